Source: an optimization exercise on an open RTL-to-GDS flow (aim: small area). Production flows keep margins and buffers that such runs may drop. At most, simulation tests tie the RTL to the original design; equivalence was not proved. The runs stand in the order in which they began. Some may have run side by side, so a run need not build on the results above it, and the first need not be the original design. The series may have gaps, and a smaller design here may also do less where the tests do not look. Function not checked in runs 1 and 3: the RTL went through the layout flow alone. Power figures rest on the tool's default switching activity, not on a simulated workload.

==> flow/design.v <==
module pccpu(
	input clock, reset,
	input start, enable,
	input [15:0]d_datain, i_datain,
	input [3:0] select_y,
	output [7:0] i_addr,
	output [7:0]d_addr,
	output d_we,
	output reg[15:0]  y,
	output [15:0]d_dataout
	);
	reg[7:0] pc; 
	reg[15:0] id_ir; 
	reg[15:0] gr[0:7]; 
	reg[7:0] ex_ir, wb_ir, mem_ir;
	reg[15:0]  smdr, reg_C, smdr_1, reg_C1;
	reg[15:0] reg_B, reg_A;
	reg zf, nf, cf;
	reg dw;
	reg cout;
	reg [15:0] ALUo;
	reg state;
	reg next_state;
always @(posedge clock or posedge reset)
	begin
		if (reset)
			state <= 1'b0;
		else
			state <= next_state;
	end
always @(*)
	begin
		case (state)
			1'b0 : 
				if ((enable == 1'b1) 
				&& (start == 1'b1))
					next_state <= 1'b1;
				else	
					next_state <= 1'b0;
			1'b1 :
				if ((enable == 1'b0) 
				|| (wb_ir[7:3] == 5'b00110))
					next_state <= 1'b0;
				else
					next_state <= 1'b1;
			default : next_state <= 1'b0;
		endcase
	end
always @(posedge clock or posedge reset)
	begin
		if (reset)
			begin
				id_ir <= 16'b1001_0000_0000_0000;
				pc <= 8'b0000_0000;
			end
		else if (state == 1'b1)
			begin
				if(id_ir[12:11] == 2'b11) 
				begin
					id_ir <= {5'b11001,11'b000_0000_0000};
					pc <= pc;
				end
				else if((id_ir[15:11] == 5'b11001) 
					||(id_ir[15:11]==5'b11110&&{i_datain[3:0]}=={1'b0,id_ir[10:8]}) 
					||(id_ir[15:11]==5'b11110&&{i_datain[7:4]}=={1'b0,id_ir[10:8]})
					||(id_ir[15:11]==5'b11110&&{i_datain[11:8]}=={1'b1,id_ir[10:8]})
					) 
				begin
					id_ir <= {5'b01001,11'b000_0000_0000};
					pc <= pc;
				end
				else 
				begin
					id_ir <= i_datain;
					if(((mem_ir[7:3] == 5'b11111)&& (zf == 1'b1)) 
					|| ((mem_ir[7:3] == 5'b00111)&& (nf == 1'b1))
					|| ((mem_ir[7:3] == 5'b10011)&& (cf == 1'b1))
					|| ((mem_ir[7:3] == 5'b11011)&& (zf == 1'b0)) 
					|| ((mem_ir[7:3] == 5'b01111)&& (nf == 1'b0))
					|| ((mem_ir[7:3] == 5'b10111)&& (cf == 1'b0)) 
					|| (mem_ir[7:3] == 5'b01011)
					|| (mem_ir[7:3] == 5'b00011))
					begin 	
						pc <= reg_C[7:0];
					end
					else
					begin 
					pc <= pc + 1'b1;
					end
				end
			end
	end
assign i_addr = pc; 
	always @(posedge clock or posedge reset)
	begin
		if (reset)
			begin
				ex_ir <= 8'b1001_0000;
				reg_A <= 16'b0000_0000_0000_0000;
				reg_B <= 16'b0000_0000_0000_0000;
				smdr <= 16'b0000_0000_0000_0000;
			end
		else if (state == 1'b1)
			begin				
				ex_ir <= id_ir[15:8];
				if(id_ir[11]==1'b1) 
					begin
					if(ex_ir[2:0]==id_ir[10:8])
							begin
								reg_A <= ALUo;  
							end
					else if(mem_ir[2:0]==id_ir[10:8]||wb_ir[2:0]==id_ir[10:8] )
							begin
							if(ex_ir[7:3] == 5'b01001&&mem_ir[2:0]==id_ir[10:8])
								begin		
									reg_A <= d_datain;  
								end
							else if(ex_ir[7:3] == 5'b11110)
								begin
									reg_A <= reg_C1;
								end
							else
								begin
									reg_A <= reg_C; 
								end
							end
					else	
						reg_A <= gr[id_ir[10:8]];
					end
				else 
					begin
					if(ex_ir[2:0]==id_ir[6:4]) 
							begin
								reg_A <= ALUo;
							end 
					else if(mem_ir[2:0]==id_ir[6:4]||wb_ir[2:0]==id_ir[6:4])
							begin
							if(ex_ir[7:3] == 5'b01001&&mem_ir[2:0]==id_ir[6:4])
								begin
									reg_A <= d_datain; 
								end
							else if(wb_ir[2:0]==id_ir[6:4])
								begin
									reg_A <= reg_C1;	
								end
							else
								begin
									reg_A <= reg_C;     
								end
							end
					else
						reg_A <= gr[id_ir[6:4]];
					end
				if(id_ir[4:3]==2'b00) 
					begin
					if(ex_ir[2:0]==id_ir[2:0]) 
						begin
							reg_B <= ALUo; 
						end
					else if(mem_ir[2:0]==id_ir[2:0]||wb_ir[2:0]==id_ir[2:0])
						begin
							if(ex_ir[7:3] == 5'b01001)
								begin
									reg_B <= d_datain; 
								end
							else if(wb_ir[2:0]==id_ir[2:0])
								begin
									reg_B <= reg_C1;
								end
							else
								begin
									reg_B <= reg_C; 
								end
						end
					else
							reg_B <= gr[id_ir[2:0]];
					end
				else  
					begin
					if(id_ir[15:11]==	5'b00001)
						reg_B <= {id_ir[7:0], 8'b0000_0000};
					else if(id_ir[12:11]==2'b11
							||id_ir[15:11]==5'b00101
							||id_ir[15:11]==5'b01101)
						reg_B <= {8'b0000_0000, id_ir[7:0]};
					else
						reg_B <= {12'b0000_0000_0000, id_ir[3:0]};
				   end
				if(id_ir[15:11]==5'b11010)
					begin
					if(mem_ir[2:0]==id_ir[10:8]) 
							begin 
							if(mem_ir[7:3] == 5'b11110)
								smdr <= d_datain;
							else
								smdr <= ALUo;
							end
					else
							smdr <= gr[id_ir[10:8]];
					end
				else
					smdr <= smdr;
			end
	end		
always @(*)
	begin
		if(reset)
			begin
				ALUo <= 0;
				cout <= 0;
			end
		else
			begin
				if(ex_ir[4:3] == 2'b11||ex_ir[7:3]==5'b11110
				||ex_ir[7:3]==5'b11010||ex_ir[7:3]==5'b00001||
				ex_ir[7:3]==5'b00101||ex_ir[7:3]==5'b11100
				)begin
					{cout, ALUo} <= reg_A + reg_B;
					end
				else if(ex_ir[7:3] ==5'b01100||ex_ir[7:3] ==5'b01101||ex_ir[7:3] == 5'b11000)
					begin 
						{cout, ALUo}<= reg_A - reg_B;
					end
				else if(ex_ir[7:3]==5'b10100)
					begin {cout, ALUo}<= (reg_A - reg_B) - cf ; end
				else if(ex_ir[7:3]==5'b00100)
					begin {cout, ALUo} <= (reg_A + reg_B) + cf; end
				else if(ex_ir[7:3]==5'b01000)
					begin {cout, ALUo}<= reg_A & reg_B;         end
				else if(ex_ir[7:3]==5'b10000)
					begin {cout, ALUo}<= reg_A | reg_B;         end
				else if(ex_ir[7:3]==5'b00000)
					begin {cout, ALUo}<= reg_A ^ reg_B;         end
				else if(ex_ir[7:3]==5'b01010)
					begin {cout, ALUo}<= reg_A << reg_B;        end
				else if(ex_ir[7:3]==5'b00010)
					begin {cout, ALUo}<= reg_A <<< reg_B;       end
				else if(ex_ir[7:3]==5'b10110)
					begin ALUo <= reg_A >>> reg_B; cout<=cf;    end
				else if(ex_ir[7:3]==5'b01110)
					begin ALUo<= reg_A >> reg_B;  cout<=cf;     end
				else
					begin {cout, ALUo} <= {cf,16'b0};           end
			end		
	end
always @(posedge clock or posedge reset)
	begin
		if (reset)
			begin
				mem_ir <= 8'b1001_0000;
				reg_C <= 16'b0000_0000_0000_0000;
				zf <= 0;
				cf <= 0;
				nf <= 0;
				dw <= 1'b0;
				smdr_1 <= 16'b0000_0000_0000_0000;
			end	
		else if (state == 1'b1)
			begin
				mem_ir <= ex_ir;
				reg_C <= ALUo;
				if ((ex_ir[3] == 1'b1) 
				|| (ex_ir[7:3] == 5'b00101)
				|| (ex_ir[7:3] == 5'b00001)
				|| (ex_ir[7:3] == 5'b01101))
					begin				
						if (reg_C == 16'b0000_0000_0000_0000)
							zf <= 1'b1;
						else
							zf <= 1'b0;
						nf <= reg_C[15];
						cf <= cout;
					end
				else
					begin
						zf <= zf;
						nf <= nf;
						cf <= cf;
					end
				if (ex_ir[7:3] == 5'b11010)
					begin
						dw <= 1'b1;
						smdr_1 <= smdr;
					end
				else
					begin
					dw <= 1'b0;
					smdr_1 <= smdr_1;
					end
			end
	end
always @(posedge clock or posedge reset)
	begin
		if (reset)
			begin
				wb_ir <= 8'b1001_0000;
				reg_C1 <= 16'b0000_0000_0000_0000;
			end	
		else if (state == 1'b1)
			begin
				wb_ir <= mem_ir;				
				if (mem_ir[7:3] == 5'b11110)
					reg_C1 <= d_datain;
				else
					reg_C1 <= reg_C;
			end
		else
			begin
				wb_ir <= wb_ir;
				reg_C1 <= reg_C1;
			end
	end	
assign d_we = dw;
assign d_dataout = smdr_1;
assign d_addr = reg_C[7:0];
always @(posedge clock or posedge reset)
	begin
		if (reset)
			begin
				gr[0] <= 16'b0000_0000_0000_0000;
				gr[1] <= 16'b0000_0000_0000_0000;
				gr[2] <= 16'b0000_0000_0000_0000;
				gr[3] <= 16'b0000_0000_0000_0000;
				gr[4] <= 16'b0000_0000_0000_0000;
				gr[5] <= 16'b0000_0000_0000_0000;
				gr[6] <= 16'b0000_0000_0000_0000;
				gr[7] <= 16'b0000_0000_0000_0000;
			end	
		else if (state == 1'b1)
			begin
				if ((wb_ir[7:3] == 5'b10010)
				||(wb_ir[4:3] == 2'b11)
				||(wb_ir[7:3] == 5'b00110)
				||(wb_ir[7:3] == 5'b11001)
				||(wb_ir[7:3] ==5'b01001)
				||(wb_ir[7:3] ==5'b11010)
				||(wb_ir[7:3] ==5'b11000))
					gr[wb_ir[2:0]] <= gr[wb_ir[2:0]];					
				else
					gr[wb_ir[2:0]] <= reg_C1;
			end
		else
			gr[wb_ir[2:0]] <= gr[wb_ir[2:0]];
	end
always @(*)
   begin
     case (select_y)
       4'b0001 : y = gr[1];
       4'b0010 : y = gr[2];
       4'b0011 : y = gr[3];
       4'b0100 : y = gr[4];
       4'b0101 : y = gr[5];
       4'b0110 : y = gr[6];
       4'b0111 : y = gr[7];
       4'b1000 : y = reg_A;
       4'b1001 : y = reg_B;
       4'b1011 : y = reg_C;
       4'b1100 : y = reg_C1;
       4'b1101 : y = smdr;
       4'b1110 : y = id_ir;
       default : y = {3'b000, dw, 2'b00, zf, nf, pc};
     endcase
   end
endmodule
==> flow/run.sh <==
#!/bin/bash
# synth_recipe.tcl (not shown) runs the flow's synth.tcl, then flattens the netlist and writes it again
# the make line also repeats each setting of config.mk as NAME=value (left out here)
make -C /OpenROAD-flow-scripts/flow DESIGN_CONFIG=/design/flow/config.mk WORK_HOME=/design/flow/orfs CLKGATE_MAP_FILE= SYNTH_SCRIPT=/design/flow/synth_recipe.tcl finish
==> flow/config.mk <==
export PLATFORM = sky130hd
export DESIGN_NAME = pccpu
export DESIGN_NICKNAME = pccpu
export VERILOG_FILES = /design/flow/design.v
export SDC_FILE = /design/flow/constraint.sdc
export NUM_CORES = 4
export LEC_CHECK = 0
export CAP_MARGIN = 20
export CORE_MARGIN = 2
export CORE_UTILIZATION = 40
export SLEW_MARGIN = 20
==> flow/constraint.sdc <==
create_clock -name core_clock -period 8.0 [get_ports {clock}]
set_input_delay 1.6000 -clock core_clock [delete_from_list [all_inputs] [get_ports {clock}]]
set_output_delay 1.6000 -clock core_clock [all_outputs]
set_load 0.01 [all_outputs]
==> results of run 1 <==
-- per-layer routing --
layer,routed length (um),up-vias,track usage [%]
met2,45200,1619,52.2
met5,115,-,0
li1,-,9926,-
met3,12000,362,8.43
met4,8010,8,21.8
met1,42400,11500,47.1
-- path summary, 6_finish.rpt --
check	start	endpoint	slack, ns	cells after the start
hold / removal	smdr_1[4]	smdr_1[4]	0.50	1
min in group asynchronous	reset	reg_C[3]	1.95	4
setup / recovery	select_y[1]	y[5]	1.99	6
max in group asynchronous	reset	id_ir[10]	4.46	5
hold reg to reg	smdr_1[4]	smdr_1[4]	0.50	1
setup reg to reg	reg_B[2]	reg_B[13]	2.67	14
-- worst max-delay path: stages --
cell             delay (ns)
clkdlybuf4s50_1        0.65
xor2_1                 0.27
o32ai_2                0.90
a21oi_1                0.19
nand3_1                0.21
clkdlybuf4s50_1        0.58
-- power groups by stage --
stage / sequential [W] / combinational (W) / clock [W]
finish: 0.00344 / 0.00748 / 0.00159
global route: 0.00344 / 0.00794 / 0.00166
CTS: 0.00332 / 0.00720 / 0.00161
detailed placement: 0.00334 / 0.00717 / 0
global placement: 0.00334 / 0.00709 / 0
floorplan: 0.00255 / 0.00512 / 0
-- through the flow --
stage / hold slack (ns) / area [um2] / utilization [%]
after floorplan: 0.467 / 22800 / -
after global placement: 0.490 / 24300 / 43.2
after global routing: 0.529 / 25400 / 45.2
after detailed placement: 0.497 / 24300 / 43.2
after CTS: 0.511 / 25400 / 45.2
final: 0.503 / 25500 / 45.2
-- state kept, by name (all words and copies together), names as in the netlist, 8 cells and up --
register,count
wb_ir,8
smdr,16
reg_B,16
reg_A,16
gr,128
pc,8
id_ir,16
smdr_1,16
reg_C,16
reg_C1,16
ex_ir,8
mem_ir,8
-- logic make-up (layout without fill, tap and decap cells) --
logic type | after synthesis | count (layout)
DFF | 277 | 277
adders and majority gates | 55 | 55
muxes | 328 | 328
buffers and inverters | 307 | 294
AOI/OAI and AO/OA | 850 | 850
other | 0 | 4
and+or+nand+nor | 760 | 760
xor gates and xnor gates | 82 | 82
-- cell type report --
| type | instances | area [um2] | area share [%] |
|---|---|---|---|
| Clock inverter | 17 | 253 | 0.993 |
| Antenna cell | 4 | 10.0 | 0.0393 |
| Tap cell | 756 | 946 | 3.72 |
| Sequential cell | 277 | 6950 | 27.3 |
| Timing Repair Buffer | 164 | 1460 | 5.75 |
| Inverter | 74 | 282 | 1.11 |
| Multi-Input combinational cell | 2075 | 14700 | 57.7 |
| Clock buffer | 39 | 866 | 3.40 |
-- cells in the mapped netlist (8+ instances only) --
library cell,count
nor2b_1,31
nand4_1,13
mux2_2,194
a31oi_1,41
a21o_1,8
o221ai_1,45
a211oi_1,20
ha_1,53
o31ai_1,14
o22ai_1,43
a22o_1,33
a222oi_1,16
buf_1,24
dfrtp_1,269
and2_1,8
a21oi_1,190
mux2i_1,101
or3_1,11
nor3b_1,10
nand3_1,89
a22oi_1,72
a211o_1,12
nor3_1,40
xor2_1,35
xnor2_1,47
mux4_2,32
buf_4,8
nor2_1,218
a221oi_1,59
nand2_1,238
o21ai_0,181
clkbuf_1,192
nor4_1,21
nand2b_1,25
and3_1,17
a221o_1,13
o211ai_1,22
inv_1,65
dfstp_2,8
-- cell usage in the layout, fill, tap and decap left out, types with 64 or more instances in the layout --
| cell type | Yosys | routed |
|---|---|---|
| a21oi_1 | 190 | 190 |
| a22oi_1 | 72 | 72 |
| buf_4 | 8 | 74 |
| clkdlybuf4s50_1 | 0 | 88 |
| dfrtp_1 | 269 | 263 |
| inv_1 | 65 | 64 |
| mux2_2 | 194 | 194 |
| mux2i_1 | 101 | 101 |
| nand2_1 | 238 | 238 |
| nand3_1 | 89 | 89 |
| nor2_1 | 218 | 215 |
| o21ai_0 | 181 | 181 |
==> summary.md, run 1 <==
| Metric | Value |
|---|---|
| Max Buffers Root-to-Sink | 3 |
| FP Rows | 87 |
| Post-Syn Nets | 2,754 |
| Antenna violations before repair | 4 |
| CTS buffer count | 31 |
| Post-route ant nets | 0 |
| Max-Cap Viols | 0 |
| Cell Pwr Density | 491 nW/um2 |
| DRT Pass-1 Iters | 9 |
| Total of fill cells in the finished design | 5,468 |
| Synth area leader | dfrtp_1 |
| Place WS | 1.96 ns |
| Crit Path Max Fanout | 11 |
| Setup violators final | 0 |
| Peak VDD IR | 0.000225 V |
| Drt total wl | 108,000 um |
| Number of global-route vias before repair | 22,100 |
| Simple-gate portion of the synthesized area | 15.5% |
| Gate power share | 59.8% |
| Wire per inst | 31.7 um |
| Clk Latency, worst-skew pair | 0.61 ns |
| Total grt overflow | 0 |
| Synth Area in Compound Gates | 25.1% |
| Synth area leaders | dfrtp_1 30%, mux2_2 9.6%, mux2i_1 4.4% |
| Kind of critical path | input port to output pin |
| CTS H-tree lvls | 1 |
| Cell Int Power | 0.00579 W |
| Die Ht | 242 um |
| Vias | 23,400 |
| Port Buffer Count | 88 |
| Slew @ Worst Pin | 1.24 ns |
| RSZ-0062 raised after global routing | no |
| Post-synth EDFFs | 0 |
| Clock sinks | 277 |
| Root cell of the clock tree | clkbuf_16 |
| CTS resizes | 0 |
| NumNets Final | 2,718 |
| Leak | 10.2 nW |
| Post-synthesis cell type count | 89 |
| Clock Power Share | 12.7% |
| Sequential element share of the synthesized area | 30.5% |
| Post-CTS Setup Repair Bufs | 0 |
| Worst Setup Start Kind | input port |
| Yosys warns | 2 |
| Post-synthesis instance area | 22,700 um2 |
| Post-Synth Adder-Cell Area | 3.09% |
| Main combinational cell family by area after synthesis | compound AO/OA/AOI/OAI gates |
| Drc violations | 0 |
| Seq cells post-synth | 277 |
| Post-synthesis mux area share | 17.3% |
| First-pass GRT wire length | 157,000 um |
| Req. time, crit path | 6.40 ns |
| DIE WIDTH | 242 um |
| RePlAce Congestion | 1.06 |
| Final Power | 0.0125 W |
| Sequential Power Share | 27.5% |
| Hold_buf cts | 0 |
| Max Freq | 166 MHz |
| Final setup margin | 1.99 ns |
| DR vias/cell | 6.87 |
| Final Non-Filler Cells | 3,406 |
| Critical Path AT | 4.41 ns |
| Min cycle time layout | 6.01 ns |
| Post-Place Cells | 3,345 |
| Outcome | no timing/DRC/antenna violations |
| Hold WC Path Type | flip-flop to flip-flop |
| GRT Total Usage | 35.5% |
| Syn Area/Cell | 8.55 um2 |
| Synth async-reset ratio | 100% |
| Synth top area share | 29.6% |
| DR iter-0 viols | 3,446 |
| Reg clk slew, reported paths | 0.06 ns |
| CTS tree | done |
| Clock skew | 0.0228 ns |
| Synth Instances | 2,659 |
| I/O pin total | 89 |
| Area grow syn2layout | 11.9% |
| Fraction of the cycle the final worst path needs | 75.2% |
| Hpwl dp | 77,800 um |
| Setup tns final | 0 ns |
| Die area | 58,800 um2 |
| CORE AREA | 56,300 um2 |
| Final Hold Vio Count | 0 |
| Slew HR | 17.3% |
| CP endpoint kind | output pin |
| Largest net degree at the start of global routing | 84 |
| Layout cells sized above 1 | 15.5% |
| Switch share | 53.7% |
| Xor/xnor share of the synthesized area | 3.16% |
| Initial Util | 40.4% |
| Slew Limit Fails | 0 |
| Sw Pwr | 0.00672 W |
| Ys flop type | dfrtp_1 |
==> inputs of run 2 (changes only) <==
==> flow/design.v (replaced) <==
module pccpu(
	input clock, reset,
	input start, enable,
	input [15:0] d_datain, i_datain,
	input [3:0] select_y,
	output [7:0] i_addr,
	output [7:0] d_addr,
	output d_we,
	output reg [15:0] y,
	output [15:0] d_dataout
	);
	localparam [4:0] OP_LDIH = 5'b00001, OP_ADDI = 5'b00101, OP_SUBI = 5'b01101,
	                 OP_HALT = 5'b00110, OP_STALL1 = 5'b01001, OP_STALL2 = 5'b11001,
	                 OP_STORE = 5'b11010, OP_LOAD = 5'b11110, OP_NOP = 5'b10010,
	                 OP_CMP = 5'b11000, OP_JUMP = 5'b01011, OP_JMPR = 5'b00011,
	                 OP_BZ = 5'b11111, OP_BNZ = 5'b11011, OP_BN = 5'b00111,
	                 OP_BNN = 5'b01111, OP_BC = 5'b10011, OP_BNC = 5'b10111,
	                 OP_ADD = 5'b11100, OP_ADDC = 5'b00100, OP_SUB = 5'b01100,
	                 OP_SUBC = 5'b10100, OP_AND = 5'b01000, OP_OR = 5'b10000,
	                 OP_XOR = 5'b00000, OP_SLL = 5'b01010, OP_SLA = 5'b00010,
	                 OP_SRL = 5'b01110, OP_SRA = 5'b10110;
	reg state;
	reg [7:0] pc;
	reg [15:0] id_ir;
	reg [7:0] ex_ir, mem_ir;
	reg [2:0] wb_d;
	reg wb_we, wb_halt;
	reg [15:0] reg_A, reg_B, reg_C, reg_C1, smdr, smdr_1;
	reg zf, nf, cf, dw;
	reg [15:0] gr [0:7];
	reg [7:0] gv;
	wire run = state;
	wire [4:0] id_op = id_ir[15:11];
	wire [4:0] ex_op = ex_ir[7:3];
	wire [4:0] mem_op = mem_ir[7:3];
	wire [2:0] ex_d = ex_ir[2:0];
	wire [2:0] mem_d = mem_ir[2:0];
	always @(posedge clock or posedge reset)
		if (reset) state <= 1'b0;
		else if (!state) state <= enable & start;
		else state <= enable & ~wb_halt;
	wire id_branch = id_ir[12] & id_ir[11];
	wire id_load = (id_op == OP_LOAD);
	wire ld_haz = id_load & (({1'b0, id_ir[10:8]} == i_datain[3:0]) |
	                         ({1'b0, id_ir[10:8]} == i_datain[7:4]) |
	                         ({1'b1, id_ir[10:8]} == i_datain[11:8]));
	wire stall1 = (id_op == OP_STALL2) | ld_haz;
	reg taken;
	always @(*) begin
		if (mem_op[1:0] == 2'b11)
			case (mem_op[4:2])
				3'b111: taken = zf;
				3'b110: taken = ~zf;
				3'b001: taken = nf;
				3'b011: taken = ~nf;
				3'b100: taken = cf;
				3'b101: taken = ~cf;
				default: taken = 1'b1;
			endcase
		else
			taken = 1'b0;
	end
	always @(posedge clock or posedge reset)
		if (reset) begin
			id_ir <= 16'b1001_0000_0000_0000;
			pc <= 8'd0;
		end else if (run) begin
			if (id_branch)
				id_ir <= {OP_STALL2, 11'b0};
			else if (stall1)
				id_ir <= {OP_STALL1, 11'b0};
			else begin
				id_ir <= i_datain;
				pc <= taken ? reg_C[7:0] : pc + 8'd1;
			end
		end
	assign i_addr = pc;
	wire [2:0] ra = id_ir[11] ? id_ir[10:8] : id_ir[6:4];
	wire [2:0] rb = id_ir[2:0];
	wire [2:0] rs = id_ir[10:8];
	function [15:0] rd;
		input [2:0] a;
		input [7:0] v;
		input [127:0] f;
		integer i;
		begin
			rd = 16'd0;
			for (i = 0; i < 8; i = i + 1)
				rd = rd | ({16{(a == i) & v[i]}} & f[16*i +: 16]);
		end
	endfunction
	wire [127:0] grf = {gr[7], gr[6], gr[5], gr[4], gr[3], gr[2], gr[1], gr[0]};
	wire [15:0] gr_a = rd(ra, gv, grf);
	wire [15:0] gr_b = rd(rb, gv, grf);
	wire [15:0] gr_s = rd(rs, gv, grf);
	wire [15:0] ALUo;
	wire cout;
	wire ex_stall1 = (ex_op == OP_STALL1);
	wire ex_load = (ex_op == OP_LOAD);
	wire op_sub = (ex_op == OP_SUB) | (ex_op == OP_SUBI) | (ex_op == OP_CMP) | (ex_op == OP_SUBC);
	wire op_add = (ex_op[1:0] == 2'b11) | ex_load | (ex_op == OP_STORE) | (ex_op == OP_LDIH) |
	              (ex_op == OP_ADDI) | (ex_op == OP_ADD) | (ex_op == OP_ADDC);
	wire use_cf = (ex_op == OP_ADDC) | (ex_op == OP_SUBC);
	wire cin = op_sub ^ (use_cf & cf);
	wire [15:0] bx = reg_B ^ {16{op_sub}};
	wire [15:0] pp = reg_A ^ bx;
	wire [15:0] gg = reg_A & bx;
	wire [16:0] cc;
	assign cc[0] = cin;
	genvar gi;
	generate
		for (gi = 0; gi < 16; gi = gi + 1) begin : rca
			assign cc[gi + 1] = gg[gi] | (pp[gi] & cc[gi]);
		end
	endgenerate
	wire [15:0] sum = pp ^ cc[15:0];
	wire op_shl = (ex_op == OP_SLL) | (ex_op == OP_SLA);
	wire op_shr = (ex_op == OP_SRL) | (ex_op == OP_SRA);
	wire big = |reg_B[15:4];
	function [15:0] rev16;
		input [15:0] x;
		integer i;
		begin
			for (i = 0; i < 16; i = i + 1) rev16[i] = x[15 - i];
		end
	endfunction
	wire [15:0] sh_in = op_shl ? rev16(reg_A) : reg_A;
	wire [15:0] sh_r = sh_in >> reg_B[3:0];
	wire [15:0] sh_o = big ? 16'd0 : (op_shl ? rev16(sh_r) : sh_r);
	assign ALUo = ((op_add | op_sub) ? sum : 16'd0) |
	              (((ex_op == OP_AND) | (ex_op == OP_OR)) ? gg : 16'd0) |
	              (((ex_op == OP_XOR) | (ex_op == OP_OR)) ? pp : 16'd0) |
	              ((op_shl | op_shr) ? sh_o : 16'd0);
	wire flag_wr = ex_op[0];
	wire cf_keep = ~(op_add | op_sub);
	assign cout = cf_keep ? cf : (cc[16] ^ op_sub);
	wire a_ex = (ex_d == ra);
	wire a_mem = (mem_d == ra);
	wire a_wb = (wb_d == ra);
	wire b_ex = (ex_d == rb);
	wire b_mem = (mem_d == rb);
	wire b_wb = (wb_d == rb);
	wire mem_load = (mem_op == OP_LOAD);
	reg [15:0] a_nx, b_nx;
	always @(*) begin
		if (a_ex) a_nx = ALUo;
		else if (a_mem | a_wb) begin
			if (ex_stall1 & a_mem) a_nx = d_datain;
			else if (id_ir[11] ? ex_load : a_wb) a_nx = reg_C1;
			else a_nx = reg_C;
		end else a_nx = gr_a;
		if (id_ir[4:3] == 2'b00) begin
			if (b_ex) b_nx = ALUo;
			else if (b_mem | b_wb) begin
				if (ex_stall1) b_nx = d_datain;
				else if (b_wb) b_nx = reg_C1;
				else b_nx = reg_C;
			end else b_nx = gr_b;
		end else if (id_op == OP_LDIH)
			b_nx = {id_ir[7:0], 8'b0};
		else if (id_branch | (id_op == OP_ADDI) | (id_op == OP_SUBI))
			b_nx = {8'b0, id_ir[7:0]};
		else
			b_nx = {12'b0, id_ir[3:0]};
	end
	wire [15:0] s_nx = (mem_d == rs) ? (mem_load ? d_datain : ALUo) : gr_s;
	always @(posedge clock or posedge reset)
		if (reset) begin
			ex_ir <= 8'b1001_0000;
			reg_A <= 16'd0;
			reg_B <= 16'd0;
			smdr <= 16'd0;
		end else if (run) begin
			ex_ir <= id_ir[15:8];
			reg_A <= a_nx;
			reg_B <= b_nx;
			if (id_op == OP_STORE) smdr <= s_nx;
		end
	always @(posedge clock or posedge reset)
		if (reset) begin
			mem_ir <= 8'b1001_0000;
			reg_C <= 16'd0;
			zf <= 1'b0;
			nf <= 1'b0;
			cf <= 1'b0;
			dw <= 1'b0;
			smdr_1 <= 16'd0;
		end else if (run) begin
			mem_ir <= ex_ir;
			reg_C <= ALUo;
			if (flag_wr) begin
				zf <= (reg_C == 16'd0);
				nf <= reg_C[15];
				cf <= cout;
			end
			dw <= (ex_op == OP_STORE);
			if (ex_op == OP_STORE) smdr_1 <= smdr;
		end
	wire mem_nowr = (mem_op == OP_NOP) | (mem_op[1:0] == 2'b11) | (mem_op == OP_HALT) |
	                (mem_op == OP_STALL2) | (mem_op == OP_STALL1) | (mem_op == OP_STORE) |
	                (mem_op == OP_CMP);
	always @(posedge clock or posedge reset)
		if (reset) begin
			wb_d <= 3'd0;
			wb_we <= 1'b0;
			wb_halt <= 1'b0;
			reg_C1 <= 16'd0;
		end else if (run) begin
			wb_d <= mem_d;
			wb_we <= ~mem_nowr;
			wb_halt <= (mem_op == OP_HALT);
			reg_C1 <= mem_load ? d_datain : reg_C;
		end
	assign d_we = dw;
	assign d_dataout = smdr_1;
	assign d_addr = reg_C[7:0];
	wire wr = run & wb_we;
	always @(posedge clock or posedge reset)
		if (reset) gv <= 8'd0;
		else if (wr) gv[wb_d] <= 1'b1;
	integer k;
	always @(posedge clock)
		for (k = 0; k < 8; k = k + 1)
			if (wr && wb_d == k) gr[k] <= reg_C1;
	wire [15:0] gr_y = rd(select_y[2:0], gv & 8'hFE, grf);
	always @(*) begin
		case (select_y)
			4'b0001, 4'b0010, 4'b0011, 4'b0100,
			4'b0101, 4'b0110, 4'b0111: y = gr_y;
			4'b1000: y = reg_A;
			4'b1001: y = reg_B;
			4'b1011: y = reg_C;
			4'b1100: y = reg_C1;
			4'b1101: y = smdr;
			4'b1110: y = id_ir;
			default: y = {3'b000, dw, 2'b00, zf, nf, pc};
		endcase
	end
endmodule
==> summary.md, run 2 <==
| Metric | Value |
|---|---|
| Clock skew | 0.0247 ns (+0.00190 ns) |
| Bufs and invs on worst path | 2 (unchanged) |
| Main combinational cell family by area after synthesis | compound AO/OA/AOI/OAI gates |
| RePlAce Congestion | 1.02 (-3.8%) |
| CORE AREA | 45,600 um2 (-19%) |
| Place WS | -0.00888 ns (-1.97 ns) |
| Max Freq | 127 MHz (-23%) |
| Port Buffer Count | 88 (unchanged) |
| Clk Latency, worst-skew pair | 0.56 ns (-0.05 ns) |
| Die Ht | 220 um (-9.5%) |
| Slew HR | 16.7% (-0.60 points) |
| Reg clk slew, reported paths | 0.06 ns (about the same) |
| Post-route ant nets | 0 (unchanged) |
| Max incr delay on CP | 0.46 ns (-0.44 ns) |
| Fin Hold WS | 0.504 ns (+0.000406 ns) |
| Simple-gate portion of the synthesized area | 14.3% (-1.3 points) |
| Synth Area in Compound Gates | 27.1% (+1.9 points) |
| Max Buffers Root-to-Sink | 3 (unchanged) |
| CP dominant cell by count | fa_2 |
| Top-count cell post-synth | a22oi_1 |
| Die area | 48,200 um2 (-18%) |
| Synth cell count leaders | 175 x a22oi_1, 154 x nand2_1, 148 x dfrtp_1, 128 x edfxtp_1, 123 x clkbuf_1 |
| Max-Cap Viols | 0 (unchanged) |
| Total of fill cells in the finished design | 4,276 (-22%) |
| Post-Syn Nets | 1,960 (-29%) |
| Antenna violations before repair | 4 (unchanged) |
| Outcome | no timing/DRC/antenna violations |
| Largest register by flop count | gr |
| Largest register FFs | 128 (unchanged) |
| Largest net degree at the start of global routing | 82 (-2.4%) |
| DRT Pass-1 Iters | 10 (+1) |
| Root cell of the clock tree | clkbuf_16 |
| RSZ-0062 raised after global routing | yes |
| Cell Pwr Density | 453 nW/um2 (-7.9%) |
| CTS H-tree lvls | 2 (+1) |
| Xor/xnor share of the synthesized area | 2.45% (-0.71 points) |
| Kind of critical path | flip-flop to flip-flop |
| Hold_buf cts | 0 (unchanged) |
| Critical Path AT | 8.30 ns (+3.89 ns) |
| Hold WC Path Type | flip-flop to flip-flop |
| Crit-path slowest cell | dfrtp_2 |
| CTS buffer count | 35 (+13%) |
| Total grt overflow | 0 (unchanged) |
| Synth async-reset ratio | 54.6% (-45 points) |
| Final setup margin | 0.143 ns (-1.84 ns) |
| Crit Path Max Fanout | 5 (-6) |
| Sequential element share of the synthesized area | 41.5% (+11 points) |
| GRT Total Usage | 35.8% (+0.32 points) |
| FP Rows | 78 (-10%) |
| CP endpoint kind | flip-flop |
| First-pass GRT wire length | 125,000 um (-20%) |
| Slew Limit Fails | 0 (unchanged) |
| Synth area leaders | edfxtp_1 21%, dfrtp_1 20%, a22oi_1 7.1% |
| Drt total wl | 87,600 um (-19%) |
| Commonest non-fill, non-tap cell in the layout | a22oi_1 |
| Drc violations | 0 (unchanged) |
| Post-synthesis mux area share | 7.04% (-10 points) |
| DR vias/cell | 7.22 (+5.1%) |
| Design area | 21,600 um2 (-15%) |
| Commonest cells after routing, fill and taps aside | 175 x a22oi_1, 154 x nand2_1, 145 x dfrtp_1, 128 x edfxtp_1, 104 x nor2_1 |
| Post-synthesis instance area | 18,600 um2 (-18%) |
| Leak | 8.08 nW (-21%) |
| Hpwl dp | 61,200 um (-21%) |
| Synth Instances | 1,880 (-29%) |
| Post-synth EDFFs | 128 (+128) |
| ANT cells | 0 (-4) |
| Area post-placement | 20,400 um2 (-16%) |
| Number of global-route vias before repair | 17,100 (-22%) |
| Fraction of the cycle the final worst path needs | 98.2% (+23 points) |
| Worst Setup Start Kind | flip-flop |
| CTS tree | done |
| Setup tns final | 0 ns (unchanged) |
| Final Hold Vio Count | 0 (unchanged) |
| Initial Util | 40.8% (+0.36 points) |
| DR iter-0 viols | 3,591 (+4.2%) |
| Vias | 18,500 (-21%) |
| Ys flop type | dfrtp_1 |
| Kind of cell adding the most delay to the critical path | adder cells |
| Seq cells post-synth | 282 (+1.8%) |
| Syn Area/Cell | 9.89 um2 (+16%) |
| Area grow syn2layout | 16.1% |
| Setup violators final | 0 (unchanged) |
| Post-Synth Adder-Cell Area | 3.34% (+0.25 points) |
| Synth top area share | 20.7% (-8.9 points) |
| Layout cells sized above 1 | 14.4% (-1.1 points) |
| Wire per inst | 34.2 um (+8.1%) |
| Yosys warns | 2 (unchanged) |
| Post-synthesis cell type count | 89 (unchanged) |
| Clock sinks | 282 (+1.8%) |
| DIE WIDTH | 220 um (-9.5%) |
| Slew @ Worst Pin | 1.25 ns (+0.00806 ns) |
| Req. time, crit path | 8.44 ns (+2.04 ns) |
| I/O pin total | 89 (unchanged) |
| Synth area leader | edfxtp_1 |
| Peak VDD IR | 0.000272 V (+21%) |
| NumNets Final | 2,012 (-26%) |
| Min cycle time layout | 7.86 ns (+1.84 ns) |
-- run 2: cell types whose count changed after synthesis, sizes merged, moves of 29 or more --
| cell | before | now |
|---|---|---|
| nand2 | 238 | 154 |
| a22oi | 72 | 175 |
| ha | 53 | 24 |
| clkbuf | 192 | 123 |
| dfrtp | 269 | 148 |
| o22ai | 43 | 6 |
| mux2 | 195 | 38 |
| edfxtp | 0 | 128 |
| a21oi | 191 | 85 |
| inv | 71 | 39 |
| nor2 | 219 | 107 |
| o21ai | 183 | 77 |
| mux2i | 101 | 53 |
-- run 2: logic make-up after synthesis --
group | count (synthesis)
buffers and inverters | 201
flip-flops | 282
AO/OA/AOI/OAI | 672
adder cells (fa/ha/maj) | 40
XOR/XNOR | 52
multiplexers | 106
AND/OR/NAND/NOR | 527
-- run 2: stage by stage --
| step | std cells | power (W) | util [%] |
|---|---|---|---|
| CTS | 2556 | 0.00948 | 47.3 |
| global placement | 2492 | 0.00788 | 44.8 |
| finish | 2559 | 0.00977 | 47.3 |
| global route | 2559 | 0.0101 | 47.3 |
| floorplan | 1880 | 0.00558 | - |
| detailed placement | 2492 | 0.00791 | 44.8 |
-- run 2: timing repair --
item                       CTS  global route
resized for setup            0             5
setup endpoints to repair    0             6
buffers inserted             0             3
-- run 2: layout make-up --
cell class                      instances  area [um2]  share of cell area (%)
Sequential cell                       282        7710                    35.7
Multi-Input combinational cell       1397       10300                    47.7
Inverter                               40         155                   0.719
Timing Repair Buffer                  176        1540                    7.14
Tap cell                              600         751                    3.48
Clock buffer                           46         968                    4.49
Clock inverter                         18         154                   0.713
-- run 2: routing by layer --
| layer | routed length (um) | track usage (%) |
|---|---|---|
| met1 | 32500 | 46.9 |
| met2 | 37700 | 54.1 |
| met3 | 11200 | 10.0 |
| met4 | 6010 | 18.4 |
| met5 | 71 | 0 |
-- run 2: worst register-to-register path: stages (launching register included) --
cell and delay (ns):
dfrtp_2 0.46, nor2b_4 0.14, nand2b_1 0.12, nand3b_1 0.13
a21oi_4 0.24, xnor2_4 0.09, fa_2 0.37, fa_2 0.38
fa_2 0.41, fa_2 0.41, fa_2 0.36, fa_2 0.35
fa_2 0.35, fa_2 0.36, fa_2 0.35, fa_2 0.34
fa_2 0.35, fa_2 0.36, inv_2 0.07, fa_1 0.15
inv_1 0.05, fa_2 0.35, fa_2 0.36, fa_1 0.46
a222oi_1 0.30, nand2_1 0.16, a221o_1 0.32
-- run 2: power breakdown --
| group | internal (W) | switching [W] |
|---|---|---|
| clock network | 0.000897 | 0.000672 |
| logic | 0.00196 | 0.00347 |
| registers | 0.00194 | 0.000829 |
| total | 0.00480 | 0.00497 |
-- run 2: worst paths after layout --
| kind | start | endpoint | slack [ns] | cells after the start |
|---|---|---|---|---|
| worst max-delay path | ex_ir[5] | reg_A[15] | 0.14 | 26 |
| max in group asynchronous | reset | state | 5.31 | 3 |
| worst min-delay path | smdr_1[11] | smdr_1[11] | 0.50 | 1 |
| min in group asynchronous | reset | smdr[13] | 1.47 | 2 |
| worst max register to register | ex_ir[5] | reg_A[15] | 0.14 | 26 |
| worst min register to register | smdr_1[11] | smdr_1[11] | 0.50 | 1 |
==> inputs of run 3 (changes only) <==
--- a/flow/design.v
+++ b/flow/design.v
@@ -6,7 +6,7 @@
 	output [7:0] i_addr,
 	output [7:0] d_addr,
 	output d_we,
-	output reg [15:0] y,
+	output [15:0] y,
 	output [15:0] d_dataout
 	);
 	localparam [4:0] OP_LDIH = 5'b00001, OP_ADDI = 5'b00101, OP_SUBI = 5'b01101,
@@ -27,6 +27,7 @@
 	reg wb_we, wb_halt;
 	reg [15:0] reg_A, reg_B, reg_C, reg_C1, smdr, smdr_1;
 	reg zf, nf, cf, dw;
+	reg ex_sub;
 	reg [15:0] gr [0:7];
 	reg [7:0] gv;
 	wire run = state;
@@ -97,7 +98,7 @@
 	wire cout;
 	wire ex_stall1 = (ex_op == OP_STALL1);
 	wire ex_load = (ex_op == OP_LOAD);
-	wire op_sub = (ex_op == OP_SUB) | (ex_op == OP_SUBI) | (ex_op == OP_CMP) | (ex_op == OP_SUBC);
+	wire op_sub = ex_sub;
 	wire op_add = (ex_op[1:0] == 2'b11) | ex_load | (ex_op == OP_STORE) | (ex_op == OP_LDIH) |
 	              (ex_op == OP_ADDI) | (ex_op == OP_ADD) | (ex_op == OP_ADDC);
 	wire use_cf = (ex_op == OP_ADDC) | (ex_op == OP_SUBC);
@@ -105,15 +106,24 @@
 	wire [15:0] bx = reg_B ^ {16{op_sub}};
 	wire [15:0] pp = reg_A ^ bx;
 	wire [15:0] gg = reg_A & bx;
-	wire [16:0] cc;
+	wire [10:0] cc;
+	wire [16:10] c0, c1;
 	assign cc[0] = cin;
+	assign c0[10] = 1'b0;
+	assign c1[10] = 1'b1;
 	genvar gi;
 	generate
-		for (gi = 0; gi < 16; gi = gi + 1) begin : rca
+		for (gi = 0; gi < 10; gi = gi + 1) begin : rca
 			assign cc[gi + 1] = gg[gi] | (pp[gi] & cc[gi]);
 		end
+		for (gi = 10; gi < 16; gi = gi + 1) begin : csa
+			assign c0[gi + 1] = gg[gi] | (pp[gi] & c0[gi]);
+			assign c1[gi + 1] = gg[gi] | (pp[gi] & c1[gi]);
+		end
 	endgenerate
-	wire [15:0] sum = pp ^ cc[15:0];
+	wire [16:10] chi = cc[10] ? c1 : c0;
+	wire [15:0] sum = pp ^ {chi[15:10], cc[9:0]};
+	wire c16 = chi[16];
 	wire op_shl = (ex_op == OP_SLL) | (ex_op == OP_SLA);
 	wire op_shr = (ex_op == OP_SRL) | (ex_op == OP_SRA);
 	wire big = |reg_B[15:4];
@@ -126,14 +136,16 @@
 	endfunction
 	wire [15:0] sh_in = op_shl ? rev16(reg_A) : reg_A;
 	wire [15:0] sh_r = sh_in >> reg_B[3:0];
-	wire [15:0] sh_o = big ? 16'd0 : (op_shl ? rev16(sh_r) : sh_r);
+	wire sh_l = op_shl & ~big;
+	wire sh_rr = op_shr & ~big;
 	assign ALUo = ((op_add | op_sub) ? sum : 16'd0) |
 	              (((ex_op == OP_AND) | (ex_op == OP_OR)) ? gg : 16'd0) |
 	              (((ex_op == OP_XOR) | (ex_op == OP_OR)) ? pp : 16'd0) |
-	              ((op_shl | op_shr) ? sh_o : 16'd0);
+	              (sh_l ? rev16(sh_r) : 16'd0) |
+	              (sh_rr ? sh_r : 16'd0);
 	wire flag_wr = ex_op[0];
 	wire cf_keep = ~(op_add | op_sub);
-	assign cout = cf_keep ? cf : (cc[16] ^ op_sub);
+	assign cout = cf_keep ? cf : (c16 ^ op_sub);
 	wire a_ex = (ex_d == ra);
 	wire a_mem = (mem_d == ra);
 	wire a_wb = (wb_d == ra);
@@ -141,37 +153,50 @@
 	wire b_mem = (mem_d == rb);
 	wire b_wb = (wb_d == rb);
 	wire mem_load = (mem_op == OP_LOAD);
-	reg [15:0] a_nx, b_nx;
-	always @(*) begin
-		if (a_ex) a_nx = ALUo;
-		else if (a_mem | a_wb) begin
-			if (ex_stall1 & a_mem) a_nx = d_datain;
-			else if (id_ir[11] ? ex_load : a_wb) a_nx = reg_C1;
-			else a_nx = reg_C;
-		end else a_nx = gr_a;
-		if (id_ir[4:3] == 2'b00) begin
-			if (b_ex) b_nx = ALUo;
-			else if (b_mem | b_wb) begin
-				if (ex_stall1) b_nx = d_datain;
-				else if (b_wb) b_nx = reg_C1;
-				else b_nx = reg_C;
-			end else b_nx = gr_b;
-		end else if (id_op == OP_LDIH)
-			b_nx = {id_ir[7:0], 8'b0};
-		else if (id_branch | (id_op == OP_ADDI) | (id_op == OP_SUBI))
-			b_nx = {8'b0, id_ir[7:0]};
-		else
-			b_nx = {12'b0, id_ir[3:0]};
-	end
-	wire [15:0] s_nx = (mem_d == rs) ? (mem_load ? d_datain : ALUo) : gr_s;
+	wire a_fw = ~a_ex & (a_mem | a_wb);
+	wire a_din = ex_stall1 & a_mem;
+	wire a_c1 = id_ir[11] ? ex_load : a_wb;
+	wire sa_alu = a_ex;
+	wire sa_din = a_fw & a_din;
+	wire sa_c1 = a_fw & ~a_din & a_c1;
+	wire sa_c = a_fw & ~a_din & ~a_c1;
+	wire sa_gr = ~a_ex & ~a_mem & ~a_wb;
+	wire b_reg = (id_ir[4:3] == 2'b00);
+	wire b_fw = ~b_ex & (b_mem | b_wb);
+	wire sb_alu = b_reg & b_ex;
+	wire sb_din = b_reg & b_fw & ex_stall1;
+	wire sb_c1 = b_reg & b_fw & ~ex_stall1 & b_wb;
+	wire sb_c = b_reg & b_fw & ~ex_stall1 & ~b_wb;
+	wire sb_gr = b_reg & ~b_ex & ~b_mem & ~b_wb;
+	wire id_ldih = (id_op == OP_LDIH);
+	wire imm_hi = ~b_reg & id_ldih;
+	wire imm_lo8 = ~b_reg & ~id_ldih & (id_branch | (id_op == OP_ADDI) | (id_op == OP_SUBI));
+	wire imm_lo4 = ~b_reg & ~id_ldih;
+	wire s_m = (mem_d == rs);
+	wire ss_din = s_m & mem_load;
+	wire ss_alu = s_m & ~mem_load;
+	wire ss_gr = ~s_m;
+	function [15:0] sel;
+		input s;
+		input [15:0] x;
+		sel = {16{s}} & x;
+	endfunction
+	wire [15:0] a_nx = sel(sa_alu, ALUo) | sel(sa_din, d_datain) | sel(sa_c1, reg_C1) |
+	                   sel(sa_c, reg_C) | rd(ra, gv & {8{sa_gr}}, grf);
+	wire [15:0] b_nx = sel(sb_alu, ALUo) | sel(sb_din, d_datain) | sel(sb_c1, reg_C1) |
+	                   sel(sb_c, reg_C) | rd(rb, gv & {8{sb_gr}}, grf) |
+	                   {{8{imm_hi}} & id_ir[7:0], {4{imm_lo8}} & id_ir[7:4], {4{imm_lo4}} & id_ir[3:0]};
+	wire [15:0] s_nx = sel(ss_din, d_datain) | sel(ss_alu, ALUo) | rd(rs, gv & {8{ss_gr}}, grf);
 	always @(posedge clock or posedge reset)
 		if (reset) begin
 			ex_ir <= 8'b1001_0000;
+			ex_sub <= 1'b0;
 			reg_A <= 16'd0;
 			reg_B <= 16'd0;
 			smdr <= 16'd0;
 		end else if (run) begin
 			ex_ir <= id_ir[15:8];
+			ex_sub <= (id_op == OP_SUB) | (id_op == OP_SUBI) | (id_op == OP_CMP) | (id_op == OP_SUBC);
 			reg_A <= a_nx;
 			reg_B <= b_nx;
 			if (id_op == OP_STORE) smdr <= s_nx;
@@ -222,18 +247,10 @@
 	always @(posedge clock)
 		for (k = 0; k < 8; k = k + 1)
 			if (wr && wb_d == k) gr[k] <= reg_C1;
-	wire [15:0] gr_y = rd(select_y[2:0], gv & 8'hFE, grf);
-	always @(*) begin
-		case (select_y)
-			4'b0001, 4'b0010, 4'b0011, 4'b0100,
-			4'b0101, 4'b0110, 4'b0111: y = gr_y;
-			4'b1000: y = reg_A;
-			4'b1001: y = reg_B;
-			4'b1011: y = reg_C;
-			4'b1100: y = reg_C1;
-			4'b1101: y = smdr;
-			4'b1110: y = id_ir;
-			default: y = {3'b000, dw, 2'b00, zf, nf, pc};
-		endcase
-	end
+	wire [15:0] sy = 16'd1 << select_y;
+	wire sy_misc = sy[0] | sy[10] | sy[15];
+	assign y = rd(select_y[2:0], gv & {sy[7:1], 1'b0}, grf) |
+	           sel(sy[8], reg_A) | sel(sy[9], reg_B) | sel(sy[11], reg_C) |
+	           sel(sy[12], reg_C1) | sel(sy[13], smdr) | sel(sy[14], id_ir) |
+	           sel(sy_misc, {3'b000, dw, 2'b00, zf, nf, pc});
 endmodule
==> flow/flow/run.sh (new file) <==
#!/bin/bash
# Own layout flow: the standard layout (standard.sh) with two changes.
#  1. Synthesis is the standard flow's own script (synth_recipe.tcl, which sources ORFS's synth.tcl),
#     except that ABC maps the logic with flow/abc_area.script, an area-oriented script,
#     in place of ORFS's delay-oriented one. Registers are untouched: ABC runs without -dff,
#     after dfflibmap, so register names and cells are those of the standard synthesis.
#  2. Port buffers are sky130_fd_sc_hd__buf_1 (every port still gets its own buffer).
# Each tool's full output goes to a log file of its own in this folder.
set -euo pipefail
W=$PWD

sed "s#log_cmd abc {\*}\$abc_args#log_cmd abc -script $W/flow/abc_area.script {*}[lrange \$abc_args 2 end]#" \
  "$FLOW_HOME/scripts/synth.tcl" > "$W/own_synth_main.tcl"
grep -q "flow/abc_area.script" "$W/own_synth_main.tcl"
sed "s#\$::env(SCRIPTS_DIR)/synth.tcl#$W/own_synth_main.tcl#" synth_recipe.tcl > "$W/own_synth.tcl"
grep -q "own_synth_main.tcl" "$W/own_synth.tcl"
sed "s#SYNTH_SCRIPT=[^ ]*#SYNTH_SCRIPT=$W/own_synth.tcl#" standard.sh > "$W/own_standard.sh"
grep -q "own_synth.tcl" "$W/own_standard.sh"

bash "$W/own_standard.sh" synth > "$W/synth.log" 2>&1
bash standard.sh "BUFFER_PORTS_ARGS=-buffer_cell sky130_fd_sc_hd__buf_1" finish > "$W/layout.log" 2>&1
test -s out/final.def
==> flow/flow/abc_area.script (new file) <==
&get -n
&st
&dch
&nf -R 1000 -p
&put
==> flow/standard.sh (new file) <==
#!/bin/bash
# synth_recipe.tcl (not shown) runs the flow's synth.tcl, then flattens the netlist and writes it again
# the make line also repeats each setting of config.mk as NAME=value (left out here)
make -C /OpenROAD-flow-scripts/flow DESIGN_CONFIG=/design/flow/config.mk WORK_HOME=/design/flow/orfs CLKGATE_MAP_FILE= SYNTH_SCRIPT=/design/flow/synth_recipe.tcl "${@:-finish}"
removed: flow/run.sh
==> summary.md, run 3 <==
| Metric | Value |
|---|---|
| Outcome | no timing/DRC/antenna violations |
| Commonest non-fill, non-tap cell in the layout | nand2_1 |
| Hold WC Path Type | flip-flop to flip-flop |
| Post-synthesis cell type count | 57 (-36%) |
| Ys flop type | dfrtp_1 |
| Synth Instances | 1,630 (-13%) |
| Min cycle time layout | 7.55 ns (-0.302 ns) |
| NumNets Final | 1,885 (-6.3%) |
| Post-Syn Nets | 1,705 (-13%) |
| Final Hold Vio Count | 0 (unchanged) |
| Most Crowded Layer GR | met2 |
| Post-route ant nets | 0 (unchanged) |
| Setup violators final | 0 (unchanged) |
| GR Util met1 | 47.9% (+1.0 points) |
| Clock skew | 0.0237 ns (-0.00103 ns) |
| Initial Util | 40.3% (-0.52 points) |
| Leak | 6.95 nW (-14%) |
| Vias | 16,800 (-9.3%) |
| Clk Latency, worst-skew pair | 0.57 ns (about the same) |
| Total grt overflow | 0 (unchanged) |
| Post-Place Cells | 2,306 (-7.5%) |
| Bufs and invs on worst path | 1 (-1) |
| RSZ-0062 raised after global routing | no |
| Area grow syn2layout | 17.4% |
| Req. time, crit path | 8.37 ns (-0.07 ns) |
| Synth async-reset ratio | 54.8% (+0.16 points) |
| Largest net degree at the start of global routing | 149 (+82%) |
| Max Freq | 132 MHz (+4.0%) |
| Largest register by flop count | gr |
| Cell Pwr Density | 415 nW/um2 (-8.3%) |
| Max-Cap Viols | 0 (unchanged) |
| RePlAce Congestion | 0.966 (-5.1%) |
| Drc violations | 0 (unchanged) |
| CORE AREA | 40,600 um2 (-11%) |
| Reg2reg start | ex_ir[5] |
| GRT Total Usage | 36.1% (+0.26 points) |
| Design area | 19,200 um2 (-11%) |
| Crit-path slowest cell | fa_1 |
| Max Buffers Root-to-Sink | 3 (unchanged) |
| Port Buffer Count | 88 (unchanged) |
| Worst hold start | smdr_1[15] |
| Commonest cells after routing, fill and taps aside | 261 x nand2_1, 148 x dfrtp_1, 134 x a222oi_1, 128 x edfxtp_1, 125 x o21ai_0 |
| Hpwl dp | 50,600 um (-17%) |
| Worst R2R End | reg_A[15] |
| Hold Crit Depth | 1 (unchanged) |
| Wire per inst | 32.7 um (-4.4%) |
| Peak VDD IR | 0.000184 V (-32%) |
| Post-synth EDFFs | 128 (unchanged) |
| Clock sinks | 283 (+0.35%) |
| Fraction of the cycle the final worst path needs | 94.4% (-3.8 points) |
| Fin Hold WS | 0.487 ns (-0.0166 ns) |
| Die Ht | 206 um (-6.1%) |
| Setup tns final | 0 ns (unchanged) |
| Final setup margin | 0.445 ns (+0.302 ns) |
| Synth cell count leaders | 261 x nand2_1, 149 x dfrtp_1, 134 x a222oi_1, 128 x edfxtp_1, 127 x o21ai_0 |
| R2R depth | 27 (+3.8%) |
| DR iter-0 viols | 3,867 (+7.7%) |
| R2R setup slack | 0.45 ns (+0.30 ns) |
| Drt total wl | 77,400 um (-12%) |
| CP dominant cell by count | fa_1 |
| Synth area leader | edfxtp_1 |
| FP Rows | 74 (-5.1%) |
| Final Non-Filler Cells | 2,368 (-7.5%) |
| Critical Path AT | 7.92 ns (-0.38 ns) |
| Slew HR | 9.49% (-7.2 points) |
| Crit path depth | 27 (+3.8%) |
| Yosys warns | 2 (unchanged) |
| Syn Area/Cell | 10.0 um2 (+1.5%) |
| Worst Setup Start Kind | flip-flop |
| Post-CTS Setup Repair Bufs | 0 (unchanged) |
| CTS tree | done |
| Slew @ Worst Pin | 1.36 ns (+0.110 ns) |
| CP endpoint kind | flip-flop |
| DRT Pass-1 Iters | 12 (+2) |
| Area post-placement | 18,100 um2 (-12%) |
| Kind of critical path | flip-flop to flip-flop |
| Slew Limit Fails | 0 (unchanged) |
| Reg clk slew, reported paths | 0.06 ns (about the same) |
| GRT met2 Usage | 51.2% (-2.9 points) |
| Place WS | 0.157 ns (+0.166 ns) |
| ANT cells | 0 (unchanged) |
| Top-count cell post-synth | nand2_1 |
| CTS buffer count | 34 (-2.9%) |
| Layout cells sized above 1 | 9.20% (-5.2 points) |
| Synth top area share | 23.5% (+2.8 points) |
| Root cell of the clock tree | clkbuf_16 |
| Seq cells post-synth | 283 (+0.35%) |
| Sequential element share of the synthesized area | 47.2% (+5.8 points) |
| Max incr delay on CP | 0.45 ns (about the same) |
| Number of global-route vias before repair | 15,500 (-9.2%) |
| Hold_buf cts | 0 (unchanged) |
| DIE WIDTH | 206 um (-6.1%) |
| I/O pin total | 89 (unchanged) |
| Met3 Use GR | 13.0% (+3.0 points) |
| Synth area leaders | edfxtp_1 23%, dfrtp_1 23%, a222oi_1 8.2% |
| CTS H-tree lvls | 2 (unchanged) |
| First-pass GRT wire length | 110,000 um (-12%) |
| Die area | 42,500 um2 (-12%) |
| WHS Endpoint | smdr_1[15] |
| Largest register FFs | 128 (unchanged) |
| Post-synthesis instance area | 16,400 um2 (-12%) |
| Kind of cell adding the most delay to the critical path | adder cells |
| Crit Path Max Fanout | 3 (-2) |
| DR vias/cell | 7.08 (-2.0%) |
| Antenna violations before repair | 3 (-1) |
## run 3: cell types whose count changed after synthesis, sizes merged, moves of 39 or more
cell / previous run / this run
clkinv: 1 / 62
a22oi: 175 / 84
nand2: 154 / 261
a222oi: 37 / 134
o21ai: 77 / 127
inv: 39 / 0
clkbuf: 123 / 0
## run 3: metal layers
metal | vias to the layer above | part of all wire (%) | routed length, um
met1 | 8088 | 38 | 29700
met5 | - | 0.017 | 13
met2 | 1361 | 41 | 32100
li1 | 6956 | - | -
met3 | 361 | 14 | 10800
met4 | 2 | 6.2 | 4780
## run 3: kinds of logic (layout without fill, tap and decap cells)
kind of cell | Yosys count | in the layout | share of synthesized area, %
and+or+nand+nor | 573 | 573 | 16.0
buffers and inverters | 70 | 276 | 1.79
xor gates and xnor gates | 54 | 54 | 2.89
DFF | 283 | 283 | 47.2
AOI/OAI and AO/OA | 569 | 569 | 25.8
muxes | 46 | 46 | 3.10
adders and majority gates | 35 | 35 | 3.18
## run 3: worst max-delay path by stage
stage          slack (ns)   endpoint      from
3_5_place_dp         0.16  reg_A[15]  ex_ir[5]
5_1_grt              0.05  reg_A[15]  ex_ir[5]
2_1_floorplan        0.35  reg_A[15]    ex_sub
4_1_cts              0.14  reg_A[15]  ex_ir[5]
3_3_place_gp         0.26  reg_A[15]  ex_ir[5]
6_report             0.45  reg_A[15]  ex_ir[5]
## run 3: area by class of cell
cell class	count	area, um2
sequential	283	7730
tap	532	666
timing repair buffer	152	823
clock buffer	43	915
multi-input combinational	1277	8610
fill	3795	21400
clock inverter	19	223
inverter	62	238
## run 3: timing repair
item                                    in CTS  in global routing
endpoints found under the hold margin        0                  0
endpoints found under the setup margin       0                  4
gates resized for setup                      0                  7
## run 3: report_power, final
part	internal, W	total (W)	switching, W
sequential	0.00195	0.00267	0.000712
combinational	0.00128	0.00371	0.00244
clock	0.000948	0.00160	0.000651
total	0.00418	0.00798	0.00380
## run 3: worst reg2reg max path, stage by stage, from the launching register on
cell	delay [ns]
dfrtp_1	0.35
clkinv_1	0.08
nor2_1	0.15
nand3_1	0.16
xnor2_1	0.18
fa_1	0.43
fa_2	0.39
fa_1	0.43
fa_1	0.43
fa_1	0.43
fa_1	0.43
fa_1	0.43
fa_1	0.45
fa_2	0.39
fa_2	0.40
nor2_1	0.10
a21oi_1	0.07
a21oi_2	0.19
nor2b_1	0.08
o21a_1	0.19
o21ai_1	0.15
nand2b_1	0.10
fa_1	0.45
a222oi_1	0.34
a21boi_2	0.20
o21ai_0	0.13
nand2_1	0.14
o221ai_1	0.12
## run 3: per-stage QoR
step | utilization, % | total power (W)
3_5_place_dp | 44.4 | 0.00620
4_1_cts | 47.2 | 0.00781
2_1_floorplan | - | 0.00458
5_1_grt | 47.3 | 0.00835
3_3_place_gp | 44.4 | 0.00615
6_report | 47.3 | 0.00798
==> inputs of run 4 (changes only) <==
--- a/flow/design.v
+++ b/flow/design.v
@@ -28,6 +28,7 @@
 	reg [15:0] reg_A, reg_B, reg_C, reg_C1, smdr, smdr_1;
 	reg zf, nf, cf, dw;
 	reg ex_sub;
+	reg abv, sv;
 	reg [15:0] gr [0:7];
 	reg [7:0] gv;
 	wire run = state;
@@ -61,6 +62,11 @@
 		else
 			taken = 1'b0;
 	end
+	reg [7:0] pc_inc;
+	integer pi;
+	always @(*)
+		for (pi = 0; pi < 8; pi = pi + 1)
+			pc_inc[pi] = pc[pi] ^ (&(pc | ~((8'd1 << pi) - 8'd1)));
 	always @(posedge clock or posedge reset)
 		if (reset) begin
 			id_ir <= 16'b1001_0000_0000_0000;
@@ -72,7 +78,7 @@
 				id_ir <= {OP_STALL1, 11'b0};
 			else begin
 				id_ir <= i_datain;
-				pc <= taken ? reg_C[7:0] : pc + 8'd1;
+				pc <= taken ? reg_C[7:0] : pc_inc;
 			end
 		end
 	assign i_addr = pc;
@@ -187,19 +193,23 @@
 	                   sel(sb_c, reg_C) | rd(rb, gv & {8{sb_gr}}, grf) |
 	                   {{8{imm_hi}} & id_ir[7:0], {4{imm_lo8}} & id_ir[7:4], {4{imm_lo4}} & id_ir[3:0]};
 	wire [15:0] s_nx = sel(ss_din, d_datain) | sel(ss_alu, ALUo) | rd(rs, gv & {8{ss_gr}}, grf);
-	always @(posedge clock or posedge reset)
-		if (reset) begin
-			ex_ir <= 8'b1001_0000;
-			ex_sub <= 1'b0;
-			reg_A <= 16'd0;
-			reg_B <= 16'd0;
-			smdr <= 16'd0;
-		end else if (run) begin
-			ex_ir <= id_ir[15:8];
-			ex_sub <= (id_op == OP_SUB) | (id_op == OP_SUBI) | (id_op == OP_CMP) | (id_op == OP_SUBC);
+	always @(posedge clock)
+		if (run) begin
 			reg_A <= a_nx;
 			reg_B <= b_nx;
 			if (id_op == OP_STORE) smdr <= s_nx;
+		end
+	always @(posedge clock or posedge reset)
+		if (reset) begin
+			ex_ir <= 8'b1001_0000;
+			ex_sub <= 1'b0;
+			abv <= 1'b0;
+			sv <= 1'b0;
+		end else if (run) begin
+			ex_ir <= id_ir[15:8];
+			ex_sub <= (id_op == OP_SUB) | (id_op == OP_SUBI) | (id_op == OP_CMP) | (id_op == OP_SUBC);
+			abv <= 1'b1;
+			if (id_op == OP_STORE) sv <= 1'b1;
 		end
 	always @(posedge clock or posedge reset)
 		if (reset) begin
@@ -229,13 +239,13 @@
 			wb_d <= 3'd0;
 			wb_we <= 1'b0;
 			wb_halt <= 1'b0;
-			reg_C1 <= 16'd0;
 		end else if (run) begin
 			wb_d <= mem_d;
 			wb_we <= ~mem_nowr;
 			wb_halt <= (mem_op == OP_HALT);
-			reg_C1 <= mem_load ? d_datain : reg_C;
-		end
+		end
+	always @(posedge clock)
+		if (run) reg_C1 <= mem_load ? d_datain : reg_C;
 	assign d_we = dw;
 	assign d_dataout = smdr_1;
 	assign d_addr = reg_C[7:0];
@@ -250,7 +260,7 @@
 	wire [15:0] sy = 16'd1 << select_y;
 	wire sy_misc = sy[0] | sy[10] | sy[15];
 	assign y = rd(select_y[2:0], gv & {sy[7:1], 1'b0}, grf) |
-	           sel(sy[8], reg_A) | sel(sy[9], reg_B) | sel(sy[11], reg_C) |
-	           sel(sy[12], reg_C1) | sel(sy[13], smdr) | sel(sy[14], id_ir) |
+	           sel(sy[8] & abv, reg_A) | sel(sy[9] & abv, reg_B) | sel(sy[11], reg_C) |
+	           sel(sy[12] & abv, reg_C1) | sel(sy[13] & sv, smdr) | sel(sy[14], id_ir) |
 	           sel(sy_misc, {3'b000, dw, 2'b00, zf, nf, pc});
 endmodule
==> summary.md, run 4 <==
| Metric | Value |
|---|---|
| Final setup margin | 0.441 ns (-0.00418 ns) |
| Vias | 15,700 (-6.5%) |
| Clock skew | 0.0214 ns (-0.00223 ns) |
| Port Buffer Count | 88 (unchanged) |
| Hold WC Path Type | flip-flop to flip-flop |
| Sw Pwr | 0.00401 W (+5.7%) |
| CP endpoint kind | flip-flop |
| Seq cells post-synth | 285 (+0.71%) |
| Worst Setup Start Kind | flip-flop |
| Final core occ | 47.2% (about the same) |
| Yosys warns | 2 (unchanged) |
| RePlAce Congestion | 0.990 (+2.5%) |
| Min cycle time layout | 7.56 ns (+0.00418 ns) |
| Sequential element share of the synthesized area | 50.1% (+2.8 points) |
| I/O pin total | 89 (unchanged) |
| FP Rows | 73 (-1.4%) |
| Setup violators final | 0 (unchanged) |
| Commonest non-fill, non-tap cell in the layout | edfxtp_1 |
| Synth async-reset ratio | 32.6% (-22 points) |
| Drc violations | 0 (unchanged) |
| DR vias/cell | 7.22 (+2.0%) |
| DIE WIDTH | 205 um (-0.57%) |
| Clock Power Share | 17.9% (-2.1 points) |
| RSZ-0062 raised after global routing | no |
| Post-Syn Nets | 1,523 (-11%) |
| Slew Limit Fails | 0 (unchanged) |
| DR iter-0 viols | 3,880 (+0.34%) |
| R2R depth | 27 (unchanged) |
| Hpwl dp | 49,400 um (-2.4%) |
| Top-count cell post-synth | edfxtp_1 |
| Post-synth EDFFs | 192 (+50%) |
| CORE AREA | 39,800 um2 (-2.0%) |
| Place WS | -0.109 ns (-0.266 ns) |
| Switch share | 47.1% (-0.53 points) |
| Post-synthesis cell type count | 56 (-1.8%) |
| Largest register FFs | 128 (unchanged) |
| Crit Path Max Fanout | 2 (-1) |
| Outcome | no timing/DRC/antenna violations |
| Drt total wl | 73,400 um (-5.2%) |
| Total grt overflow | 0 (unchanged) |
| Synth area leaders | edfxtp_1 36%, dfrtp_1 13%, a222oi_1 9.7% |
| Cell Int Power | 0.00451 W (+7.9%) |
| Ys flop type | edfxtp_1 |
| Die Ht | 205 um (-0.57%) |
| Clock sinks | 285 (+0.71%) |
| Final Hold Vio Count | 0 (unchanged) |
| Req. time, crit path | 8.33 ns (-0.04 ns) |
| CTS H-tree lvls | 1 (-1) |
| Post-route ant nets | 0 (unchanged) |
| Commonest cells after routing, fill and taps aside | 192 x edfxtp_1, 185 x nand2_1, 156 x a222oi_1, 93 x o21ai_0, 88 x buf_1 |
| Synth top area share | 35.7% (+12 points) |
| Area grow syn2layout | 16.3% |
| Hold Crit Depth | 1 (unchanged) |
| Largest net degree at the start of global routing | 76 (-49%) |
| Slew HR | 15.3% (+5.8 points) |
| Initial Util | 40.6% (+0.35 points) |
| Peak VDD IR | 0.000177 V (-3.7%) |
| Critical Path AT | 7.89 ns (-0.03 ns) |
| Root cell of the clock tree | clkbuf_16 |
| Syn Area/Cell | 11.2 um2 (+11%) |
| Post-synthesis instance area | 16,200 um2 (-1.2%) |
| Sequential Power Share | 32.4% (-1.0 points) |
| Synth Instances | 1,445 (-11%) |
| CTS tree | done |
| Max Buffers Root-to-Sink | 3 (unchanged) |
| Max-Cap Viols | 0 (unchanged) |
| Fraction of the cycle the final worst path needs | 94.5% (about the same) |
| Synth area leader | edfxtp_1 |
| First-pass GRT wire length | 104,000 um (-4.9%) |
| Number of global-route vias before repair | 15,000 (-3.4%) |
| Layout cells sized above 1 | 9.86% (+0.66 points) |
| Leak | 6.69 nW (-3.8%) |
| Slew @ Worst Pin | 1.27 ns (-0.0865 ns) |
| Kind of critical path | flip-flop to flip-flop |
| Antenna violations before repair | 4 (+1) |
| Die area | 42,000 um2 (-1.1%) |
| Gate power share | 49.7% (+3.1 points) |
| NumNets Final | 1,697 (-10%) |
| Synth cell count leaders | 192 x edfxtp_1, 185 x nand2_1, 156 x a222oi_1, 95 x o21ai_0, 87 x dfrtp_1 |
| GRT Total Usage | 34.4% (-1.7 points) |
| Reg clk slew, reported paths | 0.07 ns (about the same) |
| CTS buffer count | 31 (-8.8%) |
| Clk Latency, worst-skew pair | 0.60 ns (+0.03 ns) |
| Largest register by flop count | gr |
| Max Freq | 132 MHz (about the same) |
| DRT Pass-1 Iters | 14 (+2) |
| Cell Pwr Density | 453 nW/um2 (+9.1%) |
| Wire per inst | 33.8 um (+3.4%) |
run 4: area by class of cell:
type / count / area, um2
Inverter: 29 / 111
Tap cell: 525 / 657
Clock inverter: 17 / 198
Clock buffer: 40 / 881
Timing Repair Buffer: 149 / 788
Multi-Input combinational cell: 1123 / 8060
Antenna cell: 3 / 7.51
Fill cell: 3763 / 21000
Sequential cell: 285 / 8100
run 4: worst max-delay path, cell delays in order, from the launching register on:
cell      delay (ns)
dfrtp_1         0.37
nand2b_1        0.17
nor3_2          0.13
nand2_1         0.09
xnor2_1         0.15
fa_2            0.38
fa_2            0.40
fa_2            0.38
fa_2            0.37
fa_2            0.37
fa_2            0.38
fa_1            0.43
fa_2            0.38
fa_1            0.43
fa_2            0.43
nor2_4          0.13
a21oi_4         0.04
a21oi_2         0.18
nor2b_2         0.07
o21a_1          0.19
o21ai_1         0.15
nand2b_1        0.10
fa_1            0.45
a222oi_1        0.33
o21ai_1         0.09
o21bai_2        0.23
a222oi_1        0.34
nand3_1         0.11
run 4: path summary, 6_finish.rpt:
path	to	slack, ns	start
max in group asynchronous	reg_C[2]	5.79	reset
setup / recovery	reg_A[15]	0.44	ex_ir[6]
min in group asynchronous	state	1.03	reset
setup reg to reg	reg_A[15]	0.44	ex_ir[6]
hold / removal	sv	0.48	sv
hold reg to reg	sv	0.48	sv
run 4: routing by layer:
metal,global-route usage (%),up-vias,part of all wire (%),wire [um]
li1,-,6407,-,-
met5,0.833,-,0.22,158
met1,43.9,7586,37,27200
met3,13.0,362,14,10500
met4,17.5,6,6.5,4800
met2,50.9,1317,42,30800
run 4: timing repair:
action                                  4_1_cts  5_1_grt
hold buffers                                  0        0
endpoints found under the setup margin        3        4
gates resized for setup                       3       15
pin swaps                                     0        5
gates cloned                                  0        0
setup buffers                                 0        1
run 4: power groups by stage:
stage,registers [W],logic (W),clock network [W]
floorplan,0.00254,0.00240,0
global placement,0.00274,0.00390,0
detailed placement,0.00274,0.00395,0
CTS,0.00272,0.00399,0.00154
global route,0.00278,0.00452,0.00160
finish,0.00276,0.00423,0.00153
run 4: logic make-up after synthesis:
group                    count (synthesis)  synth area share (%)
AND/OR/NAND/NOR                        475                  14.3
buffers and inverters                   37                  1.04
flip-flops                             285                  50.1
adder cells (fa/ha/maj)                 38                  3.45
multiplexers                            79                  5.40
XOR/XNOR                                52                  2.82
AO/OA/AOI/OAI                          479                  22.9
run 4: metrics by stage:
step,std cells,total power (W),instance area [um2],hold slack (ns),TNS (ns)
after floorplan,1445,0.00494,16200,0.435,0
after global placement,2110,0.00664,17700,0.457,-0.0218
after detailed placement,2110,0.00669,17700,0.459,-0.109
after CTS,2167,0.00825,18700,0.483,0
after global routing,2170,0.00891,18800,0.516,0
final,2171,0.00852,18800,0.479,0
==> inputs of run 5 (changes only) <==
--- a/flow/flow/run.sh
+++ b/flow/flow/run.sh
@@ -1,13 +1,15 @@
 #!/bin/bash
-# Own layout flow: the standard layout (standard.sh) with two changes.
+# Own layout flow: the standard layout (standard.sh) with these changes.
 #  1. Synthesis is the standard flow's own script (synth_recipe.tcl, which sources ORFS's synth.tcl),
 #     except that ABC maps the logic with flow/abc_area.script, an area-oriented script,
 #     in place of ORFS's delay-oriented one. Registers are untouched: ABC runs without -dff,
 #     after dfflibmap, so register names and cells are those of the standard synthesis.
 #  2. Port buffers are sky130_fd_sc_hd__buf_1 (every port still gets its own buffer).
+#  3. Clock tree: larger sink clusters, driven by clkbuf_16, without dummy loads.
 # Each tool's full output goes to a log file of its own in this folder.
 set -euo pipefail
 W=$PWD
+CLUSTER="${CLUSTER:-20 -sink_clustering_max_diameter 80}"
 
 sed "s#log_cmd abc {\*}\$abc_args#log_cmd abc -script $W/flow/abc_area.script {*}[lrange \$abc_args 2 end]#" \
   "$FLOW_HOME/scripts/synth.tcl" > "$W/own_synth_main.tcl"
@@ -18,5 +20,7 @@
 grep -q "own_synth.tcl" "$W/own_standard.sh"
 
 bash "$W/own_standard.sh" synth > "$W/synth.log" 2>&1
-bash standard.sh "BUFFER_PORTS_ARGS=-buffer_cell sky130_fd_sc_hd__buf_1" finish > "$W/layout.log" 2>&1
+bash standard.sh "BUFFER_PORTS_ARGS=-buffer_cell sky130_fd_sc_hd__buf_1" \
+  "CTS_ARGS=-sink_clustering_enable -repair_clock_nets -sink_clustering_size $CLUSTER -buf_list sky130_fd_sc_hd__clkbuf_16 -dont_use_dummy_load" \
+  finish > "$W/layout.log" 2>&1
 test -s out/final.def
==> flow/flow/abc_area.script (replaced) <==
&get -n
&st
&dc2
&dch -f
&nf -R 1000 -p -C 32 -F 8 -A 4
&put
--- a/flow/config.mk
+++ b/flow/config.mk
@@ -7,5 +7,5 @@
 export LEC_CHECK = 0
 export CAP_MARGIN = 20
 export CORE_MARGIN = 2
-export CORE_UTILIZATION = 40
+export CORE_UTILIZATION = 45
 export SLEW_MARGIN = 20
==> summary.md, run 5 <==
| Metric | Value |
|---|---|
| CTS H-tree lvls | 1 (unchanged) |
| Max Buffers Root-to-Sink | 3 (unchanged) |
| Synth area leader | edfxtp_1 |
| Total of fill cells in the finished design | 3,182 (-15%) |
| Crit-path slowest cell | fa_1 |
| Initial Util | 45.4% (+4.7 points) |
| GRT Total Usage | 40.7% (+6.3 points) |
| Clk Latency, worst-skew pair | 0.55 ns (-0.05 ns) |
| Slew @ Worst Pin | 1.38 ns (+0.111 ns) |
| Crit Path Max Fanout | 4 (+2) |
| Sw Pwr | 0.00381 W (-5.1%) |
| Drc violations | 0 (unchanged) |
| Max incr delay on CP | 0.46 ns (about the same) |
| Fraction of the cycle the final worst path needs | 95.9% (+1.4 points) |
| Gate power share | 52.5% (+2.8 points) |
| Clock skew | 0.0632 ns (+0.0418 ns) |
| Min cycle time layout | 7.67 ns (+0.111 ns) |
| Synth top area share | 36.1% (+0.44 points) |
| DRT Pass-1 Iters | 12 (-2) |
| R2R setup slack | 0.33 ns (-0.11 ns) |
| CTS tree | done |
| Wire per inst | 38.5 um (+14%) |
| Antenna violations before repair | 2 (-2) |
| Peak VDD IR | 0.000201 V (+13%) |
| Clock Power Share | 11.8% (-6.1 points) |
| Synth cell count leaders | 192 x edfxtp_1, 154 x a222oi_1, 91 x nand2_1, 87 x dfrtp_1, 72 x o21ai_0 |
| Worst Setup Start Kind | flip-flop |
| Storage cell area | 8100 um2 (unchanged) |
| Top-count cell post-synth | edfxtp_1 |
| Area grow syn2layout | 12.6% |
| Crit path capture | smdr[15] |
| Largest register by flop count | gr |
| Post-synthesis instance area | 16,000 um2 (-1.2%) |
| Drt total wl | 76,000 um (+3.6%) |
| Final Hold Vio Count | 0 (unchanged) |
| Syn Area/Cell | 11.8 um2 (+5.3%) |
| Reg2reg start | ex_ir[5] |
| CORE AREA | 35,200 um2 (-12%) |
| Kind of critical path | flip-flop to flip-flop |
| Ys flop type | edfxtp_1 |
| DR iter-0 viols | 4,383 (+13%) |
| Slew HR | 7.94% (-7.4 points) |
| Largest net degree at the start of global routing | 54 (-29%) |
| Yosys warns | 2 (unchanged) |
| Slew Limit Fails | 0 (unchanged) |
| Req. time, crit path | 8.27 ns (-0.06 ns) |
| Crit path from | ex_ir[5] |
| Design area | 18,000 um2 (-4.3%) |
| Die Ht | 192 um (-6.2%) |
| Post-Syn Nets | 1,434 (-5.8%) |
| Cell Pwr Density | 432 nW/um2 (-4.7%) |
| Layout cells sized above 1 | 8.51% (-1.4 points) |
| Total grt overflow | 0 (unchanged) |
| Largest register FFs | 128 (unchanged) |
| CP endpoint kind | flip-flop |
| Post-synthesis cell type count | 56 (unchanged) |
| Synth area leaders | edfxtp_1 36%, dfrtp_1 14%, a222oi_1 9.6% |
| RSZ-0062 raised after global routing | no |
| RePlAce Congestion | 1.02 (+3.0%) |
| Root cell of the clock tree | clkbuf_16 |
| Port Buffer Count | 88 (unchanged) |
| Die area | 37,000 um2 (-12%) |
| Max Freq | 130 MHz (-1.4%) |
| Setup tns final | 0 ns (unchanged) |
| DIE WIDTH | 192 um (-6.2%) |
| Critical Path AT | 7.94 ns (+0.05 ns) |
| Seq cells post-synth | 285 (unchanged) |
| Post-route ant nets | 0 (unchanged) |
| Fin Hold WS | 0.489 ns (+0.00924 ns) |
| Reg clk slew, reported paths | 0.08 ns (about the same) |
| Number of global-route vias before repair | 14,900 (-0.79%) |
| Setup violators final | 0 (unchanged) |
| First-pass GRT wire length | 107,000 um (+2.7%) |
| CP dominant cell by count | fa_2 |
| Vias | 15,900 (+1.5%) |
| Worst R2R End | smdr[15] |
| Switch share | 49.0% (+1.9 points) |
| Hold WC Path Type | flip-flop to flip-flop |
| Synth async-reset ratio | 32.6% (unchanged) |
| ANT cells | 0 (-3) |
| Clock sinks | 285 (unchanged) |
| Hpwl dp | 48,000 um (-2.7%) |
| Max-Cap Viols | 0 (unchanged) |
| Commonest non-fill, non-tap cell in the layout | edfxtp_1 |
| Leak | 6.34 nW (-5.2%) |
| Cell Int Power | 0.00397 W (-12%) |
| DR vias/cell | 8.05 (+12%) |
| Sequential Power Share | 35.7% (+3.3 points) |
| I/O pin total | 89 (unchanged) |
| R2R depth | 25 (-7.4%) |
| Final Power | 0.00778 W (-8.8%) |
| Outcome | no timing/DRC/antenna violations |
| Multi-input gate area | 7900 um2 (-1.9%) |
| Commonest cells after routing, fill and taps aside | 192 x edfxtp_1, 154 x a222oi_1, 91 x nand2_1, 88 x buf_1, 86 x dfrtp_1 |
| CTS buffer count | 19 (-39%) |
| FP Rows | 69 (-5.5%) |
| NumNets Final | 1,596 (-6.0%) |
| Post-synth EDFFs | 192 (unchanged) |
| Sequential element share of the synthesized area | 50.7% (+0.61 points) |
| Area post-placement | 17,500 um2 (-1.1%) |
| Synth Instances | 1,356 (-6.2%) |
[run 5: changes by cell type after synthesis, sizes merged, moves of 16 or more]
cell,change
o21ai,-23
a221oi,+18
a22o,+34
nand2,-94
a22oi,-29
and4,-16
[run 5: through the flow]
step	utilization, %	worst slack [ns]	cells
6_report	51.1	0.330	1977
5_1_grt	51.1	0.0271	1977
4_1_cts	50.9	0.0399	1976
3_5_place_dp	49.6	0.0146	1957
3_3_place_gp	49.6	0.111	1957
2_1_floorplan	-	0.238	1356
[run 5: critical path, delay by kind of cell (launching register included)]
family / cells / cell delay, ns
AND/OR/NAND/NOR: 7 / 1.07
XOR/XNOR: 1 / 0.18
adder cells (fa/ha/maj): 11 / 4.44
flip-flops: 1 / 0.36
buffers and inverters: 1 / 0.09
AO/OA/AOI/OAI: 5 / 1.26
[run 5: metal layers]
layer	GRT usage (%)	wire length (um)	up-vias
met5	0.549	27	-
met4	20.4	5510	4
met3	17.6	13100	457
met2	56.3	29700	1674
met1	54.0	27700	7590
li1	-	-	6195
[run 5: cell type report]
cell class / instances / area share (%)
well taps: 461 / 3.21
flip-flops and latches: 285 / 45.0
multi-input cells: 1027 / 43.9
repair buffers: 149 / 4.42
clock buffers: 19 / 2.64
inverters: 36 / 0.765
[run 5: how the worst min path moves through the flow]
stage / depth (start not counted) / from / slack (ns) / to
floorplan: 1 / abv / 0.44 / abv
global placement: 1 / abv / 0.46 / abv
detailed placement: 1 / abv / 0.47 / abv
CTS: 1 / abv / 0.49 / abv
global route: 1 / wb_halt / 0.51 / wb_halt
finish: 1 / smdr_1[14] / 0.49 / smdr_1[14]
[run 5: power by group through the flow]
stage	Combinational, W	Sequential (W)	Clock (W)
after global placement	0.00376	0.00274	0
final	0.00408	0.00277	0.000921
after detailed placement	0.00382	0.00275	0
after CTS	0.00383	0.00272	0.000932
after floorplan	0.00234	0.00251	0
after global routing	0.00430	0.00278	0.000976
[run 5: kinds of logic after synthesis]
family / count (synthesis) / synth area share, %
flip-flops: 285 / 50.7
multiplexers: 70 / 4.84
buffers and inverters: 44 / 1.22
AO/OA/AOI/OAI: 519 / 25.9
AND/OR/NAND/NOR: 350 / 11.1
XOR/XNOR: 50 / 2.74
adder cells (fa/ha/maj): 38 / 3.49
[run 5: timing repair]
action,CTS,global route
pin swaps,0,2
hold buffers,0,0
endpoints found under the setup margin,3,4
resized for setup,1,9
buffers inserted,0,0
==> inputs of run 6 (changes only) <==
--- a/flow/config.mk
+++ b/flow/config.mk
@@ -5,7 +5,7 @@
 export SDC_FILE = /design/flow/constraint.sdc
 export NUM_CORES = 4
 export LEC_CHECK = 0
-export CAP_MARGIN = 20
+export CAP_MARGIN = 0
 export CORE_MARGIN = 2
 export CORE_UTILIZATION = 45
-export SLEW_MARGIN = 20
+export SLEW_MARGIN = 0
==> summary.md, run 6 <==
| Metric | Value |
|---|---|
| Cell Int Power | 0.00396 W (about the same) |
| Slew Limit Fails | 0 (unchanged) |
| Post-route ant nets | 0 (unchanged) |
| DR vias/cell | 8.02 (-0.39%) |
| Sequential Power Share | 35.6% (about the same) |
| Initial Util | 45.4% (unchanged) |
| Post-synthesis instance area | 16,000 um2 (unchanged) |
| Largest net degree at the start of global routing | 54 (unchanged) |
| Post-synth EDFFs | 192 (unchanged) |
| Largest register by flop count | gr |
| Sw Pwr | 0.00381 W (about the same) |
| Seq cells post-synth | 285 (unchanged) |
| Area post-placement | 17,500 um2 (unchanged) |
| Number of global-route vias before repair | 14,900 (unchanged) |
| Clock sinks | 285 (unchanged) |
| Antenna violations before repair | 2 (unchanged) |
| I/O pin total | 89 (unchanged) |
| Vias | 15,900 (-0.39%) |
| Sequential element share of the synthesized area | 50.7% (unchanged) |
| CTS H-tree lvls | 1 (unchanged) |
| Critical Path AT | 7.91 ns (-0.03 ns) |
| DR iter-0 viols | 4,260 (-2.8%) |
| Req. time, crit path | 8.28 ns (about the same) |
| RSZ-0062 raised after global routing | no |
| Hpwl dp | 48,000 um (unchanged) |
| Layout cells sized above 1 | 8.18% (-0.32 points) |
| Commonest cells after routing, fill and taps aside | 192 x edfxtp_1, 154 x a222oi_1, 91 x nand2_1, 88 x buf_1, 86 x dfrtp_1 |
| Root cell of the clock tree | clkbuf_16 |
| CTS tree | done |
| Hold WC Path Type | flip-flop to flip-flop |
| Max-Cap Viols | 0 (unchanged) |
| Clock Power Share | 11.9% (about the same) |
| CP endpoint kind | flip-flop |
| Commonest non-fill, non-tap cell in the layout | edfxtp_1 |
| Max Freq | 131 MHz (+0.53%) |
| Setup tns final | 0 ns (unchanged) |
| Worst Setup Start Kind | flip-flop |
| Post-Syn Nets | 1,434 (unchanged) |
| CORE AREA | 35,200 um2 (unchanged) |
| Fraction of the cycle the final worst path needs | 95.4% (-0.50 points) |
| First-pass GRT wire length | 107,000 um (unchanged) |
| Top-count cell post-synth | edfxtp_1 |
| Largest register FFs | 128 (unchanged) |
| Min cycle time layout | 7.63 ns (-0.0404 ns) |
| Wire per inst | 38.5 um (+0.19%) |
| Reg clk slew, reported paths | 0.08 ns (about the same) |
| Ys flop type | edfxtp_1 |
| Die area | 37,000 um2 (unchanged) |
| RePlAce Congestion | 1.02 (unchanged) |
| Leak | 6.33 nW (-0.11%) |
| Drc violations | 0 (unchanged) |
| Clk Latency, worst-skew pair | 0.55 ns (about the same) |
| Final Hold Vio Count | 0 (unchanged) |
| Drt total wl | 76,200 um (+0.19%) |
| Setup violators final | 0 (unchanged) |
| NumNets Final | 1,595 (-0.063%) |
| Clock skew | 0.0633 ns (+0.0000947 ns) |
| Synth cell count leaders | 192 x edfxtp_1, 154 x a222oi_1, 91 x nand2_1, 87 x dfrtp_1, 72 x o21ai_0 |
| Yosys warns | 2 (unchanged) |
| Max Buffers Root-to-Sink | 3 (unchanged) |
| Synth async-reset ratio | 32.6% (unchanged) |
| Outcome | no timing/DRC/antenna violations |
| FP Rows | 69 (unchanged) |
| GRT Total Usage | 40.7% (unchanged) |
| Synth top area share | 36.1% (unchanged) |
| Port Buffer Count | 88 (unchanged) |
| Synth Instances | 1,356 (unchanged) |
| Slew HR | 3.90% (-4.0 points) |
| Syn Area/Cell | 11.8 um2 (unchanged) |
| Total grt overflow | 0 (unchanged) |
| Area grow syn2layout | 12.5% |
| Peak VDD IR | 0.000201 V (+0.14%) |
| Post-synthesis cell type count | 56 (unchanged) |
| Design area | 18,000 um2 (-0.12%) |
| Slew @ Worst Pin | 1.44 ns (+0.0605 ns) |
| Switch share | 49.0% (about the same) |
| Die Ht | 192 um (unchanged) |
| Gate power share | 52.5% (about the same) |
| Crit Path Max Fanout | 4 (unchanged) |
| R2R setup slack | 0.37 ns (+0.04 ns) |
| DRT Pass-1 Iters | 15 (+3) |
| Synth area leader | edfxtp_1 |
| CTS buffer count | 19 (unchanged) |
| Kind of critical path | flip-flop to flip-flop |
| Synth area leaders | edfxtp_1 36%, dfrtp_1 14%, a222oi_1 9.6% |
| Cell Pwr Density | 433 nW/um2 (+0.13%) |
| DIE WIDTH | 192 um (unchanged) |
-- run 6: cell counts after synthesis --
Identical to the previous run, type by type.
-- run 6: path summary, 6_finish.rpt --
kind | end | startpoint | depth (start not counted)
setup / recovery | smdr[15] | ex_ir[5] | 25
hold / removal | abv | abv | 1
setup reg to reg | smdr[15] | ex_ir[5] | 25
hold reg to reg | abv | abv | 1
max in group asynchronous | reg_C[2] | reset | 3
min in group asynchronous | state | reset | 2
-- run 6: cells by family (layout without fill, tap and decap cells) --
logic type | count (synthesis) | in the layout | synth area share [%]
buf+inv | 44 | 203 | 1.22
flops | 285 | 285 | 50.7
compound gates | 519 | 519 | 25.9
simple gates | 350 | 350 | 11.1
mux | 70 | 70 | 4.84
other cells | 0 | 1 | 0
fa+ha+maj | 38 | 38 | 3.49
xor+xnor | 50 | 50 | 2.74
-- run 6: cell type report --
class | instances | area, um2
inverter | 36 | 138
timing repair buffer | 148 | 781
multi-input combinational | 1027 | 7890
antenna | 1 | 2.50
sequential | 285 | 8100
fill | 3181 | 17300
clock buffer | 19 | 475
tap | 461 | 577
-- run 6: per-layer routing --
layer	GRT usage, %	up-vias	wire length [um]
met3	17.6	497	12800
met1	54.0	7583	27900
li1	-	6186	-
met5	0.549	-	13
met2	56.3	1590	29800
met4	20.4	2	5580
-- run 6: timing repair --
action / CTS / global route
endpoints found under the setup margin: 3 / 4
resized for setup: 1 / 9
buffers inserted: 0 / 0
hold buffers: 0 / 0
endpoints found under the hold margin: 0 / 0
pin swaps: 0 / 2
-- run 6: critical path, cell delays in order, from the launching register on --
cell,delay (ns)
dfrtp_1,0.36
clkinv_1,0.09
nor2_2,0.14
nand4_1,0.14
xnor2_2,0.18
fa_2,0.39
fa_2,0.39
fa_2,0.38
fa_2,0.37
fa_2,0.37
fa_1,0.42
fa_1,0.43
fa_2,0.37
fa_1,0.42
fa_1,0.42
or2_0,0.25
a31oi_2,0.24
nor2b_1,0.09
o21a_1,0.21
o21a_1,0.18
or2_0,0.24
fa_1,0.46
a222oi_1,0.40
o221ai_2,0.21
nand2_1,0.11
nand4_1,0.09
-- run 6: stage by stage --
| step | util, % | hold slack (ns) | std cells | worst slack (ns) | power (W) |
|---|---|---|---|---|---|
| 6_report | 51.0 | 0.486 | 1977 | 0.371 | 0.00778 |
| 5_1_grt | 51.0 | 0.510 | 1976 | 0.0271 | 0.00805 |
| 4_1_cts | 50.9 | 0.490 | 1976 | 0.0399 | 0.00748 |
| 3_5_place_dp | 49.6 | 0.467 | 1957 | 0.0146 | 0.00656 |
| 3_3_place_gp | 49.6 | 0.464 | 1957 | 0.111 | 0.00650 |
| 2_1_floorplan | - | 0.441 | 1356 | 0.238 | 0.00486 |
-- run 6: power groups by stage --
stage               Sequential [W]  Clock, W  Combinational (W)
floorplan                  0.00251         0            0.00234
global placement           0.00274         0            0.00376
detailed placement         0.00275         0            0.00382
CTS                        0.00272  0.000932            0.00383
global route               0.00278  0.000976            0.00429
finish                     0.00277  0.000922            0.00408
==> inputs of run 7 (changes only) <==
--- a/flow/flow/run.sh
+++ b/flow/flow/run.sh
@@ -4,6 +4,8 @@
 #     except that ABC maps the logic with flow/abc_area.script, an area-oriented script,
 #     in place of ORFS's delay-oriented one. Registers are untouched: ABC runs without -dff,
 #     after dfflibmap, so register names and cells are those of the standard synthesis.
+#     ORFS's adder step (extract_fa, which maps full and half adders to fa/ha cells that
+#     ABC cannot optimise through) is skipped: ABC maps the adders with the rest.
 #  2. Port buffers are sky130_fd_sc_hd__buf_1 (every port still gets its own buffer).
 #  3. Clock tree: larger sink clusters, driven by clkbuf_16, without dummy loads.
 # Each tool's full output goes to a log file of its own in this folder.
@@ -19,7 +21,7 @@
 sed "s#SYNTH_SCRIPT=[^ ]*#SYNTH_SCRIPT=$W/own_synth.tcl#" standard.sh > "$W/own_standard.sh"
 grep -q "own_synth.tcl" "$W/own_standard.sh"
 
-bash "$W/own_standard.sh" synth > "$W/synth.log" 2>&1
+bash "$W/own_standard.sh" ADDER_MAP_FILE= synth > "$W/synth.log" 2>&1
 bash standard.sh "BUFFER_PORTS_ARGS=-buffer_cell sky130_fd_sc_hd__buf_1" \
   "CTS_ARGS=-sink_clustering_enable -repair_clock_nets -sink_clustering_size $CLUSTER -buf_list sky130_fd_sc_hd__clkbuf_16 -dont_use_dummy_load" \
   finish > "$W/layout.log" 2>&1
==> summary.md, run 7 <==
| Metric | Value |
|---|---|
| Commonest cells after routing, fill and taps aside | 192 x edfxtp_1, 174 x a222oi_1, 116 x nand2_1, 98 x a21oi_1, 88 x buf_1 |
| CORE AREA | 34,500 um2 (-1.9%) |
| Drt total wl | 76,300 um (+0.17%) |
| Final Hold Vio Count | 0 (unchanged) |
| CTS tree | done |
| Area grow syn2layout | 12.4% |
| Kind of critical path | flip-flop to flip-flop |
| Synth async-reset ratio | 32.6% (unchanged) |
| Wire per inst | 37.7 um (-2.3%) |
| Synth cell count leaders | 192 x edfxtp_1, 174 x a222oi_1, 116 x nand2_1, 98 x a21oi_1, 95 x nor2_1 |
| RePlAce Congestion | 1.02 (-0.12%) |
| Max Freq | 158 MHz (+21%) |
| Outcome | complete, but fails checks |
| Storage cell area | 8100 um2 (unchanged) |
| Port Buffer Count | 88 (unchanged) |
| CTS buffer count | 21 (+2) |
| CTS H-tree lvls | 1 (unchanged) |
| Crit Path Max Fanout | 19 (+15) |
| DIE WIDTH | 191 um (-0.52%) |
| Post-CTS Setup Repair Bufs | 0 (unchanged) |
| Synth Instances | 1,419 (+4.6%) |
| Layout violations | capacitance limit, slew limit |
| DR vias/cell | 7.87 (-1.9%) |
| Req. time, crit path | 8.29 ns (about the same) |
| ANT cells | 0 (-1) |
| Area post-placement | 17,200 um2 (-1.3%) |
| Slew @ Worst Pin | 1.54 ns (+0.0991 ns) |
| Peak VDD IR | 0.000225 V (+12%) |
| Hpwl dp | 47,400 um (-1.4%) |
| Post-route ant nets | 0 (unchanged) |
| Hold_buf cts | 0 (unchanged) |
| Die Ht | 191 um (-0.52%) |
| Largest register by flop count | gr |
| Synth area leader | edfxtp_1 |
| Ys flop type | edfxtp_1 |
| Seq cells post-synth | 285 (unchanged) |
| Sequential element share of the synthesized area | 51.3% (+0.55 points) |
| Min cycle time layout | 6.32 ns (-1.31 ns) |
| Number of global-route vias before repair | 15,100 (+1.3%) |
| Layout cells sized above 1 | 6.93% (-1.3 points) |
| Drc violations | 0 (unchanged) |
| Clock sinks | 285 (unchanged) |
| Setup violators final | 0 (unchanged) |
| RSZ-0062 raised after global routing | no |
| Reg clk slew, reported paths | 0.08 ns (about the same) |
| Yosys warns | 2 (unchanged) |
| CP endpoint kind | flip-flop |
| Die area | 36,600 um2 (-1.0%) |
| Setup tns final | 0 ns (unchanged) |
| Slew HR | -3.41% (-7.3 points) |
| Vias | 15,900 (+0.57%) |
| Fraction of the cycle the final worst path needs | 79.0% (-16 points) |
| Slew Limit Fails | 26 (+26) |
| Total grt overflow | 0 (unchanged) |
| I/O pin total | 89 (unchanged) |
| Total of fill cells in the finished design | 3,141 (-1.3%) |
| Design area | 17,800 um2 (-1.2%) |
| NumNets Final | 1,614 (+1.2%) |
| Initial Util | 45.8% (+0.40 points) |
| CTS resizes | 0 (-1) |
| Post-synthesis cell type count | 56 (unchanged) |
| Max Buffers Root-to-Sink | 3 (unchanged) |
| Antenna violations before repair | 2 (unchanged) |
| Synth top area share | 36.5% (+0.39 points) |
| Post-synth EDFFs | 192 (unchanged) |
| Final core occ | 51.4% (+0.40 points) |
| DR iter-0 viols | 3,906 (-8.3%) |
| DRT Pass-1 Iters | 14 (-1) |
| Cell Pwr Density | 432 nW/um2 (-0.11%) |
| Max-Cap Viols | 4 (+4) |
| Worst Setup Start Kind | flip-flop |
| Post-Syn Nets | 1,459 (+1.7%) |
| Hold WC Path Type | flip-flop to flip-flop |
| Synth area leaders | edfxtp_1 36%, dfrtp_1 14%, a222oi_1 11% |
| FP Rows | 68 (-1.4%) |
| First-pass GRT wire length | 108,000 um (+1.2%) |
| Leak | 5.98 nW (-5.5%) |
| Root cell of the clock tree | clkbuf_16 |
| Largest net degree at the start of global routing | 60 (+11%) |
| Syn Area/Cell | 11.1 um2 (-5.5%) |
| GRT Total Usage | 41.4% (+0.73 points) |
| Critical Path AT | 6.61 ns (-1.30 ns) |
| Top-count cell post-synth | edfxtp_1 |
| Clk Latency, worst-skew pair | 0.55 ns (about the same) |
| Multi-input gate area | 7690 um2 (-2.6%) |
| Largest register FFs | 128 (unchanged) |
| Post-synthesis instance area | 15,800 um2 (-1.1%) |
| Clock skew | 0.0756 ns (+0.0123 ns) |
| Fin Hold WS | 0.489 ns (+0.00306 ns) |
| Commonest non-fill, non-tap cell in the layout | edfxtp_1 |
[run 7: cell count changes in the layout (fill, tap and decap cells not counted), sizes merged, moves of 8 or more]
cell,change
a21o,-10
a21oi,+34
a221oi,-31
a222oi,+20
a22o,-37
a22oi,+8
buf,-8
fa,-11
ha,-27
nand2,+25
nor2,+24
o221a,-9
or2,+10
xnor2,+11
[run 7: kinds of logic after synthesis]
group | count (synthesis) | synth area share (%)
and+or+nand+nor | 421 | 13.2
xor gates and xnor gates | 67 | 3.71
muxes | 68 | 4.68
buffers and inverters | 47 | 1.31
adders and majority gates | 5 | 0.317
DFF | 285 | 51.3
AOI/OAI and AO/OA | 526 | 25.5
[run 7: final timing paths]
kind,slack (ns),endpoint,from,depth (start not counted)
min,0.49,sv,sv,1
max,1.68,smdr[14],ex_sub,19
min in group asynchronous,1.13,smdr_1[2],reset,2
max reg2reg,1.68,smdr[14],ex_sub,19
max in group asynchronous,5.61,reg_C[12],reset,3
min reg2reg,0.49,sv,sv,1
[run 7: power breakdown]
part | total, W | switching [W] | internal (W)
registers | 0.00283 | 0.000762 | 0.00207
clock network | 0.000983 | 0.000518 | 0.000465
logic | 0.00386 | 0.00252 | 0.00134
[run 7: area by class of cell]
type	count	area share (%)
Sequential cell	285	45.6
Multi-Input combinational cell	1087	43.3
Timing Repair Buffer	140	4.06
Tap cell	455	3.21
Clock buffer	21	2.96
Inverter	39	0.838
[run 7: critical path: stages, from the launching register on]
cell	delay, ns
dfrtp_1	0.99
clkinv_1	0.28
xnor2_1	0.30
o21ai_0	0.17
maj3_1	0.42
maj3_1	0.37
nand2_1	0.11
a21o_1	0.16
a21o_1	0.15
a21o_1	0.14
nand2_1	0.09
maj3_1	0.40
maj3_1	0.41
maj3_1	0.52
nor2_1	0.16
a21oi_1	0.06
xor2_1	0.16
a2111oi_1	0.88
o21a_1	0.24
nand3_1	0.08
[run 7: metal layers]
layer	wire [um]	global-route usage, %	share of wire, %
met5	24	0.962	0.031
met4	5600	20.8	7.3
met2	31000	58.8	41
met3	12200	16.1	16
met1	27500	54.8	36
[run 7: metrics by stage]
stage          total power, W  std cells  setup WS (ns)
2_1_floorplan         0.00482       1419           2.41
3_3_place_gp          0.00641       2006           1.64
3_5_place_dp          0.00645       2006           1.42
4_1_cts               0.00744       2027           1.44
5_1_grt               0.00795       2027           1.17
6_report              0.00768       2027           1.68
==> inputs of run 8 (changes only) <==
--- a/flow/config.mk
+++ b/flow/config.mk
@@ -5,7 +5,7 @@
 export SDC_FILE = /design/flow/constraint.sdc
 export NUM_CORES = 4
 export LEC_CHECK = 0
-export CAP_MARGIN = 0
+export CAP_MARGIN = 20
 export CORE_MARGIN = 2
 export CORE_UTILIZATION = 45
-export SLEW_MARGIN = 0
+export SLEW_MARGIN = 20
==> summary.md, run 8 <==
| Metric | Value |
|---|---|
| Slew Limit Fails | 0 (-100%) |
| Drt total wl | 76,600 um (+0.39%) |
| Total grt overflow | 0 (unchanged) |
| DRT Pass-1 Iters | 17 (+3) |
| Setup violators final | 0 (unchanged) |
| R2R depth | 19 (unchanged) |
| CTS buffer count | 21 (unchanged) |
| Bufs and invs on worst path | 0 (-1) |
| Initial Util | 45.8% (unchanged) |
| Area grow syn2layout | 12.6% |
| Setup tns final | 0 ns (unchanged) |
| Clock sinks | 285 (unchanged) |
| Layout cells sized above 1 | 7.50% (+0.57 points) |
| DR iter-0 viols | 4,445 (+14%) |
| FP Rows | 68 (unchanged) |
| Commonest non-fill, non-tap cell in the layout | edfxtp_1 |
| Worst R2R End | smdr[14] |
| Drc violations | 0 (unchanged) |
| Clock skew | 0.0517 ns (-0.0239 ns) |
| Post-synthesis instance area | 15,800 um2 (unchanged) |
| RePlAce Congestion | 1.02 (unchanged) |
| Root cell of the clock tree | clkbuf_16 |
| R2R setup slack | 1.91 ns (+0.24 ns) |
| DIE WIDTH | 191 um (unchanged) |
| Syn Area/Cell | 11.1 um2 (unchanged) |
| Ys flop type | edfxtp_1 |
| Outcome | no timing/DRC/antenna violations |
| I/O pin total | 89 (unchanged) |
| Worst Setup Start Kind | flip-flop |
| Seq cells post-synth | 285 (unchanged) |
| Reg2reg start | ex_sub |
| Post-synthesis cell type count | 56 (unchanged) |
| Synth area leader | edfxtp_1 |
| Synth Instances | 1,419 (unchanged) |
| Die area | 36,600 um2 (unchanged) |
| CTS resizes | 0 (unchanged) |
| CORE AREA | 34,500 um2 (unchanged) |
| Max Freq | 164 MHz (+3.9%) |
| Max Buffers Root-to-Sink | 3 (unchanged) |
| Peak VDD IR | 0.000211 V (-6.4%) |
| Hold Crit Depth | 1 (unchanged) |
| Hpwl dp | 47,400 um (about the same) |
| CTS tree | done |
| Crit-path cells | xor2_1 > xnor2_1 > o21ai_0 > maj3_1 > maj3_1 > nand2_1 > a21o_1 > a21o_1 > a21o_1 > nand2_1 > maj3_1 > maj3_1 > maj3_1 > nor2_1 > a21oi_1 > xor2_1 > a2111oi_2 > o21a_1 > nand3_1 |
| Synth top area share | 36.5% (unchanged) |
| CP endpoint kind | flip-flop |
| NumNets Final | 1,615 (+0.062%) |
| Clk Latency, worst-skew pair | 0.56 ns (about the same) |
| Antenna violations before repair | 4 (+2) |
| CP dominant cell by count | maj3_1 |
| First-pass GRT wire length | 108,000 um (about the same) |
| Worst hold start | wb_halt |
| Reg clk slew, reported paths | 0.08 ns (about the same) |
| Wire per inst | 37.7 um (+0.19%) |
| Slew HR | 5.46% (+8.9 points) |
| WHS Endpoint | wb_halt |
| Post-route ant nets | 0 (unchanged) |
| Post-Place Cells | 2,006 (unchanged) |
| Final Hold Vio Count | 0 (unchanged) |
| Port Buffer Count | 88 (unchanged) |
| Number of global-route vias before repair | 15,200 (+0.49%) |
| Yosys warns | 2 (unchanged) |
| Final Power | 0.00773 W (+0.68%) |
| Kind of critical path | flip-flop to flip-flop |
| Max-Cap Viols | 0 (-4) |
| Post-Syn Nets | 1,459 (unchanged) |
| Largest register by flop count | gr |
| CTS H-tree lvls | 1 (unchanged) |
| Sequential element share of the synthesized area | 51.3% (unchanged) |
| Die Ht | 191 um (unchanged) |
| Hold WC Path Type | flip-flop to flip-flop |
| Min cycle time layout | 6.09 ns (-0.238 ns) |
| Synth cell count leaders | 192 x edfxtp_1, 174 x a222oi_1, 116 x nand2_1, 98 x a21oi_1, 95 x nor2_1 |
| GRT Total Usage | 41.5% (+0.081 points) |
| Fraction of the cycle the final worst path needs | 76.1% (-3.0 points) |
| Kind of cell adding the most delay to the critical path | adder cells |
| Crit Path Max Fanout | 19 (unchanged) |
| Final Non-Filler Cells | 2,031 (+0.20%) |
| DR vias/cell | 7.94 (+0.92%) |
| Synth async-reset ratio | 32.6% (unchanged) |
| Post-CTS Setup Repair Bufs | 0 (unchanged) |
| Crit-path slowest cell | dfrtp_1 |
| Synth area leaders | edfxtp_1 36%, dfrtp_1 14%, a222oi_1 11% |
| Top-count cell post-synth | edfxtp_1 |
| RSZ-0062 raised after global routing | no |
| Slew @ Worst Pin | 1.42 ns (-0.123 ns) |
| Max incr delay on CP | 0.99 ns (about the same) |
| Post-synth EDFFs | 192 (unchanged) |
| Total of fill cells in the finished design | 3,189 (+1.5%) |
| Critical Path AT | 6.38 ns (-0.23 ns) |
| Hold_buf cts | 0 (unchanged) |
| Leak | 5.99 nW (about the same) |
| Largest net degree at the start of global routing | 60 (unchanged) |
| Largest register FFs | 128 (unchanged) |
| Vias | 16,100 (+1.1%) |
| Req. time, crit path | 8.29 ns (about the same) |
| Commonest cells after routing, fill and taps aside | 192 x edfxtp_1, 174 x a222oi_1, 116 x nand2_1, 98 x a21oi_1, 88 x buf_1 |
| Cell Pwr Density | 434 nW/um2 (+0.49%) |
-- run 8: how the worst max path moves through the flow --
stage / from / endpoint / slack (ns) / cells past startpoint
2_1_floorplan: reg_B[0] / smdr[14] / 2.41 / 19
3_3_place_gp: ex_sub / smdr[14] / 1.64 / 19
3_5_place_dp: ex_sub / smdr[14] / 1.37 / 19
4_1_cts: ex_sub / smdr[14] / 1.41 / 19
5_1_grt: ex_sub / smdr[14] / 1.43 / 19
6_report: ex_sub / smdr[14] / 1.91 / 19
-- run 8: final cells by class --
cell class,instances,area (um2),area share (%)
Multi-Input combinational cell,1087,7710,43.3
Timing Repair Buffer,141,728,4.09
Sequential cell,285,8100,45.5
Tap cell,455,569,3.20
Inverter,39,149,0.837
Clock buffer,21,526,2.95
Antenna cell,3,7.51,0.0422
-- run 8: per-layer routing --
layer  part of all wire, %  GRT usage (%)  vias up  routed length (um)
met2                    40           58.4     1595               30800
met3                    16           16.3      482               12600
li1                      -              -     6357                   -
met5                     0              0        -                   0
met1                    36           55.0     7692               27400
met4                   7.6           21.8        0                5800
-- run 8: cell families (layout without fill, tap and decap cells) --
kind of cell	count (synthesis)	count (layout)	synth area share, %
muxes	68	68	4.68
AOI/OAI and AO/OA	526	526	25.5
buffers and inverters	47	201	1.31
xor gates and xnor gates	67	67	3.71
and+or+nand+nor	421	421	13.2
adders and majority gates	5	5	0.317
other	0	3	0
DFF	285	285	51.3
-- run 8: power by group --
group | internal, W | total, W | switching (W)
registers | 0.00207 | 0.00284 | 0.000769
clock network | 0.000465 | 0.00101 | 0.000544
logic | 0.00136 | 0.00388 | 0.00253
-- run 8: metrics by stage --
stage	hold slack [ns]	setup slack [ns]	instance area (um2)	utilization (%)
after floorplan	0.441	2.41	15800	-
after global placement	0.465	1.64	17200	49.9
after detailed placement	0.464	1.37	17200	49.9
after CTS	0.488	1.41	17800	51.4
after global routing	0.505	1.43	17800	51.5
final	0.485	1.91	17800	51.5
==> inputs of run 9 (changes only) <==
--- a/flow/config.mk
+++ b/flow/config.mk
@@ -7,5 +7,5 @@
 export LEC_CHECK = 0
 export CAP_MARGIN = 20
 export CORE_MARGIN = 2
-export CORE_UTILIZATION = 45
+export CORE_UTILIZATION = 40
 export SLEW_MARGIN = 20
==> summary.md, run 9 <==
| Metric | Value |
|---|---|
| Outcome | no timing/DRC/antenna violations |
| Synth area leaders | edfxtp_1 36%, dfrtp_1 14%, a222oi_1 11% |
| Post-synthesis cell type count | 56 (unchanged) |
| Max Freq | 161 MHz (-1.9%) |
| Max incr delay on CP | 1.00 ns (about the same) |
| Antenna violations before repair | 2 (-2) |
| Synth Instances | 1,419 (unchanged) |
| Worst hold start | abv |
| CTS H-tree lvls | 1 (unchanged) |
| Port Buffer Count | 88 (unchanged) |
| Clock sinks | 285 (unchanged) |
| Total grt overflow | 0 (unchanged) |
| Post-synth EDFFs | 192 (unchanged) |
| Slew Limit Fails | 0 (unchanged) |
| Crit Path Max Fanout | 19 (unchanged) |
| Clk Latency, worst-skew pair | 0.58 ns (+0.02 ns) |
| Vias | 16,000 (-0.89%) |
| Post-CTS Setup Repair Bufs | 0 (unchanged) |
| Area post-placement | 17,300 um2 (+0.64%) |
| Drc violations | 0 (unchanged) |
| Bufs and invs on worst path | 1 (+1) |
| Req. time, crit path | 8.30 ns (about the same) |
| R2R depth | 20 (+1) |
| Setup violators final | 0 (unchanged) |
| Post-route ant nets | 0 (unchanged) |
| Cell Pwr Density | 432 nW/um2 (-0.55%) |
| CP endpoint kind | flip-flop |
| Fin Hold WS | 0.489 ns (+0.00405 ns) |
| CP dominant cell by count | maj3_1 |
| First-pass GRT wire length | 109,000 um (+0.43%) |
| Initial Util | 40.7% (-5.0 points) |
| CORE AREA | 38,800 um2 (+12%) |
| Die area | 41,100 um2 (+12%) |
| CTS buffer count | 22 (+4.8%) |
| CTS tree | done |
| Synth cell count leaders | 192 x edfxtp_1, 174 x a222oi_1, 116 x nand2_1, 98 x a21oi_1, 95 x nor2_1 |
| Reg clk slew, reported paths | 0.09 ns (about the same) |
| Critical Path AT | 6.50 ns (+0.12 ns) |
| Max-Cap Viols | 0 (unchanged) |
| Layout cells sized above 1 | 7.55% (+0.044 points) |
| Hpwl dp | 48,300 um (+2.0%) |
| Max Buffers Root-to-Sink | 3 (unchanged) |
| Kind of cell adding the most delay to the critical path | adder cells |
| DR iter-0 viols | 3,976 (-11%) |
| Slew HR | 12.8% (+7.3 points) |
| DRT Pass-1 Iters | 22 (+5) |
| Reg2reg start | ex_sub |
| Ys flop type | edfxtp_1 |
| FP Rows | 72 (+5.9%) |
| Leak | 6.02 nW (+0.60%) |
| Post-Syn Nets | 1,459 (unchanged) |
| ANT cells | 0 (-3) |
| Largest net degree at the start of global routing | 78 (+30%) |
| Min cycle time layout | 6.20 ns (+0.116 ns) |
| Syn Area/Cell | 11.1 um2 (unchanged) |
| Root cell of the clock tree | clkbuf_16 |
| GRT Total Usage | 36.5% (-5.0 points) |
| Largest register FFs | 128 (unchanged) |
| Wire per inst | 36.6 um (-3.0%) |
| Fraction of the cycle the final worst path needs | 77.5% (+1.4 points) |
| Peak VDD IR | 0.000214 V (+1.6%) |
| Synth area leader | edfxtp_1 |
| Synth async-reset ratio | 32.6% (unchanged) |
| Hold WC Path Type | flip-flop to flip-flop |
| Post-synthesis instance area | 15,800 um2 (unchanged) |
| Worst R2R End | smdr[14] |
| Hold Crit Depth | 1 (unchanged) |
| RePlAce Congestion | 1.00 (-1.6%) |
| Commonest non-fill, non-tap cell in the layout | edfxtp_1 |
| Crit-path cells | xor2_1 > xnor2_1 > o21ai_0 > maj3_1 > maj3_1 > nand2_1 > a21o_1 > a21o_1 > a21o_1 > nand2_1 > maj3_1 > maj3_1 > maj3_1 > nor2_1 > a21oi_1 > xor2_1 > a2111oi_0 > buf_4 > o21a_1 > nand3_1 |
| CTS resizes | 0 (unchanged) |
| Largest register by flop count | gr |
| R2R setup slack | 1.80 ns (-0.12 ns) |
| Post-Place Cells | 2,071 (+3.2%) |
| Yosys warns | 2 (unchanged) |
| Seq cells post-synth | 285 (unchanged) |
| Slew @ Worst Pin | 1.31 ns (-0.110 ns) |
| Worst Setup Start Kind | flip-flop |
| Final Hold Vio Count | 0 (unchanged) |
| Synth top area share | 36.5% (unchanged) |
| Kind of critical path | flip-flop to flip-flop |
| DR vias/cell | 7.63 (-3.9%) |
| DIE WIDTH | 203 um (+5.9%) |
| NumNets Final | 1,619 (+0.25%) |
| Area grow syn2layout | 13.6% |
| Setup tns final | 0 ns (unchanged) |
| RSZ-0062 raised after global routing | no |
| Design area | 17,900 um2 (+0.85%) |
| Top-count cell post-synth | edfxtp_1 |
| Die Ht | 203 um (+5.9%) |
| Commonest cells after routing, fill and taps aside | 192 x edfxtp_1, 174 x a222oi_1, 116 x nand2_1, 98 x a21oi_1, 88 x buf_1 |
| Crit-path slowest cell | dfrtp_1 |
| Hold_buf cts | 0 (unchanged) |
| Number of global-route vias before repair | 15,100 (-0.53%) |
| WHS Endpoint | abv |
| Sequential element share of the synthesized area | 51.3% (unchanged) |
| I/O pin total | 89 (unchanged) |
| Drt total wl | 76,700 um (about the same) |
| Final core occ | 46.2% (-5.3 points) |
| Final Non-Filler Cells | 2,095 (+3.2%) |
| Clock skew | 0.0489 ns (-0.00279 ns) |
[run 9: cell counts after synthesis]
Identical to the previous run, type by type.
[run 9: logic make-up after synthesis]
family	after synthesis	share of synthesized area, %
and+or+nand+nor	421	13.2
adders and majority gates	5	0.317
DFF	285	51.3
buffers and inverters	47	1.31
xor gates and xnor gates	67	3.71
muxes	68	4.68
AOI/OAI and AO/OA	526	25.5
[run 9: how the worst max path moves through the flow]
stage | startpoint | end | slack, ns | cells after the start
floorplan | reg_B[0] | smdr[14] | 2.41 | 19
global placement | ex_sub | smdr[14] | 2.21 | 20
detailed placement | ex_sub | smdr[14] | 1.94 | 20
CTS | ex_sub | smdr[14] | 1.87 | 20
global route | ex_sub | smdr[14] | 1.50 | 20
finish | ex_sub | smdr[14] | 1.80 | 20
[run 9: cell type report]
cell class / count / area [um2]
fill: 3599 / 20900
sequential: 285 / 8100
multi-input combinational: 1087 / 7730
timing repair buffer: 144 / 766
tap: 518 / 648
clock buffer: 22 / 551
inverter: 39 / 149
[run 9: report_power, final]
group	leakage [nW]	internal [W]	switching [W]
Sequential	2.87	0.00207	0.000784
Combinational	2.88	0.00137	0.00251
Clock	0.271	0.000485	0.000532
[run 9: metrics by stage]
step | worst slack, ns | total power [W]
after floorplan | 2.41 | 0.00482
after global placement | 2.21 | 0.00645
after detailed placement | 1.94 | 0.00649
after CTS | 1.87 | 0.00750
after global routing | 1.50 | 0.00802
final | 1.80 | 0.00775
[run 9: layer usage]
layer	vias to the layer above	GRT usage [%]	wire (um)
met2	1508	52.0	31300
met5	-	0	13
met3	393	13.0	11900
met1	7721	48.7	28300
li1	6359	-	-
met4	2	19.2	5220

==> separate check: timing with driven ports <==
Ports are ideal in the flow. The routed layouts listed here were re-timed in OpenROAD. Step 1 assumes that a clkbuf_16 drives the clock port and a buf_2 every other input. Step 2 moves the port delays by t, midway between the first and last clock arrival at a register: inputs arrive t later, outputs are due t later. That takes back most of the time a late clock gives input paths. Slacks: ideal ports / drivers / drivers and shift; pairs: ideal ports / drivers.
run | t (ns) | setup WS [ns] | cell pins on the clock port's net
run 1 | 0.647 | 1.986 / 1.959 / 1.959 | 1
run 2 | 0.604 | 0.143 / 0.143 / 0.143 | 1
run 3 | 0.610 | 0.445 / 0.445 / 0.445 | 1
run 4 | 0.645 | 0.441 / 0.441 / 0.441 | 1
run 5 | 0.569 | 0.330 / 0.330 / 0.330 | 1
run 6 | 0.568 | 0.371 / 0.371 / 0.371 | 1
run 7 | 0.570 | 1.677 / 1.677 / 1.677 | 1
run 8 | 0.592 | 1.915 / 1.915 / 1.915 | 1
run 9 | 0.605 | 1.799 / 1.799 / 1.799 | 1
For run 1, which loses most, drivers alone change the setup slack by -0.027 ns; drivers and shift together by -0.027 ns.
